Source: an optimization exercise on an open RTL-to-GDS flow (aim: small area and a short achievable clock period). Production flows keep margins and buffers that such runs may drop. Function was checked by simulation only, so behaviour that the tests miss may differ from the original. The runs stand in the order in which they began. Some may have run side by side, so a run need not build on the results above it, and the first need not be the original design. Some runs may be left out. An edit can pass the tests and still lose a function that they never use. Power figures rest on the tool's default switching activity, not on a simulated workload.

==> flow/design.v <==
module Prefetch(
  input         clock,
  input         reset,
  input  [31:0] io_pc,
  input  [31:0] io_address,
  input         io_enable,
  input         io_reset,
  output [31:0] io_prefetch_address,
  output        io_prefetch_valid,
  output        io_ready,
  output        io_inited
);
  reg        prefetch_valid;
  reg [31:0] prefetch_address;
  reg        ready;
  reg        inited;
  reg        io_ready_REG;
  reg        REG;          
  reg        enable_REG;   
  reg [7:0]   valid;
  reg [255:0] e_pc;
  reg [255:0] e_addr;
  reg [255:0] e_stride;
  reg [255:0] e_rel;
  reg [63:0]  lru;
  wire req = io_enable & ~enable_REG;
  wire clr = io_reset & ~REG;
  wire [7:0] empty;       
  wire [7:0] nonempty;
  wire [7:0] is_lru;
  wire [7:0] rz, rones, rlt4;
  genvar gi, gj;
  generate
    for (gi = 0; gi < 8; gi = gi + 1) begin : g_dec
      assign empty[gi]    = ~valid[gi] | (e_pc[32*gi +: 32] == 32'h0);
      assign nonempty[gi] = ~empty[gi];
      assign rz[gi]       = (e_rel[32*gi +: 32] == 32'h0);
      assign rones[gi]    = (e_rel[32*gi +: 32] == 32'hffffffff);
      assign rlt4[gi]     = (e_rel[32*gi+2 +: 30] == 30'h0);
      wire [7:0] newer;
      for (gj = 0; gj < 8; gj = gj + 1) begin : g_n
        if (gj < gi)       assign newer[gj] = lru[8*gj+gi];
        else if (gj > gi)  assign newer[gj] = ~lru[8*gi+gj];
        else               assign newer[gj] = 1'b1;
      end
      assign is_lru[gi] = &newer;
    end
  endgenerate
  wire any_empty = |empty;
  wire [7:0] lo_empty = empty & ~(empty - 8'd1);
  wire [7:0] hi_empty;
  assign hi_empty[7] = empty[7];
  generate
    for (gi = 0; gi < 7; gi = gi + 1) begin : g_hi
      assign hi_empty[gi] = empty[gi] & ~|empty[7:gi+1];
    end
  endgenerate
  wire [7:0] victim = any_empty ? lo_empty : is_lru;
  wire [7:0] hi_empty_v = hi_empty & valid;
  wire pc_zero = (io_pc == 32'h0);
  wire [7:0] mnz;
  generate
    for (gi = 0; gi < 8; gi = gi + 1) begin : g_m
      assign mnz[gi] = nonempty[gi] & (e_pc[32*gi +: 32] == io_pc);
    end
  endgenerate
  wire any_mnz = |mnz;
  wire found = pc_zero ? any_empty : any_mnz;
  wire [7:0] rd   = pc_zero ? hi_empty_v : mnz;    
  wire [7:0] wsel = any_mnz ? mnz : victim;        
  reg [31:0] A, S, R;
  integer k;
  always @(*) begin
    A = 32'h0; S = 32'h0; R = 32'h0;
    for (k = 0; k < 8; k = k + 1) begin
      A = A | ({32{rd[k]}} & e_addr[32*k +: 32]);
      S = S | ({32{rd[k]}} & e_stride[32*k +: 32]);
      R = R | ({32{rd[k]}} & e_rel[32*k +: 32]);
    end
  end
  wire Rz    = ~|(rd & ~rz);
  wire Rlt4  = ~|(rd & ~rlt4);
  wire Rones = |(rd & rones);
  wire [31:0] hs = A ^ S ^ io_address;
  wire [31:0] cg = (A & S) | ((A ^ S) & ~io_address);
  wire same = (hs == {cg[30:0], 1'b0});
  wire [31:0] newStride = io_address - A;
  wire replace = same ? Rones : (Rlt4 & ~R[1]);
  wire vld = found & (same ? (~Rz & ~Rones) : ~Rlt4);
  wire [31:0] w_stride = ~found ? 32'h0 : replace ? newStride : S;
  wire [31:0] w_rel = ~found ? 32'h0 : replace ? 32'h1 : same ? R + 32'h1 : {1'b0, R[31:1]};
  wire [31:0] pa_next = vld ? io_address + S : 32'h0;
  integer i, j;
  always @(posedge clock) begin
    REG <= io_reset;
    enable_REG <= io_enable;
    io_ready_REG <= ready;
    if (reset) begin
      prefetch_valid <= 1'b0;
      prefetch_address <= 32'h0;
      ready <= 1'b0;
      inited <= 1'b0;
      valid <= 8'h0;
    end else begin
      ready <= io_enable;
      inited <= io_reset & (~REG | inited);
      if (req) begin
        prefetch_valid <= vld;
        prefetch_address <= pa_next;
      end
      for (i = 0; i < 8; i = i + 1) begin
        if (req & wsel[i]) valid[i] <= 1'b1;
        else if (clr) valid[i] <= 1'b0;
      end
    end
    for (i = 0; i < 8; i = i + 1) begin
      if (req & wsel[i]) begin
        e_pc[32*i +: 32] <= io_pc;
        e_addr[32*i +: 32] <= io_address;
        e_stride[32*i +: 32] <= w_stride;
        e_rel[32*i +: 32] <= w_rel;
      end
    end
    if (req) begin
      for (i = 0; i < 8; i = i + 1)
        for (j = i + 1; j < 8; j = j + 1)
          if (wsel[i]) lru[8*i+j] <= 1'b1;
          else if (wsel[j]) lru[8*i+j] <= 1'b0;
    end
  end
  assign io_prefetch_address = prefetch_address;
  assign io_prefetch_valid = prefetch_valid;
  assign io_ready = io_ready_REG;
  assign io_inited = inited;
endmodule
==> flow/run.sh <==
#!/bin/bash
# synth_recipe.tcl (not shown) runs the flow's synth.tcl, then flattens the netlist and writes it again
# the make line also repeats each setting of config.mk as NAME=value (left out here)
make -C /OpenROAD-flow-scripts/flow DESIGN_CONFIG=/design/flow/config.mk WORK_HOME=/design/flow/orfs CLKGATE_MAP_FILE= SYNTH_SCRIPT=/design/flow/synth_recipe.tcl finish
==> flow/config.mk <==
export PLATFORM = sky130hd
export DESIGN_NAME = Prefetch
export DESIGN_NICKNAME = Prefetch
export VERILOG_FILES = /design/flow/design.v
export SDC_FILE = /design/flow/constraint.sdc
export NUM_CORES = 4
export LEC_CHECK = 0
export CAP_MARGIN = 20
export CORE_MARGIN = 2
export CORE_UTILIZATION = 55
export PLACE_DENSITY = 0.7
export SETUP_SLACK_MARGIN = 5
export SLEW_MARGIN = 20
==> flow/constraint.sdc <==
create_clock -name core_clock -period 80.0 [get_ports {clock}]
set_input_delay 16.0000 -clock core_clock [delete_from_list [all_inputs] [get_ports {clock}]]
set_output_delay 16.0000 -clock core_clock [all_outputs]
set_load 0.01 [all_outputs]
==> impl_metrics.json, run 1 <==
{
  "outcome": "finished clean",
  "grt_pass1_wl_microns": 221000,
  "finalHoldViolations": 0,
  "wl_per_cell_microns": 32.5,
  "die_w_microns": 301,
  "place_ws_ns": 54.82,
  "clock_latency_ns": 0.73,
  "avgSynthCellArea_sq_um": 14.4,
  "placementRows": 108,
  "yosysSeqAreaShare_pct": 67.1,
  "setup_viol": 0,
  "slowest_stage": "clkdlybuf4s50_1",
  "ys_top_cells_by_area": "edfxtp_1, xor2_1, nor4_1, a22oi_1, a222oi_1",
  "cts.sinks": 1098,
  "grt_pass1_vias": 31455,
  "place_inst": 4525,
  "drtIter0Drc": 4961,
  "hold_ws_ns": 0.330,
  "fp.dieArea_sq_um": 90500,
  "cp.arrival_ns": 25.13,
  "hold_path_startpoint": "ready$_SDFF_PP0_",
  "num-nets-final": 3655,
  "rsz0062_at_grt": "no",
  "p_total_mw": 1.18,
  "cp-start-kind": "primary input",
  "vias_per_cell": 6.82,
  "startpoint": "io_pc[29]",
  "cp_slowest_stage_delay_ns": 0.90,
  "cts_hold_buf": 0,
  "syn-cell-area_sq_um": 48500,
  "hp-class": "register to register",
  "grt-ovfl-total": 0,
  "syn-instance-count": 3361,
  "ant_nets": 0,
  "place.gp.congestion": 0.975,
  "drive_gt1_share_pct": 7.39,
  "hpwl_microns": 99800,
  "clockBufferDepth": 3,
  "synth-seq-cells": 1098,
  "htreeDepth": 3,
  "fin_cells": 4729,
  "max_clock_freq_mhz": 40.5,
  "syn_nets": 3534,
  "synth_largest_area_cell": "edfxtp_1",
  "ys_warn_count": 1,
  "n_antenna_cell": 0,
  "grtUsageTotal_pct": 33.9,
  "initial_core_util_pct": 55.7,
  "die_h_microns": 301,
  "synthArstFlopShare_pct": 0,
  "worst_slew_pin_slew_ns": 1.15,
  "max_slew_margin_pct": 22.7,
  "ys.flop_type": "edfxtp_1",
  "synthDistinctLibCells": 85,
  "finalCriticalPeriod_ns": 24.68,
  "synth_edf_count": 1052,
  "core_area_sq_um": 87000,
  "area_delta_synth_final_pct": 12.0,
  "cp_common_cell": "buf_4",
  "cts_tree": "built",
  "powerDensity_nw_per_um2": 21.7,
  "skew_ns": 0.0340,
  "finalCritPeriodShare_pct": 30.8,
  "vdd_ir_drop_max_uv": 24.5,
  "drcViolationCount": 0,
  "crit_fanout": 53,
  "dr.pass1.iters": 9,
  "root_buffer": "clkbuf_16",
  "worstPathCellList": "clkdlybuf4s50_1 -> xnor2_1 -> nand4_1 -> nor4_1 -> and4_1 -> buf_4 -> a41o_4 -> buf_4 -> a222oi_1 -> and4_1 -> fa_1 -> xnor2_1 -> nor4_1 -> nand4_1 -> nor4_1 -> o21ai_2 -> buf_4 -> o21ai_1 -> o21a_2 -> buf_4 -> or3b_1 -> a21oi_1",
  "p_leak_nw": 16.9,
  "port_buffers": 102,
  "cap_violations": 0,
  "fin_setup_tns_ns": 0,
  "io_pins": 103,
  "vias": 32255,
  "fin_ws_ns": 55.32,
  "worstSetupPathType": "primary input to register",
  "numCtsBuffers": 109,
  "cp.required_ns": 80.45,
  "grt_max_degree": 99,
  "cts_resized": 0,
  "r2r_start": "e_pc[179]$_DFFE_PP_",
  "antenna_found_initial": 4,
  "slew_violations": 0,
  "post_cts_buffers": 0,
  "end_kind": "register",
  "synth.top_cell.area_share_pct": 65.2,
  "clk_pin_slew_worst_paths_ns": 0.06,
  "drt_wl_total_microns": 154000
}
-- synthesized netlist by cell type, types with 9 or more instances --
cell type,number
edfxtp_1,1052
nand2_1,244
xor2_1,237
nor4_1,210
a22oi_1,172
nand4_1,165
xnor2_1,131
a222oi_1,115
nor2_1,98
a21oi_1,78
ha_1,72
inv_1,71
and4_1,66
clkbuf_1,62
o21ai_0,59
dfxtp_1,46
mux2i_1,42
fa_1,33
buf_2,31
nor3_1,28
nand3_1,26
a21o_1,25
buf_4,25
buf_1,23
a31oi_1,13
o21bai_1,12
or3_1,12
a221oi_1,11
and3_1,11
o21a_1,11
and2_1,10
o211ai_1,10
nand2b_1,9
-- final cells by class --
| class | instances | area (sq um) |
|---|---|---|
| clock buffer | 154 | 3010 |
| sequential | 1098 | 32500 |
| multi-input combinational | 2043 | 15000 |
| clock inverter | 49 | 509 |
| inverter | 71 | 307 |
| fill | 6507 | 32700 |
| tap | 1155 | 1450 |
| timing repair buffer | 159 | 1480 |
-- worst paths after layout --
kind / cells after the start / endpoint / slack (ns)
max: 22 / e_stride[116]$_DFFE_PP_ / 55.32
min: 0 / io_ready_REG$_DFF_P_ / 0.33
max reg2reg: 21 / e_stride[116]$_DFFE_PP_ / 71.28
min reg2reg: 0 / io_ready_REG$_DFF_P_ / 0.33
-- critical path, delay by kind of cell --
kind                     cells  cell delay [ns]
AND/OR/NAND/NOR              8             3.08
buffers and inverters        5             2.86
AO/OA/AOI/OAI                6             1.53
XOR/XNOR                     2             1.02
adder cells (fa/ha/maj)      1             0.49
-- through the flow --
stage	util, %	cell area [sq um]
global placement	58.3	50800
CTS	62.4	54300
global route	62.4	54300
detailed placement	58.3	50800
finish	62.4	54300
floorplan	-	48500
-- kinds of logic (layout without fill, tap and decap cells) --
logic type | count (synthesis) | after routing | share of synthesized area [%]
xor+xnor | 369 | 369 | 6.70
simple gates | 942 | 942 | 10.9
fa+ha+maj | 105 | 105 | 3.22
compound gates | 583 | 583 | 9.08
buf+inv | 220 | 433 | 2.10
mux | 44 | 44 | 0.914
flops | 1098 | 1098 | 67.1
-- report_power, final --
group | internal (mW) | switching (mW) | leakage, nW
Sequential | 0.630 | 0.00279 | 9.52
Combinational | 0.0137 | 0.0283 | 5.67
Clock | 0.280 | 0.221 | 1.67
-- placed cells by master (no fill, tap or decap), types with 10 or more instances in the layout --
cell type / synthesis / final
edfxtp_1: 1052 / 1052
nand2_1: 244 / 244
xor2_1: 237 / 237
nor4_1: 210 / 209
a22oi_1: 172 / 172
nand4_1: 165 / 165
xnor2_1: 131 / 131
a222oi_1: 115 / 115
clkbuf_16: 0 / 112
clkdlybuf4s50_1: 0 / 102
nor2_1: 98 / 97
a21oi_1: 78 / 78
ha_1: 72 / 72
and4_1: 66 / 66
inv_1: 71 / 63
o21ai_0: 59 / 59
buf_4: 25 / 55
dfxtp_1: 46 / 46
mux2i_1: 42 / 42
clkbuf_1: 62 / 37
fa_1: 33 / 33
nor3_1: 28 / 27
nand3_1: 26 / 26
a21o_1: 25 / 24
a31oi_1: 13 / 13
clkinv_1: 0 / 13
or3_1: 12 / 12
o21bai_1: 12 / 12
clkinv_2: 0 / 12
and3_1: 11 / 11
a221oi_1: 11 / 11
and2_1: 10 / 10
o211ai_1: 10 / 10
-- layer usage --
layer | global-route usage, % | vias to the layer above | part of all wire, %
li1 | - | 13707 | -
met1 | 50.0 | 16244 | 41
met2 | 50.9 | 2029 | 45
met3 | 6.94 | 273 | 11
met4 | 10.5 | 2 | 3.2
met5 | 0 | - | 0.010
==> run 2: changes to the inputs <==
==> flow/flow/run.sh (new file) <==
#!/bin/bash
# The standard layout (standard.sh: the standard flow's synthesis, floorplan, placement,
# CTS, routing and finish, unchanged), with two optimisation knobs passed to
# ORFS: repair_timing aims for extra setup slack on the worst path only
# (TNS_END_PERCENT=0), and the port buffers start as buf_1 (the resizer
# upsizes those on critical paths). The SDC and clock period are the standard flow's.
set -euo pipefail
bash standard.sh \
  SETUP_SLACK_MARGIN=59 \
  TNS_END_PERCENT=0 \
  "BUFFER_PORTS_ARGS=-buffer_cell sky130_fd_sc_hd__buf_1" \
  finish > flow_make.log 2>&1
==> flow/standard.sh (new file) <==
#!/bin/bash
# synth_recipe.tcl (not shown) runs the flow's synth.tcl, then flattens the netlist and writes it again
# the make line also repeats each setting of config.mk as NAME=value (left out here)
make -C /OpenROAD-flow-scripts/flow DESIGN_CONFIG=/design/flow/config.mk WORK_HOME=/design/flow/orfs CLKGATE_MAP_FILE= SYNTH_SCRIPT=/design/flow/synth_recipe.tcl "${@:-finish}"
--- a/flow/config.mk
+++ b/flow/config.mk
@@ -8,6 +8,8 @@
 export CAP_MARGIN = 20
 export CORE_MARGIN = 2
 export CORE_UTILIZATION = 55
+export CTS_CLUSTER_DIAMETER = 80
+export CTS_CLUSTER_SIZE = 30
 export PLACE_DENSITY = 0.7
 export SETUP_SLACK_MARGIN = 5
 export SLEW_MARGIN = 20
removed: flow/run.sh
==> run 2 against run 1 <==
  * Sequential cell count unchanged
  * Routed wire length rose by 7.6%
  * Via count increased by 3.5%
  * Clock skew shrank 0.0032 ns
  * Global-route usage grew 2.5 points
  * Core utilization grew 0.48 points
  * Critical path type unchanged
  * Largest cell class unchanged
  * Largest power group unchanged
==> impl_metrics.json, run 2 <==
{
  "synthSimpleGateAreaFrac_pct": 10.9,
  "ys.flop_type": "edfxtp_1",
  "cp.required_ns": 80.43,
  "skew_ns": 0.0308,
  "synthArstFlopShare_pct": 0,
  "most-common-layout-cells": "edfxtp_1, nand2_1, xor2_1",
  "synth_largest_area_cell": "edfxtp_1",
  "finalCritPeriodShare_pct": 26.6,
  "crit_fanout": 14,
  "core_area_sq_um": 87000,
  "place_ws_ns": 55.23,
  "die_w_microns": 301,
  "outcome": "finished clean",
  "ys_top_cells_by_area": "edfxtp_1, xor2_1, nor4_1, a22oi_1, a222oi_1",
  "cp-start-kind": "primary input",
  "cp_common_cell": "a21oi_2",
  "post-route-util_pct": 62.9,
  "slew_violations": 0,
  "cts_tree": "built",
  "synth_mux_area_share_pct": 0.914,
  "rsz0062_at_grt": "yes",
  "fin_ws_ns": 58.74,
  "clockBufferDepth": 3,
  "synth_edf_count": 1052,
  "hp-class": "register to register",
  "setup_viol": 0,
  "ys_top_cells_by_count": "edfxtp_1, nand2_1, xor2_1",
  "initial_core_util_pct": 55.7,
  "finalCriticalPeriod_ns": 21.26,
  "fp.dieArea_sq_um": 90500,
  "cap_violations": 0,
  "syn_nets": 3534,
  "cp_top_family": "compound AO/OA/AOI/OAI gates",
  "place.gp.congestion": 0.977,
  "cts_hold_buf": 0,
  "p_total_uw": 986,
  "drive_gt1_share_pct": 12.5,
  "p_leak_nw": 17.0,
  "grtUsageTotal_pct": 36.4,
  "drtIter0Drc": 5741,
  "post-synth-top-count-cell": "edfxtp_1",
  "placementRows": 108,
  "vias_per_cell": 7.04,
  "wl_per_cell_microns": 34.9,
  "syn-instance-count": 3361,
  "fin_setup_tns_ns": 0,
  "drt_wl_total_microns": 165000,
  "num-nets-final": 3713,
  "synth_xor_area_share_pct": 6.70,
  "vdd_ir_drop_max_uv": 25.9,
  "max_clock_freq_mhz": 47.0,
  "synth_top_family_by_area": "simple AND/OR/NAND/NOR gates",
  "htreeDepth": 2,
  "powerDensity_nw_per_um2": 18.0,
  "worstSetupPathType": "primary input to register",
  "ant_nets": 0,
  "synth-adder-area-share_pct": 3.22,
  "crit_buf_inv": 8,
  "slowest_stage": "nor4_2",
  "final_common_cell": "edfxtp_1",
  "cts.sinks": 1098,
  "cp.arrival_ns": 21.69,
  "yosysSeqAreaShare_pct": 67.1,
  "grt_max_degree": 78,
  "area_delta_synth_final_pct": 12.9,
  "ys_warn_count": 1,
  "vias": 33372,
  "io_pins": 103,
  "die_h_microns": 301,
  "cp_slowest_stage_delay_ns": 0.45,
  "grt_pass1_vias": 32293,
  "port_buffers": 102,
  "grt-ovfl-total": 0,
  "max_slew_margin_pct": 24.7,
  "r2r_setup_slack_ns": 72.25,
  "synthDistinctLibCells": 85,
  "numCtsBuffers": 48,
  "synth-seq-cells": 1098,
  "end_kind": "register",
  "synth.top_cell.area_share_pct": 65.2,
  "drcViolationCount": 0,
  "antenna_found_initial": 6,
  "synth-compound-area-share_pct": 9.08,
  "root_buffer": "clkbuf_16",
  "finalHoldViolations": 0,
  "syn-cell-area_sq_um": 48500,
  "worst_slew_pin_slew_ns": 1.13,
  "grt_pass1_wl_microns": 235000,
  "clock_latency_ns": 0.68,
  "hpwl_microns": 99900,
  "dr.pass1.iters": 7,
  "avgSynthCellArea_sq_um": 14.4,
  "clk_pin_slew_worst_paths_ns": 0.10
}
## run 2: cell counts after synthesis
Identical to the previous run, type by type.
## run 2: report_power, final
group	switching [mW]	total [mW]	internal, mW
Clock	0.190	0.309	0.119
Sequential	0.00287	0.632	0.629
Combinational	0.0307	0.0449	0.0142
## run 2: per-stage QoR
stage	cells	cell area, sq um	hold WS [ns]
detailed placement	4542	50300	0.330
global route	4735	54700	0.358
finish	4738	54700	0.347
CTS	4725	54500	0.354
floorplan	3361	48600	0.310
global placement	4542	50300	0.317
## run 2: area by class of cell
type | instances | area [sq um]
diodes | 4 | 10.0
clock buffers | 66 | 1270
clock inverters | 23 | 263
fillers | 6423 | 32300
inverters | 71 | 305
multi-input cells | 2051 | 16200
flip-flops and latches | 1098 | 32500
well taps | 1155 | 1450
repair buffers | 270 | 2750
## run 2: path summary, 6_finish.rpt
check / start / endpoint / cells after the start
min: ready$_SDFF_PP0_ / io_ready_REG$_DFF_P_ / 0
min reg2reg: ready$_SDFF_PP0_ / io_ready_REG$_DFF_P_ / 0
max reg2reg: e_pc[194]$_DFFE_PP_ / e_stride[190]$_DFFE_PP_ / 25
max: io_pc[0] / e_stride[255]$_DFFE_PP_ / 29
## run 2: logic make-up after synthesis
logic type	after synthesis
muxes	44
buffers and inverters	220
xor gates and xnor gates	369
adders and majority gates	105
DFF	1098
and+or+nand+nor	942
AOI/OAI and AO/OA	583
## run 2: per-layer routing
layer | track usage [%] | part of all wire, %
met1 | 51.7 | 39
met2 | 54.9 | 45
met3 | 8.69 | 12
met4 | 13.1 | 4.2
met5 | 0 | 0.036
## run 2: worst reg2reg max path, stage by stage (launching register included)
cell       delay [ns]
edfxtp_1         0.52
nor4_1           0.61
nand4_1          0.62
o21ai_0          0.87
nor4_4           0.13
buf_6            0.21
a41o_4           0.31
buf_16           0.17
bufbuf_16        0.31
a222oi_1         0.34
nand2_1          0.16
ha_1             0.23
fa_1             0.44
nand3b_1         0.25
a21o_1           0.23
nand2_1          0.14
a21oi_2          0.14
o211ai_1         0.35
a31oi_1          0.17
o31ai_2          0.40
a21oi_1          0.15
nor2b_2          0.16
o41a_1           0.18
xor2_1           0.15
mux2i_1          0.10
nor2_2           0.25
## run 2: what timing repair did
action,4_1_cts,5_1_grt
hold endpoints to repair,0,0
setup buffers,64,4
cloned,30,0
pin swaps,57,8
setup endpoints to repair,657,512
resized for setup,311,20
==> run 3: changes to the inputs <==
--- a/flow/design.v
+++ b/flow/design.v
@@ -18,6 +18,7 @@
   reg        REG;          
   reg        enable_REG;   
   reg [7:0]   valid;
+  reg [7:0]   nonempty;    
   reg [255:0] e_pc;
   reg [255:0] e_addr;
   reg [255:0] e_stride;
@@ -25,18 +26,11 @@
   reg [63:0]  lru;
   wire req = io_enable & ~enable_REG;
   wire clr = io_reset & ~REG;
-  wire [7:0] empty;       
-  wire [7:0] nonempty;
+  wire [7:0] empty = ~nonempty;    
   wire [7:0] is_lru;
-  wire [7:0] rz, rones, rlt4;
   genvar gi, gj;
   generate
     for (gi = 0; gi < 8; gi = gi + 1) begin : g_dec
-      assign empty[gi]    = ~valid[gi] | (e_pc[32*gi +: 32] == 32'h0);
-      assign nonempty[gi] = ~empty[gi];
-      assign rz[gi]       = (e_rel[32*gi +: 32] == 32'h0);
-      assign rones[gi]    = (e_rel[32*gi +: 32] == 32'hffffffff);
-      assign rlt4[gi]     = (e_rel[32*gi+2 +: 30] == 30'h0);
       wire [7:0] newer;
       for (gj = 0; gj < 8; gj = gj + 1) begin : g_n
         if (gj < gi)       assign newer[gj] = lru[8*gj+gi];
@@ -65,9 +59,9 @@
     end
   endgenerate
   wire any_mnz = |mnz;
-  wire found = pc_zero ? any_empty : any_mnz;
-  wire [7:0] rd   = pc_zero ? hi_empty_v : mnz;    
-  wire [7:0] wsel = any_mnz ? mnz : victim;        
+  wire found = any_mnz | (pc_zero & any_empty);
+  wire [7:0] rd   = mnz | ({8{pc_zero}} & hi_empty_v);    
+  wire [7:0] wsel = any_mnz ? mnz : victim;                
   reg [31:0] A, S, R;
   integer k;
   always @(*) begin
@@ -78,18 +72,28 @@
       R = R | ({32{rd[k]}} & e_rel[32*k +: 32]);
     end
   end
-  wire Rz    = ~|(rd & ~rz);
-  wire Rlt4  = ~|(rd & ~rlt4);
-  wire Rones = |(rd & rones);
+  wire Rz    = (R == 32'h0);
+  wire Rle1  = (R[31:1] == 31'h0);
+  wire Rlt4  = (R[31:2] == 30'h0);
+  wire Rones = (R == 32'hffffffff);
   wire [31:0] hs = A ^ S ^ io_address;
   wire [31:0] cg = (A & S) | ((A ^ S) & ~io_address);
   wire same = (hs == {cg[30:0], 1'b0});
   wire [31:0] newStride = io_address - A;
-  wire replace = same ? Rones : (Rlt4 & ~R[1]);
-  wire vld = found & (same ? (~Rz & ~Rones) : ~Rlt4);
-  wire [31:0] w_stride = ~found ? 32'h0 : replace ? newStride : S;
-  wire [31:0] w_rel = ~found ? 32'h0 : replace ? 32'h1 : same ? R + 32'h1 : {1'b0, R[31:1]};
-  wire [31:0] pa_next = vld ? io_address + S : 32'h0;
+  wire [31:0] sum = io_address + S;
+  wire [31:0] Rinc = R + 32'h1;
+  wire [31:0] ws_s = ~found ? 32'h0 : Rones ? newStride : S;
+  wire [31:0] ws_d = ~found ? 32'h0 : Rle1 ? newStride : S;
+  wire [31:0] wr_s = ~found ? 32'h0 : Rones ? 32'h1 : Rinc;
+  wire [31:0] wr_d = ~found ? 32'h0 : Rle1 ? 32'h1 : {1'b0, R[31:1]};
+  wire vld_s = found & ~Rz & ~Rones;
+  wire vld_d = found & ~Rlt4;
+  wire [31:0] pa_s = vld_s ? sum : 32'h0;
+  wire [31:0] pa_d = vld_d ? sum : 32'h0;
+  wire [31:0] w_stride = same ? ws_s : ws_d;
+  wire [31:0] w_rel    = same ? wr_s : wr_d;
+  wire        vld      = same ? vld_s : vld_d;
+  wire [31:0] pa_next  = same ? pa_s : pa_d;
   integer i, j;
   always @(posedge clock) begin
     REG <= io_reset;
@@ -101,6 +105,7 @@
       ready <= 1'b0;
       inited <= 1'b0;
       valid <= 8'h0;
+      nonempty <= 8'h0;
     end else begin
       ready <= io_enable;
       inited <= io_reset & (~REG | inited);
@@ -109,8 +114,13 @@
         prefetch_address <= pa_next;
       end
       for (i = 0; i < 8; i = i + 1) begin
-        if (req & wsel[i]) valid[i] <= 1'b1;
-        else if (clr) valid[i] <= 1'b0;
+        if (req & wsel[i]) begin
+          valid[i] <= 1'b1;
+          nonempty[i] <= ~pc_zero;
+        end else if (clr) begin
+          valid[i] <= 1'b0;
+          nonempty[i] <= 1'b0;
+        end
       end
     end
     for (i = 0; i < 8; i = i + 1) begin
==> run 3 against run 2 <==
  * Still clean
  * Die area is 0.97% higher
  * Via count is 4.7% lower
  * Core utilization is 2.2 points lower
  * Clock power is 5% lower
  * Non-clock buffer count is 32 lower
  * Critical path depth is 6 lower
  * Count of clock-buffer cells in the layout is 11 lower
  * Hold slack worse by 0.0060 ns
  * Critical endpoint is now e_stride[227]$_DFFE_PP_
  * Largest cell class unchanged
==> impl_metrics.json, run 3 <==
{
  "outcome": "finished clean",
  "hpwl_microns": 77000,
  "hold_path_startpoint": "ready$_SDFF_PP0_",
  "ys_top_cells_by_count": "edfxtp_1, xnor2_1, a22oi_1",
  "ant_nets": 0,
  "max_clock_freq_mhz": 47.3,
  "drt_wl_total_microns": 141000,
  "syn_nets": 3531,
  "synth_largest_area_cell": "edfxtp_1",
  "numCtsBuffers": 47,
  "crit_fanout": 26,
  "ys.flop_type": "edfxtp_1",
  "final_common_cell": "edfxtp_1",
  "p_total_uw": 972,
  "finalHoldViolations": 0,
  "ys_warn_count": 1,
  "synth-seq-cells": 1106,
  "worst_slew_pin_slew_ns": 1.10,
  "most-common-layout-cells": "edfxtp_1, xnor2_1, a22oi_1",
  "grtUsageTotal_pct": 30.3,
  "fin_setup_tns_ns": 0,
  "slew_violations": 0,
  "cp.required_ns": 80.36,
  "grt_max_degree": 86,
  "rsz0062_at_grt": "yes",
  "hold_ws_ns": 0.341,
  "clockBufferDepth": 3,
  "post-route-util_pct": 60.7,
  "post-synth-top-count-cell": "edfxtp_1",
  "drcViolationCount": 0,
  "root_buffer": "clkbuf_16",
  "synthArstFlopShare_pct": 0,
  "synth.top_cell.area_share_pct": 64.5,
  "vias_per_cell": 6.85,
  "finalCriticalPeriod_ns": 21.16,
  "antenna_found_initial": 6,
  "vdd_ir_drop_max_uv": 17.5,
  "drtIter0Drc": 4872,
  "powerDensity_nw_per_um2": 18.1,
  "io_pins": 103,
  "hp-class": "register to register",
  "avgSynthCellArea_sq_um": 14.5,
  "fp.dieArea_sq_um": 91400,
  "syn-instance-count": 3365,
  "r2r_start": "nonempty[2]$_SDFFE_PP0P_",
  "htreeDepth": 2,
  "place.gp.congestion": 0.938,
  "synth_edf_count": 1052,
  "clk_pin_slew_worst_paths_ns": 0.11,
  "wl_per_cell_microns": 30.3,
  "area_delta_synth_final_pct": 9.37,
  "yosysSeqAreaShare_pct": 66.7,
  "core_area_sq_um": 88200,
  "grt-ovfl-total": 0,
  "syn-cell-area_sq_um": 49000,
  "initial_core_util_pct": 55.5,
  "drive_gt1_share_pct": 11.3,
  "grt_pass1_wl_microns": 204000,
  "num-nets-final": 3617,
  "placementRows": 109,
  "dr.pass1.iters": 11,
  "startpoint": "io_pc[0]",
  "die_h_microns": 302,
  "cp-start-kind": "primary input",
  "cap_violations": 0,
  "cts_hold_buf": 0,
  "skew_ns": 0.0428,
  "port_buffers": 102,
  "cp.arrival_ns": 21.52,
  "max_slew_margin_pct": 26.5,
  "p_leak_nw": 17.6,
  "fin_ws_ns": 58.84,
  "synthDistinctLibCells": 86,
  "ys_top_cells_by_area": "edfxtp_1, xnor2_1, a22oi_1, dfxtp_1, ha_1",
  "die_w_microns": 302,
  "cts_tree": "built",
  "worstSetupPathType": "primary input to register",
  "grt_pass1_vias": 31148,
  "cts.sinks": 1106,
  "place_ws_ns": 55.88,
  "clock_latency_ns": 0.66,
  "end_kind": "register",
  "finalCritPeriodShare_pct": 26.5,
  "vias": 31816,
  "setup_viol": 0
}
## run 3: per-layer routing
metal  up-vias  share of wire, %  GRT usage [%]
li1      13355                 -              -
met1     15969                38           42.5
met2      2104                46           48.2
met3       382                11           5.16
met4         6               3.9           11.1
met5         -             0.021              0
## run 3: logic make-up after synthesis
kind of cell,after synthesis,share of synthesized area [%]
AO/OA/AOI/OAI,784,12.3
flip-flops,1106,66.7
buffers and inverters,317,3.26
adder cells (fa/ha/maj),98,3.01
XOR/XNOR,357,6.42
AND/OR/NAND/NOR,672,7.67
multiplexers,31,0.634
## run 3: final timing paths
path / end / depth (start not counted) / slack [ns]
max reg2reg: e_stride[159]$_DFFE_PP_ / 24 / 73.74
min: io_ready_REG$_DFF_P_ / 0 / 0.34
min reg2reg: io_ready_REG$_DFF_P_ / 0 / 0.34
max: e_stride[227]$_DFFE_PP_ / 23 / 58.84
## run 3: power by group
part	switching, mW	internal (mW)	total [mW]
sequential	0.00149	0.632	0.634
combinational	0.0287	0.0151	0.0439
clock	0.177	0.117	0.294
## run 3: area by class of cell
cell class / count / area (sq um)
Clock buffer: 55 / 1250
Fill cell: 6457 / 34700
Timing Repair Buffer: 238 / 2090
Antenna cell: 3 / 7.51
Multi-Input combinational cell: 1949 / 15400
Inverter: 109 / 457
Tap cell: 1165 / 1460
Sequential cell: 1106 / 32700
Clock inverter: 20 / 201
## run 3: what timing repair did
action                                  in CTS  in global routing
hold endpoints to repair                     0                  0
resized for setup                          141                 89
buffers inserted                            15                 39
pin swaps                                   16                 15
endpoints found under the setup margin     905                905
gates cloned                                12                  0
## run 3: through the flow
stage                     cell area, sq um  cells
after global routing                 53500   4644
after global placement               50300   4500
final                                53500   4645
after floorplan                      49000   3365
after detailed placement             50400   4501
after CTS                            52700   4603
## run 3: worst max-delay path: stages
cell       delay (ns)
buf_1            0.12
buf_6            0.24
nor4_1           0.09
and4_1           0.19
and2_4           0.21
buf_12           0.22
a32o_4           0.38
buf_16           0.22
a22o_1           0.25
a221o_1          0.26
or2_2            0.35
fa_1             0.57
xor2_2           0.34
nand4_1          0.22
nor4_2           0.20
nand4_1          0.16
buf_6            0.19
nor3b_4          0.24
o2bb2ai_4        0.22
clkbuf_16        0.22
buf_6            0.20
mux2i_1          0.26
nor2_2           0.11
==> run 4: changes to the inputs <==
==> flow/design.v (replaced) <==
module Prefetch(
  input         clock,
  input         reset,
  input  [31:0] io_pc,
  input  [31:0] io_address,
  input         io_enable,
  input         io_reset,
  output [31:0] io_prefetch_address,
  output        io_prefetch_valid,
  output        io_ready,
  output        io_inited
);
  reg        ready;
  reg        inited;
  reg        io_ready_REG;
  reg        REG;          
  reg        enable_REG;   
  reg        ph;           
  reg        pv_reg;       
  reg [31:0] aq;           
  reg [7:0]  rdq;          
  reg [7:0]  wq;           
  reg        fq;           
  reg [7:0]   valid;
  reg [7:0]   nonempty;    
  reg [255:0] e_pc;
  reg [255:0] e_addr;
  reg [255:0] e_stride;
  reg [255:0] e_rel;
  reg [63:0]  lru;
  wire req = io_enable & ~enable_REG;
  wire clr = io_reset & ~REG;
  wire [7:0] empty = ~nonempty;    
  wire [7:0] is_lru;
  genvar gi, gj;
  generate
    for (gi = 0; gi < 8; gi = gi + 1) begin : g_dec
      wire [7:0] newer;
      for (gj = 0; gj < 8; gj = gj + 1) begin : g_n
        if (gj < gi)       assign newer[gj] = lru[8*gj+gi];
        else if (gj > gi)  assign newer[gj] = ~lru[8*gi+gj];
        else               assign newer[gj] = 1'b1;
      end
      assign is_lru[gi] = &newer;
    end
  endgenerate
  wire any_empty = |empty;
  wire [7:0] lo_empty = empty & ~(empty - 8'd1);
  wire [7:0] hi_empty;
  assign hi_empty[7] = empty[7];
  generate
    for (gi = 0; gi < 7; gi = gi + 1) begin : g_hi
      assign hi_empty[gi] = empty[gi] & ~|empty[7:gi+1];
    end
  endgenerate
  wire [7:0] victim = any_empty ? lo_empty : is_lru;
  wire [7:0] hi_empty_v = hi_empty & valid;
  wire pc_zero = (io_pc == 32'h0);
  wire [7:0] mnz;
  generate
    for (gi = 0; gi < 8; gi = gi + 1) begin : g_m
      assign mnz[gi] = nonempty[gi] & (e_pc[32*gi +: 32] == io_pc);
    end
  endgenerate
  wire any_mnz = |mnz;
  wire found = any_mnz | (pc_zero & any_empty);
  wire [7:0] rd   = mnz | ({8{pc_zero}} & hi_empty_v);
  wire [7:0] wsel = any_mnz ? mnz : victim;
  reg [31:0] A, S, R;
  integer k;
  always @(*) begin
    A = 32'h0; S = 32'h0; R = 32'h0;
    for (k = 0; k < 8; k = k + 1) begin
      A = A | ({32{rdq[k]}} & e_addr[32*k +: 32]);
      S = S | ({32{rdq[k]}} & e_stride[32*k +: 32]);
      R = R | ({32{rdq[k]}} & e_rel[32*k +: 32]);
    end
  end
  wire Rz    = (R == 32'h0);
  wire Rle1  = (R[31:1] == 31'h0);
  wire Rlt4  = (R[31:2] == 30'h0);
  wire Rones = (R == 32'hffffffff);
  wire [31:0] hs = A ^ S ^ aq;
  wire [31:0] cg = (A & S) | ((A ^ S) & ~aq);
  wire same = (hs == {cg[30:0], 1'b0});
  reg [31:0] newStride, Rinc;
  reg        cs, ci;
  integer b;
  always @(*) begin
    cs = 1'b1; ci = 1'b1;
    for (b = 0; b < 32; b = b + 1) begin
      newStride[b] = aq[b] ^ ~A[b] ^ cs;
      cs = (aq[b] & ~A[b]) | (aq[b] & cs) | (~A[b] & cs);
      Rinc[b] = R[b] ^ ci;
      ci = R[b] & ci;
    end
  end
  wire replace = same ? Rones : Rle1;
  wire vld = fq & (same ? (~Rz & ~Rones) : ~Rlt4);
  wire [31:0] w_stride = ~fq ? 32'h0 : replace ? newStride : S;
  wire [31:0] w_rel = ~fq ? 32'h0 : replace ? 32'h1 : same ? Rinc : {1'b0, R[31:1]};
  wire pv_out = ph ? vld : pv_reg;
  wire [31:0] sum = aq + S;
  integer i, j;
  always @(posedge clock) begin
    REG <= io_reset;
    enable_REG <= io_enable;
    io_ready_REG <= ready;
    if (req) begin
      aq <= io_address;
      rdq <= rd;
      wq <= wsel;
      fq <= found;
    end
    if (reset) begin
      ph <= 1'b0;
      pv_reg <= 1'b0;
      ready <= 1'b0;
      inited <= 1'b0;
      valid <= 8'h0;
      nonempty <= 8'h0;
    end else begin
      ph <= req;
      if (ph) pv_reg <= vld;
      ready <= io_enable;
      inited <= io_reset & (~REG | inited);
      for (i = 0; i < 8; i = i + 1) begin
        if (req & wsel[i]) begin
          valid[i] <= 1'b1;
          nonempty[i] <= ~pc_zero;
        end else if (clr) begin
          valid[i] <= 1'b0;
          nonempty[i] <= 1'b0;
        end
      end
    end
    for (i = 0; i < 8; i = i + 1) begin
      if (req & wsel[i])
        e_pc[32*i +: 32] <= io_pc;
      if (ph & wq[i]) begin
        e_addr[32*i +: 32] <= aq;
        e_stride[32*i +: 32] <= w_stride;
        e_rel[32*i +: 32] <= w_rel;
      end
    end
    if (req) begin
      for (i = 0; i < 8; i = i + 1)
        for (j = i + 1; j < 8; j = j + 1)
          if (wsel[i]) lru[8*i+j] <= 1'b1;
          else if (wsel[j]) lru[8*i+j] <= 1'b0;
    end
  end
  assign io_prefetch_address = {32{pv_out}} & sum;
  assign io_prefetch_valid = pv_out;
  assign io_ready = io_ready_REG;
  assign io_inited = inited;
endmodule
--- a/flow/flow/run.sh
+++ b/flow/flow/run.sh
@@ -6,7 +6,7 @@
 # upsizes those on critical paths). The SDC and clock period are the standard flow's.
 set -euo pipefail
 bash standard.sh \
-  SETUP_SLACK_MARGIN=59 \
+  SETUP_SLACK_MARGIN=60 \
   TNS_END_PERCENT=0 \
   "BUFFER_PORTS_ARGS=-buffer_cell sky130_fd_sc_hd__buf_1" \
   finish > flow_make.log 2>&1
==> run 4 against run 3 <==
  * Power rose by 7.1%
  * Fmax fell by 0.69%
  * Sequential share of layout area up 4.6 points
  * Critical path type is now register to primary output
==> impl_metrics.json, run 4 <==
{
  "grt_pass1_wl_microns": 177000,
  "p_leak_nw": 16.7,
  "core_area_sq_um": 83700,
  "ys_top_cells_by_area": "edfxtp_1, a22oi_1, xnor2_1, xor2_1, fa_1",
  "max_clock_freq_mhz": 46.9,
  "skew_ns": 0.0603,
  "htreeDepth": 2,
  "grt_max_degree": 63,
  "antenna_found_initial": 1,
  "synth_edf_count": 1101,
  "place_inst": 4053,
  "synth_largest_area_cell": "edfxtp_1",
  "ys_warn_count": 1,
  "vias": 27344,
  "post-synth-top-count-cell": "edfxtp_1",
  "placementRows": 106,
  "r2r_setup_slack_ns": 63.96,
  "drcViolationCount": 0,
  "max_slew_margin_pct": 20.5,
  "numCtsBuffers": 48,
  "synthArstFlopShare_pct": 0,
  "clockBufferDepth": 3,
  "vdd_ir_drop_max_uv": 27.8,
  "cp.required_ns": 64.00,
  "syn-cell-area_sq_um": 46500,
  "cap_violations": 0,
  "top_usage_layer": "met2",
  "crit_fanout": 25,
  "end_kind": "primary output",
  "powerDensity_nw_per_um2": 20.4,
  "drt_wl_total_microns": 120000,
  "syn-instance-count": 2904,
  "drtIter0Drc": 3213,
  "dr.pass1.iters": 6,
  "outcome": "finished clean",
  "p_total_mw": 1.04,
  "num-nets-final": 3229,
  "finalCritPeriodShare_pct": 26.6,
  "port_buffers": 102,
  "rsz0062_at_grt": "yes",
  "post-route-util_pct": 61.0,
  "most-common-layout-cells": "edfxtp_1, a22oi_1, xnor2_1",
  "met1_usage_pct": 38.5,
  "io_pins": 103,
  "root_buffer": "clkbuf_16",
  "area_delta_synth_final_pct": 9.83,
  "slew_violations": 0,
  "ys_top_cells_by_count": "edfxtp_1, a22oi_1, xnor2_1, xor2_1, nand4_1",
  "finalHoldViolations": 0,
  "wl_per_cell_microns": 28.5,
  "initial_core_util_pct": 55.6,
  "die_w_microns": 295,
  "cp.arrival_ns": 5.31,
  "setup_viol": 0,
  "hp-class": "register to register",
  "grtUsageTotal_pct": 27.7,
  "syn_nets": 3097,
  "fin_cells": 4206,
  "finalCriticalPeriod_ns": 21.31,
  "cp-start-kind": "register",
  "synthDistinctLibCells": 70,
  "synth.top_cell.area_share_pct": 71.1,
  "ant_nets": 0,
  "grt_use_met3_pct": 4.44,
  "vias_per_cell": 6.50,
  "use_met2_pct": 45.0,
  "hpwl_microns": 62900,
  "ys.flop_type": "edfxtp_1",
  "yosysSeqAreaShare_pct": 72.1,
  "grt-ovfl-total": 0,
  "fp.dieArea_sq_um": 86900,
  "avgSynthCellArea_sq_um": 16.0,
  "drive_gt1_share_pct": 8.73,
  "worstSetupPathType": "register to primary output",
  "clock_latency_ns": 0.67,
  "cts.sinks": 1124,
  "clk_pin_slew_worst_paths_ns": 0.11,
  "synth-seq-cells": 1124,
  "cts_tree": "built",
  "fin_setup_tns_ns": 0,
  "place.gp.congestion": 0.891,
  "final_common_cell": "edfxtp_1",
  "grt_pass1_vias": 27277,
  "worst_slew_pin_slew_ns": 1.18,
  "die_h_microns": 295
}
-- run 4: changes by cell type in the layout (fill, tap and decap cells not counted), moves of 38 or more --
cell      before   now
nand3_1       64    26
xnor2_1      282   153
nor3_1        23    61
nor2_1        79   139
inv_1         99    61
a222oi_1      69     0
nor4_1        21    59
a22oi_1      233   383
a22o_1        90     7
xor2_1        67   152
nand2_1      165    68
nand4_1       95   143
edfxtp_1    1052  1101
-- run 4: critical path: stages, from the launching register on --
cell	delay, ns
edfxtp_1	0.44
buf_12	0.22
buf_16	0.22
a22oi_1	0.19
nand4_1	0.23
inv_2	0.16
fa_1	0.48
xnor2_1	0.24
nor4_2	0.45
nand2_1	0.12
or4_4	0.56
o311ai_4	0.27
a41oi_4	0.19
buf_12	0.19
bufbuf_16	0.29
nor2_1	0.19
buf_1	0.18
-- run 4: final cells by class --
class / count / area [sq um]
antenna: 2 / 5.00
clock buffer: 67 / 1350
clock inverter: 17 / 240
fill: 6073 / 32600
inverter: 65 / 250
multi-input combinational: 1566 / 12100
sequential: 1124 / 33500
tap: 1134 / 1420
timing repair buffer: 231 / 2160
-- run 4: power by group --
part           switching, mW  leakage [nW]  internal [mW]
Sequential           0.00464          10.2          0.654
Clock                  0.183         0.759          0.127
Combinational         0.0471          5.77         0.0249
Total                  0.235          16.7          0.806
-- run 4: cell families (layout without fill, tap and decap cells) --
group                      Yosys count  after routing  synth area share, %
other                                0              2                    0
muxes                                2              2               0.0431
adders and majority gates          125            125                 4.36
xor gates and xnor gates           314            314                 5.91
AOI/OAI and AO/OA                  546            546                 8.69
DFF                               1124           1124                 72.1
and+or+nand+nor                    579            579                 6.60
buffers and inverters              214            380                 2.29
-- run 4: repair_timing --
action,CTS,global route
pin swaps,30,8
hold buffers,0,0
endpoints found under the setup margin,33,33
hold endpoints to repair,0,0
cloned,21,0
gates resized for setup,83,6
buffers inserted,40,6
-- run 4: worst paths after layout --
kind / startpoint / end / cells after the start
max: rdq[3]$_DFFE_PP_ / io_prefetch_address[2] / 16
min: ready$_SDFF_PP0_ / io_ready_REG$_DFF_P_ / 0
max reg2reg: rdq[7]$_DFFE_PP_ / e_stride[159]$_DFFE_PP_ / 39
min reg2reg: ready$_SDFF_PP0_ / io_ready_REG$_DFF_P_ / 0
-- run 4: metal layers --
layer,vias up,wire length (microns)
li1,11637,-
met2,1552,57300
met1,13878,47700
met4,0,4000
met3,277,11100
met5,-,0
-- run 4: through the flow --
stage               hold slack (ns)  worst slack, ns  cell area [sq um]
floorplan                     0.310            59.99              46600
CTS                           0.317            58.94              51000
detailed placement            0.318            58.47              48000
global placement              0.315            58.60              48000
finish                        0.320            58.69              51100
global route                  0.315            58.53              51100
==> run 5: changes to the inputs <==
--- a/flow/design.v
+++ b/flow/design.v
@@ -19,8 +19,9 @@
   reg        pv_reg;       
   reg [31:0] aq;           
   reg [7:0]  rdq;          
-  reg [7:0]  wq;           
-  reg        fq;           
+  reg        mq;           
+  reg        zq;           
+  reg        cq;           
   reg [7:0]   valid;
   reg [7:0]   nonempty;    
   reg [255:0] e_pc;
@@ -66,13 +67,15 @@
   wire found = any_mnz | (pc_zero & any_empty);
   wire [7:0] rd   = mnz | ({8{pc_zero}} & hi_empty_v);
   wire [7:0] wsel = any_mnz ? mnz : victim;
-  reg [31:0] A, S, R;
+  wire       fq = mq | (zq & any_empty);
+  wire [7:0] wq = mq ? rdq : victim;
+  reg [31:0] A1, S1, A, S, R;
   integer k;
   always @(*) begin
-    A = 32'h0; S = 32'h0; R = 32'h0;
+    A1 = 32'h0; S1 = 32'h0; R = 32'h0;
     for (k = 0; k < 8; k = k + 1) begin
-      A = A | ({32{rdq[k]}} & e_addr[32*k +: 32]);
-      S = S | ({32{rdq[k]}} & e_stride[32*k +: 32]);
+      A1 = A1 | ({32{rd[k]}} & e_addr[32*k +: 32]);
+      S1 = S1 | ({32{rd[k]}} & e_stride[32*k +: 32]);
       R = R | ({32{rdq[k]}} & e_rel[32*k +: 32]);
     end
   end
@@ -108,12 +111,15 @@
     io_ready_REG <= ready;
     if (req) begin
       aq <= io_address;
+      A <= A1;
+      S <= S1;
       rdq <= rd;
-      wq <= wsel;
-      fq <= found;
+      mq <= any_mnz;
+      zq <= pc_zero;
     end
     if (reset) begin
       ph <= 1'b0;
+      cq <= 1'b0;
       pv_reg <= 1'b0;
       ready <= 1'b0;
       inited <= 1'b0;
@@ -124,13 +130,14 @@
       if (ph) pv_reg <= vld;
       ready <= io_enable;
       inited <= io_reset & (~REG | inited);
+      cq <= clr & req;
       for (i = 0; i < 8; i = i + 1) begin
-        if (req & wsel[i]) begin
-          valid[i] <= 1'b1;
-          nonempty[i] <= ~pc_zero;
-        end else if (clr) begin
+        if ((clr & ~req) | (ph & cq & ~wq[i])) begin
           valid[i] <= 1'b0;
           nonempty[i] <= 1'b0;
+        end else if (ph & wq[i]) begin
+          valid[i] <= 1'b1;
+          nonempty[i] <= ~zq;
         end
       end
     end
@@ -143,11 +150,11 @@
         e_rel[32*i +: 32] <= w_rel;
       end
     end
-    if (req) begin
+    if (ph) begin
       for (i = 0; i < 8; i = i + 1)
         for (j = i + 1; j < 8; j = j + 1)
-          if (wsel[i]) lru[8*i+j] <= 1'b1;
-          else if (wsel[j]) lru[8*i+j] <= 1'b0;
+          if (wq[i]) lru[8*i+j] <= 1'b1;
+          else if (wq[j]) lru[8*i+j] <= 1'b0;
     end
   end
   assign io_prefetch_address = {32{pv_out}} & sum;
--- a/flow/config.mk
+++ b/flow/config.mk
@@ -7,9 +7,9 @@
 export LEC_CHECK = 0
 export CAP_MARGIN = 20
 export CORE_MARGIN = 2
-export CORE_UTILIZATION = 55
-export CTS_CLUSTER_DIAMETER = 80
-export CTS_CLUSTER_SIZE = 30
-export PLACE_DENSITY = 0.7
+export CORE_UTILIZATION = 65
+export CTS_CLUSTER_DIAMETER = 70
+export CTS_CLUSTER_SIZE = 27
+export PLACE_DENSITY = 0.75
 export SETUP_SLACK_MARGIN = 5
 export SLEW_MARGIN = 20
==> run 5 against run 4 <==
  * Combinational power shrank 15%
  * Synthesized cell count rose by 3.9%
  * Critical path depth fell by 2
  * Area after synthesis increased by 4.8%
  * Clock skew decreased by 0.019 ns
  * Largest power group unchanged
  * Sequential power is 4.7% higher
  * Fmax up 6.1%
  * Highest routed layer unchanged
  * Cell area rose by 3.3%
  * Via count up 3.5%
  * Core utilization is 10 points higher
  * Count of clock-buffer cells in the layout fell by 3
  * Setup slack improved by 1.2 ns
==> impl_metrics.json, run 5 <==
{
  "initial_core_util_pct": 65.5,
  "place.gp.congestion": 0.913,
  "synth_edf_count": 1158,
  "die_w_microns": 278,
  "vdd_ir_drop_max_uv": 21.1,
  "hpwl_microns": 67900,
  "most-common-layout-cells": "edfxtp_1, a22oi_1, xnor2_1",
  "outcome": "finished clean",
  "syn-cell-area_sq_um": 48700,
  "powerDensity_nw_per_um2": 20.5,
  "cts_tree": "built",
  "finalHoldViolations": 0,
  "worstPathCellList": "inv_2 -> fa_1 -> xnor2_1 -> nor4_2 -> nand4_1 -> nor3_2 -> nand4_1 -> buf_6 -> buf_12 -> o21ai_4 -> a41oi_4 -> clkbuf_16 -> nor3_2 -> buf_1",
  "yosysSeqAreaShare_pct": 72.4,
  "hold_path_startpoint": "ready$_SDFF_PP0_",
  "stdcell_area_sq_um": 52800,
  "cap_violations": 0,
  "n_antenna_cell": 0,
  "cp_slowest_stage_delay_ns": 0.49,
  "comb_power_share_pct": 5.6,
  "end_kind": "primary output",
  "ant_nets": 0,
  "synth.top_cell.area_share_pct": 71.4,
  "crit_fanout": 7,
  "rsz0062_at_grt": "yes",
  "finalCriticalPeriod_ns": 20.09,
  "max_clock_freq_mhz": 49.8,
  "slew_violations": 0,
  "worst_slew_pin_slew_ns": 1.14,
  "post-synth-top-count-cell": "edfxtp_1",
  "hold_end": "io_ready_REG$_DFF_P_",
  "cp.required_ns": 64.00,
  "vias_per_cell": 6.86,
  "max_slew_margin_pct": 23.7,
  "hold_ws_ns": 0.348,
  "synthArstFlopShare_pct": 0,
  "dr.pass1.iters": 6,
  "die_h_microns": 278,
  "grtUsageTotal_pct": 31.5,
  "cp-start-kind": "register",
  "p_total_mw": 1.08,
  "r2r_setup_slack_ns": 65.79,
  "crit_buf_inv": 5,
  "slowest_stage": "fa_1",
  "startpoint": "aq[11]$_DFFE_PP_",
  "grt-ovfl-total": 0,
  "htreeDepth": 2,
  "p_leak_nw": 17.4,
  "p_int_uw": 849,
  "vias": 28288,
  "root_buffer": "clkbuf_16",
  "core_area_sq_um": 74300,
  "io_pins": 103,
  "ys.flop_type": "edfxtp_1",
  "grt_pass1_wl_microns": 180000,
  "num-nets-final": 3318,
  "fp.dieArea_sq_um": 77100,
  "hold_depth": 0,
  "cp.arrival_ns": 4.09,
  "wl_per_cell_microns": 29.5,
  "synthDistinctLibCells": 74,
  "synth_largest_area_cell": "edfxtp_1",
  "antenna_found_initial": 0,
  "sw_frac_of_total_pct": 21.6,
  "numCtsBuffers": 55,
  "drt_wl_total_microns": 122000,
  "power_frac_seq_pct": 63.6,
  "reg2reg_depth": 35,
  "skew_ns": 0.0411,
  "clock_latency_ns": 0.68,
  "ys_top_cells_by_count": "edfxtp_1, a22oi_1, xnor2_1",
  "placementRows": 100,
  "r2r_start": "aq[0]$_DFFE_PP_",
  "ys_top_cells_by_area": "edfxtp_1, a22oi_1, xnor2_1, fa_1, xor2_1",
  "worstSetupPathType": "register to primary output",
  "syn_nets": 3210,
  "avgSynthCellArea_sq_um": 16.1,
  "clockBufferDepth": 3,
  "power.share.clock_pct": 30.8,
  "cts_hold_buf": 0,
  "hp-class": "register to register",
  "cts.sinks": 1182,
  "finalCritPeriodShare_pct": 25.1,
  "ys_warn_count": 1,
  "reg2reg_to": "e_stride[31]$_DFFE_PP_",
  "synth-seq-cells": 1182,
  "final_common_cell": "edfxtp_1",
  "grt_pass1_vias": 28099,
  "drtIter0Drc": 3635,
  "drive_gt1_share_pct": 9.88,
  "dpl_cell_area_sq_um": 50000,
  "place_ws_ns": 59.87,
  "syn-instance-count": 3017,
  "drcViolationCount": 0,
  "worst-path-stages": 14,
  "fin_ws_ns": 59.91,
  "setup_viol": 0,
  "grt_max_degree": 66,
  "area_delta_synth_final_pct": 8.32,
  "port_buffers": 102,
  "clk_pin_slew_worst_paths_ns": 0.10,
  "fillers": 4755,
  "cp_top_family": "simple AND/OR/NAND/NOR gates",
  "p_sw_uw": 234,
  "fin_setup_tns_ns": 0
}
[run 5: cell types whose count changed after synthesis, sizes merged, moves of 35 or more]
cell | before | now
o21ai | 22 | 70
a22oi | 384 | 238
nand3 | 31 | 78
nand2 | 75 | 121
nor2 | 142 | 102
a22o | 7 | 49
a221oi | 0 | 47
xor2 | 157 | 122
edfxtp | 1101 | 1158
[run 5: final cells by class]
| type | instances | area (sq um) | share of cell area [%] |
|---|---|---|---|
| multi-input cells | 1610 | 12800 | 24.2 |
| repair buffers | 212 | 1500 | 2.85 |
| flip-flops and latches | 1182 | 35300 | 66.8 |
| clock buffers | 64 | 1460 | 2.77 |
| inverters | 64 | 268 | 0.507 |
| clock inverters | 25 | 287 | 0.543 |
| well taps | 969 | 1210 | 2.30 |
[run 5: what timing repair did]
action | 4_1_cts | 5_1_grt
endpoints found under the setup margin | 33 | 33
pin swaps | 12 | 12
buffers inserted | 42 | 9
cloned | 3 | 1
resized for setup | 51 | 40
[run 5: layer usage]
layer	up-vias	track usage, %	wire [microns]
li1	12074	-	-
met3	266	4.83	11300
met2	1628	51.8	59400
met1	14320	43.5	46300
met5	-	0	0
met4	0	11.6	4860
[run 5: power groups by stage]
| stage | combinational [mW] | sequential [mW] | clock, mW |
|---|---|---|---|
| floorplan | 0.0345 | 0.702 | 0 |
| detailed placement | 0.0538 | 0.705 | 0 |
| global route | 0.0650 | 0.690 | 0.356 |
| CTS | 0.0588 | 0.689 | 0.336 |
| finish | 0.0609 | 0.689 | 0.334 |
| global placement | 0.0525 | 0.704 | 0 |
[run 5: worst max path at each step]
stage	slack (ns)	end
after floorplan	60.48	e_pc[0]$_DFFE_PP_
after global placement	59.92	io_prefetch_address[3]
after detailed placement	59.87	e_pc[122]$_DFFE_PP_
after CTS	59.87	io_prefetch_address[25]
after global routing	59.80	io_prefetch_address[18]
final	59.91	io_prefetch_address[19]
[run 5: cell families (layout without fill, tap and decap cells)]
kind of cell,Yosys count,count (layout),synth area share (%)
xor gates and xnor gates,301,301,5.41
AOI/OAI and AO/OA,586,586,9.04
DFF,1182,1182,72.4
muxes,37,37,0.771
buffers and inverters,225,365,2.29
adders and majority gates,125,125,4.17
and+or+nand+nor,561,561,5.95
[run 5: metrics by stage]
step,util [%],instances
after floorplan,-,3017
after global placement,67.3,3975
after detailed placement,67.3,3976
after CTS,70.5,4110
after global routing,71.0,4126
final,71.0,4126
==> run 6: changes to the inputs <==
--- a/flow/design.v
+++ b/flow/design.v
@@ -98,10 +98,11 @@
       ci = R[b] & ci;
     end
   end
-  wire replace = same ? Rones : Rle1;
+  wire same_w = (newStride == S);
+  wire replace = same_w ? Rones : Rle1;
   wire vld = fq & (same ? (~Rz & ~Rones) : ~Rlt4);
   wire [31:0] w_stride = ~fq ? 32'h0 : replace ? newStride : S;
-  wire [31:0] w_rel = ~fq ? 32'h0 : replace ? 32'h1 : same ? Rinc : {1'b0, R[31:1]};
+  wire [31:0] w_rel = ~fq ? 32'h0 : replace ? 32'h1 : same_w ? Rinc : {1'b0, R[31:1]};
   wire pv_out = ph ? vld : pv_reg;
   wire [31:0] sum = aq + S;
   integer i, j;
--- a/flow/flow/run.sh
+++ b/flow/flow/run.sh
@@ -6,7 +6,7 @@
 # upsizes those on critical paths). The SDC and clock period are the standard flow's.
 set -euo pipefail
 bash standard.sh \
-  SETUP_SLACK_MARGIN=60 \
+  SETUP_SLACK_MARGIN=61 \
   TNS_END_PERCENT=0 \
   "BUFFER_PORTS_ARGS=-buffer_cell sky130_fd_sc_hd__buf_1" \
   finish > flow_make.log 2>&1
==> run 6 against run 5 <==
  * Still clean on timing, DRC and antenna
  * First-iteration DRC count is 15% higher
  * Cell area hardly changed
  * Core utilization is essentially flat
  * Via count grew 1.4%
  * Cell count increased by 1.5%
  * Synthesized cell count grew 1.1%
  * Hold slack got worse by 0.014 ns
  * Sequential cell count unchanged
==> impl_metrics.json, run 6 <==
{
  "htreeDepth": 2,
  "die_w_microns": 278,
  "antenna_found_initial": 0,
  "cp.arrival_ns": 3.95,
  "num-nets-final": 3385,
  "cts_hold_buf": 0,
  "reg2reg_depth": 43,
  "root_buffer": "clkbuf_16",
  "wl_per_cell_microns": 29.1,
  "most-common-layout-cells": "edfxtp_1, xor2_1, a22oi_1",
  "synth_edf_count": 1158,
  "max_slew_margin_pct": 22.4,
  "syn-instance-count": 3050,
  "dpl_cell_area_sq_um": 50300,
  "ys_warn_count": 1,
  "core_area_sq_um": 74300,
  "vias": 28670,
  "stdcell_area_sq_um": 52800,
  "avgSynthCellArea_sq_um": 16.0,
  "hpwl_microns": 69500,
  "finalHoldViolations": 0,
  "hold_end": "io_ready_REG$_DFF_P_",
  "synth_largest_area_cell": "edfxtp_1",
  "r2r_setup_slack_ns": 62.85,
  "initial_core_util_pct": 65.6,
  "die_h_microns": 278,
  "finalCritPeriodShare_pct": 24.9,
  "cts.sinks": 1182,
  "final_common_cell": "edfxtp_1",
  "yosysSeqAreaShare_pct": 72.3,
  "ys_top_cells_by_count": "edfxtp_1, xor2_1, a22oi_1",
  "r2r_start": "aq[0]$_DFFE_PP_",
  "vias_per_cell": 6.85,
  "synth-seq-cells": 1182,
  "end_kind": "primary output",
  "grt_max_degree": 66,
  "rsz0062_at_grt": "yes",
  "worst_slew_pin_slew_ns": 1.16,
  "drcViolationCount": 0,
  "clk_pin_slew_worst_paths_ns": 0.10,
  "p_total_mw": 1.08,
  "numCtsBuffers": 54,
  "syn-cell-area_sq_um": 48800,
  "n_antenna_cell": 0,
  "max_clock_freq_mhz": 50.1,
  "p_leak_nw": 17.7,
  "drt_wl_total_microns": 122000,
  "cap_violations": 0,
  "clock_latency_ns": 0.68,
  "reg2reg_to": "e_rel[182]$_DFFE_PP_",
  "drtIter0Drc": 4179,
  "io_pins": 103,
  "setup_viol": 0,
  "cp.required_ns": 64.00,
  "slew_violations": 0,
  "cts_tree": "built",
  "cp-start-kind": "register",
  "grt_pass1_wl_microns": 180000,
  "clockBufferDepth": 3,
  "synthArstFlopShare_pct": 0,
  "synthDistinctLibCells": 62,
  "syn_nets": 3243,
  "grtUsageTotal_pct": 31.5,
  "ys_top_cells_by_area": "edfxtp_1, xor2_1, a22oi_1, xnor2_1, fa_1",
  "fin_setup_tns_ns": 0,
  "synth.top_cell.area_share_pct": 71.3,
  "post-synth-top-count-cell": "edfxtp_1",
  "port_buffers": 102,
  "skew_ns": 0.0479,
  "hold_path_startpoint": "ready$_SDFF_PP0_",
  "worstSetupPathType": "register to primary output",
  "fp.dieArea_sq_um": 77200,
  "grt-ovfl-total": 0,
  "drive_gt1_share_pct": 8.29,
  "ys.flop_type": "edfxtp_1",
  "finalCriticalPeriod_ns": 19.95,
  "crit_fanout": 14,
  "outcome": "finished clean",
  "vdd_ir_drop_max_uv": 18.9,
  "hold_depth": 0,
  "hold_ws_ns": 0.334,
  "ant_nets": 0,
  "area_delta_synth_final_pct": 8.21,
  "place.gp.congestion": 1.00,
  "placementRows": 100,
  "grt_pass1_vias": 28508,
  "hp-class": "register to register",
  "dr.pass1.iters": 7,
  "powerDensity_nw_per_um2": 20.4
}
-- run 6: worst max-delay path by stage --
| stage | from | endpoint | slack, ns |
|---|---|---|---|
| floorplan | io_pc[9] | e_pc[192]$_DFFE_PP_ | 60.36 |
| global placement | aq[23]$_DFFE_PP_ | io_prefetch_address[30] | 59.59 |
| CTS | aq[18]$_DFFE_PP_ | io_prefetch_address[26] | 60.14 |
| finish | A[23]$_DFFE_PP_ | io_prefetch_address[22] | 60.05 |
| global route | S[7]$_DFFE_PP_ | io_prefetch_address[20] | 59.94 |
| detailed placement | aq[23]$_DFFE_PP_ | io_prefetch_address[30] | 59.55 |
-- run 6: per-layer routing --
metal	GRT usage [%]	routed length, microns
met1	44.8	45600
met5	0	0
met4	9.95	3850
met3	5.66	14100
met2	50.3	58500
-- run 6: what timing repair did --
item	4_1_cts	5_1_grt
hold endpoints to repair	0	0
gates cloned	1	0
buffers inserted	53	2
gates resized for setup	33	3
setup endpoints to repair	321	309
pin swaps	9	0
-- run 6: worst max-delay path, stage by stage (launching register included) --
cell,delay [ns]
edfxtp_1,0.45
fa_1,0.53
xnor2_1,0.22
nor4_2,0.34
nand4_1,0.14
buf_4,0.22
or4_4,0.64
a41oi_4,0.29
buf_6,0.20
nor2_1,0.07
buf_1,0.15
-- run 6: area by class of cell --
type / count / area (sq um)
flip-flops and latches: 1182 / 35300
fillers: 4703 / 21500
multi-input cells: 1636 / 12800
repair buffers: 225 / 1490
clock buffers: 62 / 1400
well taps: 969 / 1210
inverters: 93 / 374
clock inverters: 21 / 236
-- run 6: cells by family after synthesis --
logic type      share of synthesized area, %
fa+ha+maj                               4.16
xor+xnor                                6.05
simple gates                            6.70
flops                                   72.3
buf+inv                                 2.15
compound gates                          7.22
mux                                     1.43
-- run 6: stage by stage --
step	util [%]	std cells	worst slack [ns]
after floorplan	-	3050	60.36
after global placement	67.7	4042	59.59
after detailed placement	67.7	4042	59.55
after CTS	70.7	4179	60.14
after global routing	71.0	4188	59.94
final	71.0	4188	60.05
-- run 6: report_power, final --
group	total (mW)	switching [mW]	internal [mW]
Combinational	0.0668	0.0448	0.0220
Clock	0.322	0.189	0.133
Sequential	0.689	0.00430	0.684
Total	1.08	0.238	0.840
==> run 7: changes to the inputs <==
--- a/flow/design.v
+++ b/flow/design.v
@@ -110,13 +110,13 @@
     REG <= io_reset;
     enable_REG <= io_enable;
     io_ready_REG <= ready;
+    A <= A1;
+    rdq <= rd;
+    mq <= any_mnz;
+    zq <= pc_zero;
     if (req) begin
       aq <= io_address;
-      A <= A1;
       S <= S1;
-      rdq <= rd;
-      mq <= any_mnz;
-      zq <= pc_zero;
     end
     if (reset) begin
       ph <= 1'b0;
==> run 7 against run 6 <==
  * Power is 1.8% lower
  * Critical endpoint is now io_prefetch_address[12]
  * Register-to-register slack lost 0.19 ns
  * Global-route usage down 0.44 points
  * Area after synthesis is 0.45% lower
==> impl_metrics.json, run 7 <==
{
  "setup_viol": 0,
  "htreeDepth": 2,
  "most-common-layout-cells": "edfxtp_1, xor2_1, a22oi_1",
  "fp.dieArea_sq_um": 76900,
  "grt_pass1_wl_microns": 178000,
  "synth-seq-cells": 1182,
  "vdd_ir_drop_max_uv": 18.8,
  "rsz0062_at_grt": "yes",
  "finalHoldViolations": 0,
  "slowest_stage": "or4_4",
  "skew_ns": 0.0390,
  "antenna_found_initial": 1,
  "num-nets-final": 3389,
  "p_leak_nw": 17.3,
  "cap_violations": 0,
  "grt_max_degree": 66,
  "vias": 28454,
  "fillers": 4698,
  "synthArstFlopShare_pct": 0,
  "cp-start-kind": "register",
  "syn-instance-count": 3080,
  "yosysSeqAreaShare_pct": 71.7,
  "port_buffers": 102,
  "grt-ovfl-total": 0,
  "syn_nets": 3273,
  "ys_top_cells_by_area": "edfxtp_1, xor2_1, dfxtp_1, a22oi_1, fa_1",
  "root_buffer": "clkbuf_16",
  "worstSetupPathType": "register to primary output",
  "die_h_microns": 277,
  "numCtsBuffers": 56,
  "drcViolationCount": 0,
  "synthDistinctLibCells": 64,
  "clk_pin_slew_worst_paths_ns": 0.10,
  "end_kind": "primary output",
  "core_area_sq_um": 74200,
  "max_slew_margin_pct": 22.4,
  "layout.area.seq_sq_um": 34800,
  "grt_pass1_vias": 28437,
  "powerDensity_nw_per_um2": 20.1,
  "ys_top_cells_by_count": "edfxtp_1, xor2_1, a22oi_1, nand2_1, xnor2_1",
  "reg2reg_to": "e_rel[83]$_DFFE_PP_",
  "post-synth-top-count-cell": "edfxtp_1",
  "cp.required_ns": 64.00,
  "ys_warn_count": 1,
  "finalCriticalPeriod_ns": 20.40,
  "vias_per_cell": 6.76,
  "ys.flop_type": "edfxtp_1",
  "clockBufferDepth": 3,
  "outcome": "finished clean",
  "grtUsageTotal_pct": 31.1,
  "wl_per_cell_microns": 28.5,
  "finalCritPeriodShare_pct": 25.5,
  "dr.pass1.iters": 13,
  "slew_violations": 0,
  "fin_setup_tns_ns": 0,
  "hold_end": "io_ready_REG$_DFF_P_",
  "worst_slew_pin_slew_ns": 1.16,
  "avgSynthCellArea_sq_um": 15.8,
  "synth.top_cell.area_share_pct": 69.0,
  "hold_path_startpoint": "ready$_SDFF_PP0_",
  "worstPathCellList": "inv_2 -> fa_1 -> xnor2_2 -> nor4_4 -> nand4_1 -> or4_4 -> a221oi_4 -> mux2i_4 -> clkbuf_16 -> buf_16 -> a211oi_4 -> buf_2",
  "initial_core_util_pct": 65.4,
  "drive_gt1_share_pct": 8.51,
  "n_antenna_cell": 0,
  "ant_nets": 0,
  "hp-class": "register to register",
  "hold_depth": 0,
  "area_delta_synth_final_pct": 8.22,
  "r2r_setup_slack_ns": 62.66,
  "r2r_start": "aq[0]$_DFFE_PP_",
  "placementRows": 100,
  "io_pins": 103,
  "max_clock_freq_mhz": 49.0,
  "multi_input_area_sq_um": 12900,
  "drt_wl_total_microns": 120000,
  "reg2reg_depth": 43,
  "cts.sinks": 1182,
  "syn-cell-area_sq_um": 48600,
  "place.gp.congestion": 0.902,
  "die_w_microns": 277,
  "final_common_cell": "edfxtp_1",
  "cts_tree": "built",
  "p_total_mw": 1.06,
  "crit_fanout": 15,
  "drtIter0Drc": 4137,
  "synth_largest_area_cell": "edfxtp_1",
  "cp_slowest_stage_delay_ns": 0.53,
  "synth_edf_count": 1116,
  "hpwl_microns": 67800,
  "cp.arrival_ns": 4.40,
  "clock_latency_ns": 0.67
}
[run 7: cell count changes in the layout (fill, tap and decap cells not counted), moves of 16 or more]
cell / change
edfxtp_1: -42
clkbuf_1: +17
xor2_1: +16
a222oi_1: -16
dfxtp_1: +42
[run 7: area by class of cell]
| cell class | instances | share of cell area, % |
|---|---|---|
| clock inverter | 19 | 0.481 |
| inverter | 87 | 0.662 |
| tap | 969 | 2.31 |
| sequential | 1182 | 66.3 |
| timing repair buffer | 212 | 2.60 |
| clock buffer | 85 | 3.01 |
| multi-input combinational | 1657 | 24.6 |
[run 7: power breakdown]
part	internal (mW)	switching, mW	total [mW]
sequential	0.675	0.00304	0.678
clock	0.146	0.192	0.339
combinational	0.0144	0.0278	0.0422
total	0.835	0.223	1.06
[run 7: critical path: cells and delay by family, from the launching register on]
kind | cells | cell delay (ns)
AO/OA/AOI/OAI | 2 | 0.60
XOR/XNOR | 1 | 0.17
adder cells (fa/ha/maj) | 1 | 0.45
buffers and inverters | 4 | 0.66
flip-flops | 1 | 0.45
multiplexers | 1 | 0.14
AND/OR/NAND/NOR | 3 | 1.24
[run 7: worst max-delay path by stage]
stage,startpoint,endpoint,cells after the start,slack (ns)
finish,aq[6]$_DFFE_PP_,io_prefetch_address[12],12,59.60
CTS,aq[2]$_DFFE_PP_,io_prefetch_address[12],12,59.63
detailed placement,aq[5]$_DFFE_PP_,io_prefetch_address[12],12,59.58
global route,aq[6]$_DFFE_PP_,io_prefetch_address[12],12,59.57
global placement,aq[5]$_DFFE_PP_,io_prefetch_address[24],10,59.61
floorplan,io_pc[31],e_pc[0]$_DFFE_PP_,9,60.37
[run 7: cell families after synthesis]
group                    Yosys count  synth area share (%)
flip-flops                      1182                  71.7
XOR/XNOR                         340                  6.13
buffers and inverters            241                  2.37
AND/OR/NAND/NOR                  656                  6.83
AO/OA/AOI/OAI                    470                  7.37
adder cells (fa/ha/maj)          125                  4.18
multiplexers                      66                  1.37
[run 7: what timing repair did]
item,4_1_cts,5_1_grt
pin swaps,5,8
setup buffers,40,8
hold buffers,0,0
gates cloned,0,1
endpoints found under the setup margin,352,321
gates resized for setup,27,18
[run 7: stage by stage]
stage | setup WS [ns] | cells | hold WS (ns) | cell area (sq um) | util (%)
floorplan | 60.37 | 3080 | 0.310 | 48600 | -
global placement | 59.61 | 4051 | 0.317 | 49900 | 67.3
detailed placement | 59.58 | 4053 | 0.322 | 50000 | 67.4
CTS | 59.63 | 4197 | 0.344 | 52300 | 70.4
global route | 59.57 | 4211 | 0.347 | 52500 | 70.8
finish | 59.60 | 4211 | 0.345 | 52500 | 70.8
[run 7: routing by layer]
layer  wire, microns  track usage, %  share of wire (%)  vias up
li1                -               -                  -    12142
met1           46500            44.1                 39    14309
met2           57700            50.4                 48     1767
met3           12300            5.00                 10      234
met4            3270            9.10                2.7        2
met5               8               0             0.0067        -
==> run 8: changes to the inputs <==
==> flow/run.sh (new file) <==
#!/bin/bash
# synth_recipe.tcl (not shown) runs the flow's synth.tcl, then flattens the netlist and writes it again
# the make line also repeats each setting of config.mk as NAME=value (left out here)
make -C /OpenROAD-flow-scripts/flow DESIGN_CONFIG=/design/flow/config.mk WORK_HOME=/design/flow/orfs CLKGATE_MAP_FILE= SYNTH_SCRIPT=/design/flow/synth_recipe.tcl finish
removed: flow/flow/run.sh
removed: flow/standard.sh
==> run 8 against run 7 <==
  * Setup slack got worse by 1.4 ns
  * Power increased by 0.32%
  * Still clean on timing, DRC and antenna
  * Clock power is 1% higher
  * Largest power group unchanged
  * Highest routed layer is now met4
  * Largest cell class unchanged
==> impl_metrics.json, run 8 <==
{
  "outcome": "finished clean",
  "port_buffers": 102,
  "grt_pass1_wl_microns": 175000,
  "grtUsageTotal_pct": 30.4,
  "vias_per_cell": 6.69,
  "met1_length_microns": 45900,
  "synth_largest_area_cell": "edfxtp_1",
  "hp-class": "register to register",
  "hpwl_microns": 68200,
  "htreeDepth": 2,
  "clk_pin_slew_worst_paths_ns": 0.10,
  "cp.arrival_ns": 5.84,
  "p_leak_nw": 17.3,
  "skew_ns": 0.0272,
  "grt_pass1_vias": 27889,
  "ys_warn_count": 1,
  "area_delta_synth_final_pct": 8.43,
  "yosysSeqAreaShare_pct": 71.7,
  "ys.flop_type": "edfxtp_1",
  "most-common-layout-cells": "edfxtp_1, xor2_1, a22oi_1",
  "cts.sinks": 1182,
  "io_pins": 103,
  "rsz0062_at_grt": "no",
  "cts_resized": 0,
  "cap_violations": 0,
  "ys_top_cells_by_area": "edfxtp_1, xor2_1, dfxtp_1, a22oi_1, fa_1",
  "numCtsBuffers": 56,
  "finalCriticalPeriod_ns": 21.84,
  "crit_fanout": 26,
  "place.gp.congestion": 0.904,
  "max_slew_margin_pct": 25.9,
  "cp.required_ns": 64.00,
  "post-route-util_pct": 71.0,
  "worst_slew_pin_slew_ns": 1.11,
  "clock_latency_ns": 0.66,
  "place_inst": 4058,
  "slew_violations": 0,
  "num-nets-final": 3342,
  "clockBufferDepth": 3,
  "cts_hold_buf": 0,
  "synthArstFlopShare_pct": 0,
  "root_buffer": "clkbuf_16",
  "avgSynthCellArea_sq_um": 15.8,
  "drtIter0Drc": 4055,
  "ys_top_cells_by_count": "edfxtp_1, xor2_1, a22oi_1, nand2_1, xnor2_1",
  "drcViolationCount": 0,
  "initial_core_util_pct": 65.4,
  "core_area_sq_um": 74200,
  "end_kind": "primary output",
  "synth-seq-cells": 1182,
  "die_h_microns": 277,
  "fin_cells": 4164,
  "n_antenna_cell": 0,
  "fin_setup_tns_ns": 0,
  "grt_max_degree": 66,
  "drt_wl_total_microns": 117000,
  "antenna_found_initial": 0,
  "wl_met3_microns": 11200,
  "grt-ovfl-total": 0,
  "route.met2.wl_microns": 56800,
  "post_cts_buffers": 0,
  "ant_nets": 0,
  "dr.pass1.iters": 8,
  "powerDensity_nw_per_um2": 20.2,
  "fp.dieArea_sq_um": 76900,
  "final_common_cell": "edfxtp_1",
  "post-synth-top-count-cell": "edfxtp_1",
  "syn-cell-area_sq_um": 48600,
  "wl_per_cell_microns": 28.0,
  "placementRows": 100,
  "synth.top_cell.area_share_pct": 69.0,
  "drive_gt1_share_pct": 6.17,
  "cts_tree": "built",
  "finalCritPeriodShare_pct": 27.3,
  "cp-start-kind": "register",
  "place_ws_ns": 58.96,
  "vdd_ir_drop_max_uv": 18.8,
  "max_clock_freq_mhz": 45.8,
  "fin_ws_ns": 58.16,
  "setup_viol": 0,
  "syn_nets": 3273,
  "synth_edf_count": 1116,
  "syn-instance-count": 3080,
  "synthDistinctLibCells": 64,
  "die_w_microns": 277,
  "top_layer_used": "met4",
  "vias": 27866,
  "worstSetupPathType": "register to primary output",
  "finalHoldViolations": 0
}
-- run 8: cell families (layout without fill, tap and decap cells) --
family,Yosys count,in the layout,share of synthesized area [%]
AO/OA/AOI/OAI,470,470,7.37
XOR/XNOR,340,340,6.13
adder cells (fa/ha/maj),125,125,4.18
buffers and inverters,241,356,2.37
flip-flops,1182,1182,71.7
multiplexers,66,66,1.37
AND/OR/NAND/NOR,656,656,6.83
-- run 8: final timing paths --
kind	from	end	slack [ns]	cells after the start
setup / recovery	aq[5]$_DFFE_PP_	io_prefetch_address[30]	58.16	11
hold / removal	ready$_SDFF_PP0_	io_ready_REG$_DFF_P_	0.35	0
setup reg to reg	aq[0]$_DFFE_PP_	e_rel[211]$_DFFE_PP_	62.62	41
hold reg to reg	ready$_SDFF_PP0_	io_ready_REG$_DFF_P_	0.35	0
-- run 8: worst max-delay path, stage by stage, from the launching register on --
cell and delay (ns):
edfxtp_1 0.66, inv_1 0.11, fa_1 0.46, xnor2_1 0.14, nor4_1 0.77, nand4_1 0.43, or4_1 0.58, a221oi_1 0.49
mux2i_4 0.28, buf_16 0.26, a2111oi_0 0.36, clkdlybuf4s50_1 0.62
-- run 8: metal layers --
layer,track usage [%],vias up
met5,0,-
met1,43.8,14067
met4,7.26,0
met2,49.7,1555
met3,4.58,211
li1,-,12033
-- run 8: power by group --
group          internal [mW]  switching [mW]
Clock                  0.150           0.193
Combinational         0.0153          0.0247
Sequential             0.675         0.00456
Total                  0.840           0.222
-- run 8: cell type report --
cell class,count,area [sq um]
flip-flops and latches,1182,34800
fillers,4702,21600
multi-input cells,1657,12800
repair buffers,165,1640
clock buffers,82,1580
well taps,969,1210
inverters,87,348
clock inverters,22,270
-- run 8: metrics by stage --
step	hold slack, ns	area (sq um)	power (mW)
4_1_cts	0.348	52600	1.06
2_1_floorplan	0.310	48600	0.715
5_1_grt	0.357	52600	1.09
3_5_place_dp	0.326	50700	0.733
3_3_place_gp	0.319	50600	0.731
6_report	0.348	52600	1.06
==> run 9: changes to the inputs <==
--- a/flow/design.v
+++ b/flow/design.v
@@ -104,7 +104,23 @@
   wire [31:0] w_stride = ~fq ? 32'h0 : replace ? newStride : S;
   wire [31:0] w_rel = ~fq ? 32'h0 : replace ? 32'h1 : same_w ? Rinc : {1'b0, R[31:1]};
   wire pv_out = ph ? vld : pv_reg;
-  wire [31:0] sum = aq + S;
+  reg [31:0] sum, bg, bp;
+  integer d, e;
+  always @(*) begin
+    bg = aq & S;
+    bp = aq ^ S;
+    for (d = 1; d < 32; d = d * 2)
+      for (e = 2*d-1; e < 32; e = e + 2*d) begin
+        bg[e] = bg[e] | (bp[e] & bg[e-d]);
+        bp[e] = bp[e] & bp[e-d];
+      end
+    for (d = 8; d >= 1; d = d / 2)
+      for (e = 3*d-1; e < 32; e = e + 2*d) begin
+        bg[e] = bg[e] | (bp[e] & bg[e-d]);
+        bp[e] = bp[e] & bp[e-d];
+      end
+    sum = (aq ^ S) ^ {bg[30:0], 1'b0};
+  end
   integer i, j;
   always @(posedge clock) begin
     REG <= io_reset;
==> flow/flow/run.sh (new file) <==
#!/bin/bash
# The standard layout (standard.sh: the standard flow's synthesis, floorplan, placement,
# CTS, routing and finish, unchanged), with two optimisation knobs passed to
# ORFS: repair_timing aims for extra setup slack on the worst path only
# (TNS_END_PERCENT=0), and the port buffers start as buf_1 (the resizer
# upsizes those on critical paths). The SDC and clock period are the standard flow's.
set -euo pipefail
bash standard.sh \
  SETUP_SLACK_MARGIN=61 \
  TNS_END_PERCENT=0 \
  "BUFFER_PORTS_ARGS=-buffer_cell sky130_fd_sc_hd__buf_1" \
  finish > flow_make.log 2>&1
==> flow/standard.sh (new file) <==
#!/bin/bash
# synth_recipe.tcl (not shown) runs the flow's synth.tcl, then flattens the netlist and writes it again
# the make line also repeats each setting of config.mk as NAME=value (left out here)
make -C /OpenROAD-flow-scripts/flow DESIGN_CONFIG=/design/flow/config.mk WORK_HOME=/design/flow/orfs CLKGATE_MAP_FILE= SYNTH_SCRIPT=/design/flow/synth_recipe.tcl "${@:-finish}"
removed: flow/run.sh
==> run 9 against run 8 <==
  * Register-to-register slack improved by 0.27 ns
  * Sequential power barely moved
  * Still clean
  * Clock skew rose by 0.015 ns
  * Area after synthesis fell by 1.2%
  * Highest routed layer unchanged
  * Setup slack improved by 1.7 ns
  * Die area fell by 1.2%
  * Clock power fell by 3%
  * Sequential cell count did not move
  * Routed wire length fell by 3.1%
  * Cell area fell by 1.9%
  * Critical path type unchanged
==> impl_metrics.json, run 9 <==
{
  "cts_hold_buf": 0,
  "ys_top_cells_by_count": "edfxtp_1, a22oi_1, xor2_1",
  "dpl_cell_area_sq_um": 49500,
  "fin_ws_ns": 59.84,
  "synthArstFlopShare_pct": 0,
  "fp.dieArea_sq_um": 76000,
  "syn-instance-count": 2938,
  "multi_input_area_sq_um": 12300,
  "r2r_start": "aq[0]$_DFFE_PP_",
  "post-synth-top-count-cell": "edfxtp_1",
  "ant_nets": 0,
  "antenna_found_initial": 1,
  "synth.top_cell.area_share_pct": 69.9,
  "crit_fanout": 4,
  "die_h_microns": 276,
  "rsz0062_at_grt": "yes",
  "slew_violations": 0,
  "end_kind": "primary output",
  "cap_violations": 0,
  "cp.arrival_ns": 4.16,
  "layout.area.seq_sq_um": 34800,
  "drcViolationCount": 0,
  "place_ws_ns": 60.11,
  "p_total_mw": 1.05,
  "cts.sinks": 1182,
  "grtUsageTotal_pct": 30.0,
  "setup_viol": 0,
  "powerDensity_nw_per_um2": 20.3,
  "final_common_cell": "edfxtp_1",
  "fillers": 4628,
  "syn-cell-area_sq_um": 48000,
  "die_w_microns": 276,
  "htreeDepth": 2,
  "finalHoldViolations": 0,
  "synthDistinctLibCells": 56,
  "root_buffer": "clkbuf_16",
  "max_slew_margin_pct": 24.1,
  "num-nets-final": 3259,
  "drt_wl_total_microns": 113000,
  "worstSetupPathType": "register to primary output",
  "place_inst": 3915,
  "ys_top_cells_by_area": "edfxtp_1, xor2_1, a22oi_1, fa_1, dfxtp_1",
  "syn_nets": 3144,
  "numCtsBuffers": 54,
  "hp-class": "register to register",
  "p_leak_nw": 17.0,
  "synth_largest_area_cell": "edfxtp_1",
  "clockBufferDepth": 3,
  "skew_ns": 0.0418,
  "place.gp.congestion": 0.908,
  "avgSynthCellArea_sq_um": 16.3,
  "fin_setup_tns_ns": 0,
  "grt_pass1_wl_microns": 168000,
  "port_buffers": 102,
  "yosysSeqAreaShare_pct": 72.6,
  "cp-start-kind": "register",
  "startpoint": "S[9]$_DFFE_PP_",
  "vdd_ir_drop_max_uv": 19.2,
  "drive_gt1_share_pct": 7.24,
  "stdcell_area_sq_um": 51600,
  "grt_max_degree": 66,
  "drtIter0Drc": 3257,
  "ys.flop_type": "edfxtp_1",
  "max_clock_freq_mhz": 49.6,
  "n_antenna_cell": 0,
  "grt-ovfl-total": 0,
  "initial_core_util_pct": 65.7,
  "vias_per_cell": 6.61,
  "grt_pass1_vias": 26706,
  "dr.pass1.iters": 9,
  "core_area_sq_um": 73000,
  "clock_latency_ns": 0.66,
  "area_delta_synth_final_pct": 7.67,
  "worst_slew_pin_slew_ns": 1.14,
  "post-route-util_pct": 70.8,
  "ys_warn_count": 1,
  "finalCritPeriodShare_pct": 25.2,
  "clk_pin_slew_worst_paths_ns": 0.10,
  "io_pins": 103,
  "most-common-layout-cells": "edfxtp_1, a22oi_1, xor2_1",
  "hold_path_startpoint": "ready$_SDFF_PP0_",
  "vias": 26795,
  "cp.required_ns": 64.00,
  "wl_per_cell_microns": 27.9,
  "placementRows": 99,
  "cts_tree": "built",
  "synth-seq-cells": 1182,
  "hold_ws_ns": 0.315,
  "hpwl_microns": 63000,
  "finalCriticalPeriod_ns": 20.16,
  "outcome": "finished clean",
  "fin_cells": 4054,
  "synth_edf_count": 1116
}
-- run 9: cell types whose count changed in the layout (fill, tap and decap cells not counted), sizes merged, moves of 15 or more --
cell	delta
a21oi	-20
a222oi	-41
a22oi	+81
buf	+139
clkdlybuf4s50	-102
fa	+15
nand2	-65
nand4	-26
nor2	-29
o21ai	-18
xnor2	-44
xor2	+42
-- run 9: routing by layer --
layer | wire length [microns] | vias up | global-route usage (%)
met1 | 43500 | 13518 | 42.2
met5 | 0 | - | 0
met2 | 55700 | 1472 | 49.9
li1 | - | 11564 | -
met4 | 4150 | 0 | 10.1
met3 | 9640 | 241 | 3.07
-- run 9: path summary, 6_finish.rpt --
path | cells past startpoint | slack, ns | to
setup reg to reg | 44 | 62.89 | e_rel[51]$_DFFE_PP_
setup / recovery | 12 | 59.84 | io_prefetch_address[30]
hold reg to reg | 0 | 0.32 | io_ready_REG$_DFF_P_
hold / removal | 0 | 0.32 | io_ready_REG$_DFF_P_
-- run 9: critical path, cell delays in order, from the launching register on --
cell and delay [ns]:
edfxtp_1 0.53, ha_1 0.41, a21oi_1 0.23, o21ai_0 0.19
a221oi_2 0.44, o211ai_1 0.27, a311oi_2 0.32, o21bai_1 0.12
a21oi_2 0.16, o21a_1 0.15, fa_1 0.41, nor2_1 0.12
buf_2 0.15
-- run 9: cell families (layout without fill, tap and decap cells) --
logic type               after synthesis  count (layout)  synth area share [%]
flip-flops                          1182            1182                  72.6
AO/OA/AOI/OAI                        452             452                  7.22
XOR/XNOR                             338             338                  6.17
buffers and inverters                239             396                  2.25
multiplexers                          66              66                  1.39
adder cells (fa/ha/maj)              138             138                  4.81
AND/OR/NAND/NOR                      523             523                  5.51
-- run 9: cell type report --
| class | instances | share of cell area, % |
|---|---|---|
| Inverter | 95 | 0.732 |
| Clock inverter | 18 | 0.446 |
| Timing Repair Buffer | 203 | 2.31 |
| Multi-Input combinational cell | 1517 | 23.7 |
| Tap cell | 959 | 2.32 |
| Sequential cell | 1182 | 67.5 |
| Clock buffer | 80 | 2.97 |
-- run 9: what timing repair did --
action | in CTS | in global routing
endpoints found under the hold margin | 0 | 0
pin swaps | 5 | 3
setup endpoints to repair | 279 | 312
gates resized for setup | 11 | 2
setup buffers | 11 | 28
-- run 9: where the power goes --
group | total (mW) | internal (mW) | switching, mW
Clock | 0.331 | 0.144 | 0.187
Sequential | 0.679 | 0.675 | 0.00390
Combinational | 0.0368 | 0.0129 | 0.0240

==> what the ideal ports hide <==
Ports are ideal in the flow. The routed layouts listed here were re-timed in OpenROAD. Step 1 assumes that a clkbuf_16 drives the clock port and a buf_2 every other input. Step 2 adds t to the input delays and takes it off the output delays; t is the mean of the earliest and latest rising clock arrival at the registers after step 1. Input paths then give back, and output paths get back, about the clock's delay inside the block. Slacks: no drivers / after step 1 / after step 2; pairs: no drivers / after step 1.
| run | shift t [ns] | setup WS [ns] | hold slack, ns | worst setup path at the end | worst data-port slew with drivers (ns) |
|---|---|---|---|---|---|
| run 1 | 0.779 | 55.324 / 55.367 / 54.588 | 0.330 / 0.330 / 0.330 | input to register | 0.14 |
| run 2 | 0.732 | 58.742 / 58.785 / 58.053 | 0.347 / 0.347 / 0.347 | input to register | 0.12 |
| run 3 | 0.704 | 58.837 / 58.877 / 58.173 | 0.341 / 0.341 / 0.341 | input to register | 0.13 |
| run 4 | 0.711 | 58.690 / 58.622 / 59.332 | 0.320 / 0.320 / 0.320 | register to output | 0.04 |
| run 5 | 0.726 | 59.914 / 59.845 / 59.882 | 0.348 / 0.348 / 0.348 | input to register | 0.05 |
| run 6 | 0.716 | 60.050 / 59.986 / 59.949 | 0.334 / 0.334 / 0.334 | input to register | 0.12 |
| run 7 | 0.715 | 59.602 / 59.541 / 59.984 | 0.345 / 0.345 / 0.345 | input to register | 0.10 |
| run 8 | 0.712 | 58.157 / 58.091 / 58.803 | 0.348 / 0.348 / 0.348 | register to output | 0.05 |
| run 9 | 0.702 | 59.841 / 59.775 / 60.045 | 0.315 / 0.315 / 0.315 | input to register | 0.04 |
After both steps every run listed still meets setup and hold. For run 1, which loses most, drivers alone change the setup slack by +0.043 ns; drivers and shift together by -0.736 ns.
